What follows belongs to an exercise in optimizing a design on an open flow for small area; a production flow would make more cautious choices.
Function was checked by simulation only, so behaviour that the tests miss may differ from the original.
The runs stand in the order in which they began. Some may have run side by side, so a run need not build on the results above it, and the first need not be the original design.
The series may have gaps, and a smaller design here may also do less where the tests do not look.
Power is estimated from default activity; no workload was simulated.

**design/flow/design.v**
```verilog
module ram_tester
#(
     parameter AXI_ID           = 0
)
(
     input          clk_i
    ,input          rst_i
    ,input          cfg_awvalid_i
    ,input  [31:0]  cfg_awaddr_i
    ,input          cfg_wvalid_i
    ,input  [31:0]  cfg_wdata_i
    ,input  [3:0]   cfg_wstrb_i
    ,input          cfg_bready_i
    ,input          cfg_arvalid_i
    ,input  [31:0]  cfg_araddr_i
    ,input          cfg_rready_i
    ,input          outport_awready_i
    ,input          outport_wready_i
    ,input          outport_bvalid_i
    ,input  [1:0]   outport_bresp_i
    ,input  [3:0]   outport_bid_i
    ,input          outport_arready_i
    ,input          outport_rvalid_i
    ,input  [31:0]  outport_rdata_i
    ,input  [1:0]   outport_rresp_i
    ,input  [3:0]   outport_rid_i
    ,input          outport_rlast_i
    ,output         cfg_awready_o
    ,output         cfg_wready_o
    ,output         cfg_bvalid_o
    ,output [1:0]   cfg_bresp_o
    ,output         cfg_arready_o
    ,output         cfg_rvalid_o
    ,output [31:0]  cfg_rdata_o
    ,output [1:0]   cfg_rresp_o
    ,output         outport_awvalid_o
    ,output [31:0]  outport_awaddr_o
    ,output [3:0]   outport_awid_o
    ,output [7:0]   outport_awlen_o
    ,output [1:0]   outport_awburst_o
    ,output         outport_wvalid_o
    ,output [31:0]  outport_wdata_o
    ,output [3:0]   outport_wstrb_o
    ,output         outport_wlast_o
    ,output         outport_bready_o
    ,output         outport_arvalid_o
    ,output [31:0]  outport_araddr_o
    ,output [3:0]   outport_arid_o
    ,output [7:0]   outport_arlen_o
    ,output [1:0]   outport_arburst_o
    ,output         outport_rready_o
);
reg awvalid_q;
reg wvalid_q;
wire wr_cmd_accepted_w  = (cfg_awvalid_i && cfg_awready_o) || awvalid_q;
wire wr_data_accepted_w = (cfg_wvalid_i  && cfg_wready_o)  || wvalid_q;
always @ (posedge clk_i or posedge rst_i)
if (rst_i)
    awvalid_q <= 1'b0;
else if (cfg_awvalid_i && cfg_awready_o && !wr_data_accepted_w)
    awvalid_q <= 1'b1;
else if (wr_data_accepted_w)
    awvalid_q <= 1'b0;
always @ (posedge clk_i or posedge rst_i)
if (rst_i)
    wvalid_q <= 1'b0;
else if (cfg_wvalid_i && cfg_wready_o && !wr_cmd_accepted_w)
    wvalid_q <= 1'b1;
else if (wr_cmd_accepted_w)
    wvalid_q <= 1'b0;
reg [7:0] wr_addr_q;
always @ (posedge clk_i or posedge rst_i)
if (rst_i)
    wr_addr_q <= 8'b0;
else if (cfg_awvalid_i && cfg_awready_o)
    wr_addr_q <= cfg_awaddr_i[7:0];
wire [7:0] wr_addr_w = awvalid_q ? wr_addr_q : cfg_awaddr_i[7:0];
reg [31:0] wr_data_q;
always @ (posedge clk_i or posedge rst_i)
if (rst_i)
    wr_data_q <= 32'b0;
else if (cfg_wvalid_i && cfg_wready_o)
    wr_data_q <= cfg_wdata_i;
wire [31:0] wr_data_w = wvalid_q ? wr_data_q : cfg_wdata_i;
wire read_en_w  = cfg_arvalid_i & cfg_arready_o;
wire write_en_w = wr_cmd_accepted_w && wr_data_accepted_w;
assign cfg_arready_o = ~cfg_rvalid_o;
assign cfg_awready_o = ~cfg_bvalid_o && ~cfg_arvalid_i && ~awvalid_q;
assign cfg_wready_o  = ~cfg_bvalid_o && ~cfg_arvalid_i && ~wvalid_q;
reg ram_test_cfg_wr_q;
always @ (posedge clk_i or posedge rst_i)
if (rst_i)
    ram_test_cfg_wr_q <= 1'b0;
else if (write_en_w && (wr_addr_w[7:0] == 8'h0))
    ram_test_cfg_wr_q <= 1'b1;
else
    ram_test_cfg_wr_q <= 1'b0;
reg [3:0]  ram_test_cfg_burst_len_q;
always @ (posedge clk_i or posedge rst_i)
if (rst_i)
    ram_test_cfg_burst_len_q <= 4'd0;
else if (write_en_w && (wr_addr_w[7:0] == 8'h0))
    ram_test_cfg_burst_len_q <= wr_data_w[31:28];
wire [3:0]  ram_test_cfg_burst_len_out_w = ram_test_cfg_burst_len_q;
reg        ram_test_cfg_read_q;
always @ (posedge clk_i or posedge rst_i)
if (rst_i)
    ram_test_cfg_read_q <= 1'd0;
else if (write_en_w && (wr_addr_w[7:0] == 8'h0))
    ram_test_cfg_read_q <= wr_data_w[8:8];
wire        ram_test_cfg_read_out_w = ram_test_cfg_read_q;
reg        ram_test_cfg_rnd_delay_q;
always @ (posedge clk_i or posedge rst_i)
if (rst_i)
    ram_test_cfg_rnd_delay_q <= 1'd0;
else if (write_en_w && (wr_addr_w[7:0] == 8'h0))
    ram_test_cfg_rnd_delay_q <= wr_data_w[7:7];
wire        ram_test_cfg_rnd_delay_out_w = ram_test_cfg_rnd_delay_q;
reg        ram_test_cfg_user_q;
always @ (posedge clk_i or posedge rst_i)
if (rst_i)
    ram_test_cfg_user_q <= 1'd0;
else if (write_en_w && (wr_addr_w[7:0] == 8'h0))
    ram_test_cfg_user_q <= wr_data_w[3:3];
else
    ram_test_cfg_user_q <= 1'd0;
wire        ram_test_cfg_user_out_w = ram_test_cfg_user_q;
reg        ram_test_cfg_incr_q;
always @ (posedge clk_i or posedge rst_i)
if (rst_i)
    ram_test_cfg_incr_q <= 1'd0;
else if (write_en_w && (wr_addr_w[7:0] == 8'h0))
    ram_test_cfg_incr_q <= wr_data_w[2:2];
else
    ram_test_cfg_incr_q <= 1'd0;
wire        ram_test_cfg_incr_out_w = ram_test_cfg_incr_q;
reg        ram_test_cfg_ones_q;
always @ (posedge clk_i or posedge rst_i)
if (rst_i)
    ram_test_cfg_ones_q <= 1'd0;
else if (write_en_w && (wr_addr_w[7:0] == 8'h0))
    ram_test_cfg_ones_q <= wr_data_w[1:1];
else
    ram_test_cfg_ones_q <= 1'd0;
wire        ram_test_cfg_ones_out_w = ram_test_cfg_ones_q;
reg        ram_test_cfg_zero_q;
always @ (posedge clk_i or posedge rst_i)
if (rst_i)
    ram_test_cfg_zero_q <= 1'd0;
else if (write_en_w && (wr_addr_w[7:0] == 8'h0))
    ram_test_cfg_zero_q <= wr_data_w[0:0];
else
    ram_test_cfg_zero_q <= 1'd0;
wire        ram_test_cfg_zero_out_w = ram_test_cfg_zero_q;
reg ram_test_base_wr_q;
always @ (posedge clk_i or posedge rst_i)
if (rst_i)
    ram_test_base_wr_q <= 1'b0;
else if (write_en_w && (wr_addr_w[7:0] == 8'h4))
    ram_test_base_wr_q <= 1'b1;
else
    ram_test_base_wr_q <= 1'b0;
reg [31:0]  ram_test_base_addr_q;
always @ (posedge clk_i or posedge rst_i)
if (rst_i)
    ram_test_base_addr_q <= 32'd0;
else if (write_en_w && (wr_addr_w[7:0] == 8'h4))
    ram_test_base_addr_q <= wr_data_w[31:0];
wire [31:0]  ram_test_base_addr_out_w = ram_test_base_addr_q;
reg ram_test_end_wr_q;
always @ (posedge clk_i or posedge rst_i)
if (rst_i)
    ram_test_end_wr_q <= 1'b0;
else if (write_en_w && (wr_addr_w[7:0] == 8'h8))
    ram_test_end_wr_q <= 1'b1;
else
    ram_test_end_wr_q <= 1'b0;
reg [31:0]  ram_test_end_addr_q;
always @ (posedge clk_i or posedge rst_i)
if (rst_i)
    ram_test_end_addr_q <= 32'd0;
else if (write_en_w && (wr_addr_w[7:0] == 8'h8))
    ram_test_end_addr_q <= wr_data_w[31:0];
wire [31:0]  ram_test_end_addr_out_w = ram_test_end_addr_q;
reg ram_test_sts_wr_q;
always @ (posedge clk_i or posedge rst_i)
if (rst_i)
    ram_test_sts_wr_q <= 1'b0;
else if (write_en_w && (wr_addr_w[7:0] == 8'hc))
    ram_test_sts_wr_q <= 1'b1;
else
    ram_test_sts_wr_q <= 1'b0;
reg ram_test_current_wr_q;
always @ (posedge clk_i or posedge rst_i)
if (rst_i)
    ram_test_current_wr_q <= 1'b0;
else if (write_en_w && (wr_addr_w[7:0] == 8'h10))
    ram_test_current_wr_q <= 1'b1;
else
    ram_test_current_wr_q <= 1'b0;
reg ram_test_write_wr_q;
always @ (posedge clk_i or posedge rst_i)
if (rst_i)
    ram_test_write_wr_q <= 1'b0;
else if (write_en_w && (wr_addr_w[7:0] == 8'h14))
    ram_test_write_wr_q <= 1'b1;
else
    ram_test_write_wr_q <= 1'b0;
reg [31:0]  ram_test_write_pattern_q;
always @ (posedge clk_i or posedge rst_i)
if (rst_i)
    ram_test_write_pattern_q <= 32'd0;
else if (write_en_w && (wr_addr_w[7:0] == 8'h14))
    ram_test_write_pattern_q <= wr_data_w[31:0];
wire [31:0]  ram_test_write_pattern_out_w = ram_test_write_pattern_q;
reg ram_test_time_wr_q;
always @ (posedge clk_i or posedge rst_i)
if (rst_i)
    ram_test_time_wr_q <= 1'b0;
else if (write_en_w && (wr_addr_w[7:0] == 8'h18))
    ram_test_time_wr_q <= 1'b1;
else
    ram_test_time_wr_q <= 1'b0;
reg ram_test_errors_wr_q;
always @ (posedge clk_i or posedge rst_i)
if (rst_i)
    ram_test_errors_wr_q <= 1'b0;
else if (write_en_w && (wr_addr_w[7:0] == 8'h1c))
    ram_test_errors_wr_q <= 1'b1;
else
    ram_test_errors_wr_q <= 1'b0;
reg ram_test_last_wr_q;
always @ (posedge clk_i or posedge rst_i)
if (rst_i)
    ram_test_last_wr_q <= 1'b0;
else if (write_en_w && (wr_addr_w[7:0] == 8'h20))
    ram_test_last_wr_q <= 1'b1;
else
    ram_test_last_wr_q <= 1'b0;
wire        ram_test_sts_busy_in_w;
wire [31:0]  ram_test_current_addr_in_w;
wire [31:0]  ram_test_time_cycles_in_w;
wire [31:0]  ram_test_errors_count_in_w;
wire [31:0]  ram_test_last_rd_data_in_w;
reg [31:0] data_r;
always @ *
begin
    data_r = 32'b0;
    case (cfg_araddr_i[7:0])
    8'h0:
    begin
        data_r[31:28] = ram_test_cfg_burst_len_q;
        data_r[8:8] = ram_test_cfg_read_q;
        data_r[7:7] = ram_test_cfg_rnd_delay_q;
    end
    8'h4:
    begin
        data_r[31:0] = ram_test_base_addr_q;
    end
    8'h8:
    begin
        data_r[31:0] = ram_test_end_addr_q;
    end
    8'hc:
    begin
        data_r[0:0] = ram_test_sts_busy_in_w;
    end
    8'h10:
    begin
        data_r[31:0] = ram_test_current_addr_in_w;
    end
    8'h14:
    begin
        data_r[31:0] = ram_test_write_pattern_q;
    end
    8'h18:
    begin
        data_r[31:0] = ram_test_time_cycles_in_w;
    end
    8'h1c:
    begin
        data_r[31:0] = ram_test_errors_count_in_w;
    end
    8'h20:
    begin
        data_r[31:0] = ram_test_last_rd_data_in_w;
    end
    default :
        data_r = 32'b0;
    endcase
end
reg rvalid_q;
always @ (posedge clk_i or posedge rst_i)
if (rst_i)
    rvalid_q <= 1'b0;
else if (read_en_w)
    rvalid_q <= 1'b1;
else if (cfg_rready_i)
    rvalid_q <= 1'b0;
assign cfg_rvalid_o = rvalid_q;
reg [31:0] rd_data_q;
always @ (posedge clk_i or posedge rst_i)
if (rst_i)
    rd_data_q <= 32'b0;
else if (!cfg_rvalid_o || cfg_rready_i)
    rd_data_q <= data_r;
assign cfg_rdata_o = rd_data_q;
assign cfg_rresp_o = 2'b0;
reg bvalid_q;
always @ (posedge clk_i or posedge rst_i)
if (rst_i)
    bvalid_q <= 1'b0;
else if (write_en_w)
    bvalid_q <= 1'b1;
else if (cfg_bready_i)
    bvalid_q <= 1'b0;
assign cfg_bvalid_o = bvalid_q;
assign cfg_bresp_o  = 2'b0;
wire [31:0] buffer_base_w     = {ram_test_base_addr_out_w[31:2], 2'b0};
wire [31:0] buffer_end_w      = {ram_test_end_addr_out_w[31:2],  2'b0};
wire [31:0] user_data_w       = ram_test_write_pattern_out_w;
wire        cfg_zero_w        = ram_test_cfg_zero_out_w;
wire        cfg_ones_w        = ram_test_cfg_ones_out_w;
wire        cfg_incr_w        = ram_test_cfg_incr_out_w;
wire        cfg_user_w        = ram_test_cfg_user_out_w;
wire        cfg_dly_w         = ram_test_cfg_rnd_delay_out_w;
wire        cfg_read_w        = ram_test_cfg_read_out_w;
wire        awvalid_w;
wire        arvalid_w;
wire [31:0] axaddr_w;
wire [7:0]  axlen_w;
wire        wvalid_w;
wire [31:0] wdata_w;
wire [3:0]  wstrb_w;
wire        wlast_w;
wire        accept_w;
reg [31:0]  current_addr_q;
reg [31:0]  outstanding_q;
reg         burst_q;
reg [7:0]   burst_cnt_q;
localparam STATE_W          = 3;
localparam STATE_IDLE       = 3'd0;
localparam STATE_ZERO       = 3'd1;
localparam STATE_ONES       = 3'd2;
localparam STATE_INCR       = 3'd3;
localparam STATE_USER       = 3'd4;
localparam STATE_WAIT       = 3'd5;
reg [STATE_W-1:0] state_q;
reg [STATE_W-1:0] next_state_r;
always @ *
begin
    next_state_r = state_q;
    case (state_q)
    STATE_IDLE :
    begin
        if (cfg_zero_w)
            next_state_r  = STATE_ZERO;
        else if (cfg_ones_w)
            next_state_r  = STATE_ONES;
        else if (cfg_incr_w)
            next_state_r  = STATE_INCR;
        else if (cfg_user_w)
            next_state_r  = STATE_USER;
    end
    STATE_ZERO, STATE_ONES, STATE_INCR, STATE_USER:
    begin
        if (current_addr_q == buffer_end_w && !burst_q)
            next_state_r = STATE_WAIT;
    end
    STATE_WAIT:
    begin
        if (outstanding_q == 32'd0)
            next_state_r = STATE_IDLE;
    end
    default :
       ;
    endcase
end
always @ (posedge clk_i or posedge rst_i)
if (rst_i)
    state_q <= STATE_IDLE;
else
    state_q <= next_state_r;
wire [3:0] rand_w;
ram_lfsr
#(
    .BITS(4),
    .N(16),
    .POLYNOMIAL(16'h8810)
)
u_rand
(
    .clk_i(clk_i),
    .rst_i(rst_i),
    .random_o(rand_w)
);
reg [31:0]  outstanding_r;
always @ *
begin
    outstanding_r = outstanding_q;
    if ((arvalid_w || awvalid_w) && accept_w)
        outstanding_r = outstanding_r + 32'd1;
    if (outport_bvalid_i && outport_bready_o)
        outstanding_r = outstanding_r - 32'd1;
    else if (outport_rvalid_i && outport_rlast_i && outport_rready_o)
        outstanding_r = outstanding_r - 32'd1;
end
always @ (posedge clk_i or posedge rst_i)
if (rst_i) 
    outstanding_q <= 32'b0;
else
    outstanding_q <= outstanding_r;
reg [3:0] delay_q;
always @ (posedge clk_i or posedge rst_i)
if (rst_i) 
    delay_q <= 4'b0;
else if ((awvalid_w || arvalid_w || wvalid_w) && accept_w)
    delay_q <= rand_w;
else if (delay_q != 4'b0)
    delay_q <= delay_q - 4'd1;
wire valid_w = (!cfg_dly_w || delay_q == 4'b0) &&
               (current_addr_q != buffer_end_w || burst_q) &&
               (state_q != STATE_IDLE && state_q != STATE_WAIT);
reg [7:0]   burst_length_r;
wire [31:0] remaining_w    = buffer_end_w - current_addr_q - 32'd4;
wire [31:0] remain_words_w = {2'b0, remaining_w[31:2]};
wire [31:0] max_words_w    = {28'b0, ram_test_cfg_burst_len_out_w};
always @ *
begin
    burst_length_r = 8'b0;
    if (remain_words_w > max_words_w)
        burst_length_r = max_words_w[7:0];
    else if (remain_words_w[7:0] == 8'd1 || 
             remain_words_w[7:0] == 8'd3 ||
             remain_words_w[7:0] == 8'd7)
        burst_length_r = remain_words_w[7:0];
end
wire [31:0] length_bytes_w = {22'b0, burst_length_r + 8'd1, 2'b0};
assign axlen_w = burst_length_r;
always @ (posedge clk_i or posedge rst_i)
if (rst_i) 
    burst_q <= 1'b0;
else if (awvalid_w && accept_w && axlen_w != 8'b0)
    burst_q <= 1'b1;
else if (wvalid_w && accept_w && burst_cnt_q == 8'b0)
    burst_q <= 1'b0;
always @ (posedge clk_i or posedge rst_i)
if (rst_i) 
    burst_cnt_q <= 8'b0;
else if (awvalid_w && accept_w)
    burst_cnt_q <= axlen_w - 8'd1;
else if (wvalid_w && accept_w)
    burst_cnt_q <= burst_cnt_q - 8'd1;
always @ (posedge clk_i or posedge rst_i)
if (rst_i) 
    current_addr_q <= 32'b0;
else if ((state_q == STATE_IDLE) && (next_state_r != STATE_IDLE))
    current_addr_q <= buffer_base_w;
else if (state_q != STATE_IDLE && (awvalid_w || arvalid_w) && accept_w)
    current_addr_q <= {current_addr_q[31:2], 2'b0} + length_bytes_w;
assign awvalid_w                  = valid_w & ~burst_q & ~cfg_read_w;
assign arvalid_w                  = valid_w & cfg_read_w;
assign axaddr_w                   = current_addr_q;
assign ram_test_current_addr_in_w = current_addr_q;
reg [31:0] write_data_q;
reg        cfg_inc_q;
always @ (posedge clk_i or posedge rst_i)
if (rst_i) 
    cfg_inc_q <= 1'b0;
else if (state_q == STATE_IDLE && next_state_r == STATE_INCR)
    cfg_inc_q <= 1'b1;
else if (state_q == STATE_IDLE)
    cfg_inc_q <= 1'b0;
always @ (posedge clk_i or posedge rst_i)
if (rst_i) 
    write_data_q <= 32'b0;
else if ((state_q == STATE_IDLE) && (next_state_r != STATE_IDLE))
begin
    if (next_state_r == STATE_ONES)
        write_data_q <= 32'hFFFFFFFF;
    else if (next_state_r == STATE_INCR)
        write_data_q <= 32'h33221100;
    else if (next_state_r == STATE_USER)
        write_data_q <= user_data_w;
    else
        write_data_q <= 32'b0;
end
else if (cfg_inc_q && wvalid_w && accept_w)
    write_data_q <= write_data_q + 32'h44444444;
else if (cfg_inc_q && outport_rvalid_i && outport_rready_o)
    write_data_q <= write_data_q + 32'h44444444;
assign wvalid_w = (burst_q | awvalid_w) & valid_w;
assign wdata_w  = write_data_q;
assign wstrb_w  = 4'hF;
assign wlast_w  = burst_q ? (burst_cnt_q == 8'd0) : (axlen_w == 8'd0);
reg [31:0] error_count_q;
always @ (posedge clk_i or posedge rst_i)
if (rst_i) 
    error_count_q <= 32'b0;
else if ((state_q == STATE_IDLE) && (next_state_r != STATE_IDLE))
    error_count_q <= 32'b0;
else if (outport_rvalid_i && outport_rready_o && outport_rdata_i != write_data_q)
    error_count_q <= error_count_q + 32'd1;
assign ram_test_errors_count_in_w = error_count_q;
reg [31:0] last_data_q;
always @ (posedge clk_i or posedge rst_i)
if (rst_i) 
    last_data_q <= 32'b0;
else if ((state_q == STATE_IDLE) && (next_state_r != STATE_IDLE))
    last_data_q <= 32'b0;
else if (outport_rvalid_i && outport_rready_o)
    last_data_q <= outport_rdata_i;
assign ram_test_last_rd_data_in_w = last_data_q;
reg [31:0] cycles_q;
always @ (posedge clk_i or posedge rst_i)
if (rst_i) 
    cycles_q <= 32'b0;
else if ((state_q == STATE_IDLE) && (next_state_r != STATE_IDLE))
    cycles_q <= 32'b0;
else if (state_q != STATE_IDLE)
    cycles_q <= cycles_q + 32'd1;
assign ram_test_time_cycles_in_w = cycles_q - 32'd2;  
wire        axi_valid_w;
wire        axi_awvalid_w;
wire        axi_arvalid_w;
wire        axi_wvalid_w;
wire        axi_pop_w;
generic_fifo
#(
     .WIDTH(1+1+32+8+1+32+4+1)
    ,.DEPTH(8)
    ,.ADDR_W(3)
)
u_request
(
     .clk_i(clk_i)
    ,.rst_i(rst_i)
    ,.push_i(awvalid_w | arvalid_w | wvalid_w)
    ,.data_in_i({awvalid_w, arvalid_w, axaddr_w, axlen_w, wvalid_w, wdata_w, wstrb_w, wlast_w})
    ,.accept_o(accept_w)
    ,.valid_o(axi_valid_w)
    ,.data_out_o({axi_awvalid_w, axi_arvalid_w, outport_awaddr_o, outport_awlen_o, 
                  axi_wvalid_w, outport_wdata_o, outport_wstrb_o, outport_wlast_o})
    ,.pop_i(axi_pop_w)
);
reg axi_awvalid_q;
reg axi_wvalid_q;
always @ (posedge clk_i or posedge rst_i)
if (rst_i) 
    axi_awvalid_q <= 1'b0;
else if (outport_awvalid_o && outport_awready_i && (outport_wvalid_o && !outport_wready_i))
    axi_awvalid_q <= 1'b1;
else if (axi_pop_w)
    axi_awvalid_q <= 1'b0;
always @ (posedge clk_i or posedge rst_i)
if (rst_i) 
    axi_wvalid_q <= 1'b0;
else if (outport_wvalid_o && outport_wready_i && (outport_awvalid_o && !outport_awready_i))
    axi_wvalid_q <= 1'b1;
else if (axi_pop_w)
    axi_wvalid_q <= 1'b0;
assign outport_awvalid_o = axi_valid_w & axi_awvalid_w & ~axi_awvalid_q;
assign outport_awid_o    = AXI_ID;
assign outport_awburst_o = 2'b01;
assign outport_wvalid_o  = axi_valid_w & axi_wvalid_w  & ~axi_wvalid_q;
assign outport_bready_o  = 1'b1;
assign outport_arvalid_o = axi_valid_w & axi_arvalid_w;
assign outport_arid_o    = AXI_ID;
assign outport_araddr_o  = outport_awaddr_o;
assign outport_arlen_o   = outport_awlen_o;
assign outport_arburst_o = outport_awburst_o;
assign outport_rready_o  = 1'b1;
assign axi_pop_w = (outport_arvalid_o   && outport_arready_i) ||
                   (((outport_awvalid_o && outport_awready_i) || axi_awvalid_q || !axi_awvalid_w) &&
                    ((outport_wvalid_o  && outport_wready_i)  || axi_wvalid_q || !axi_wvalid_w) && !axi_arvalid_w);
assign ram_test_sts_busy_in_w = (state_q != STATE_IDLE);
endmodule
module ram_lfsr
#(
  parameter POLYNOMIAL = 4'h9,
  parameter N          = 4,
  parameter BITS       = 4
)
(
  input  clk_i,
  input  rst_i,
  output [BITS-1:0] random_o
);
reg [N-1:0] data_q;
reg [N-1:0] data_next_r;
reg         feedback_r;
integer i;
always @* 
begin
  data_next_r = data_q;
  for (i=0; i<BITS; i=i+1)
  begin
    feedback_r  = ^( POLYNOMIAL & data_next_r);
    data_next_r = {data_next_r[N-2:0], ~feedback_r};
  end
end
always @ (posedge clk_i or posedge rst_i)
if (rst_i) 
    data_q <= 'b0;
else
    data_q <= data_next_r;
assign random_o = data_q[N-1:N-BITS];
endmodule
module generic_fifo
#(
    parameter WIDTH   = 8,
    parameter DEPTH   = 4,
    parameter ADDR_W  = 2
)
(
     input               clk_i
    ,input               rst_i
    ,input  [WIDTH-1:0]  data_in_i
    ,input               push_i
    ,input               pop_i
    ,output [WIDTH-1:0]  data_out_o
    ,output              accept_o
    ,output              valid_o
);
localparam COUNT_W = ADDR_W + 1;
reg [WIDTH-1:0]   ram_q[DEPTH-1:0];
reg [ADDR_W-1:0]  rd_ptr_q;
reg [ADDR_W-1:0]  wr_ptr_q;
reg [COUNT_W-1:0] count_q;
always @ (posedge clk_i or posedge rst_i)
if (rst_i)
begin
    count_q   <= {(COUNT_W) {1'b0}};
    rd_ptr_q  <= {(ADDR_W) {1'b0}};
    wr_ptr_q  <= {(ADDR_W) {1'b0}};
end
else
begin
    if (push_i & accept_o)
    begin
        ram_q[wr_ptr_q] <= data_in_i;
        wr_ptr_q        <= wr_ptr_q + 1;
    end
    if (pop_i & valid_o)
        rd_ptr_q      <= rd_ptr_q + 1;
    if ((push_i & accept_o) & ~(pop_i & valid_o))
        count_q <= count_q + 1;
    else if (~(push_i & accept_o) & (pop_i & valid_o))
        count_q <= count_q - 1;
end
/*verilator lint_off WIDTH*/
assign valid_o       = (count_q != 0);
assign accept_o      = (count_q != DEPTH);
/*verilator lint_on WIDTH*/
assign data_out_o    = ram_q[rd_ptr_q];
endmodule
```
**design/flow/run.sh**
```bash
#!/bin/bash
# synth_recipe.tcl (not shown) runs the flow's synth.tcl, then flattens the netlist and writes it again
# the make line also repeats each setting of config.mk as NAME=value (left out here)
make -C /OpenROAD-flow-scripts/flow DESIGN_CONFIG=/design/flow/config.mk WORK_HOME=/design/flow/orfs CLKGATE_MAP_FILE= SYNTH_SCRIPT=/design/flow/synth_recipe.tcl finish
```
**design/flow/config.mk**
```make
export PLATFORM = sky130hd
export DESIGN_NAME = ram_tester
export DESIGN_NICKNAME = ram_tester
export VERILOG_FILES = /design/flow/design.v
export SDC_FILE = /design/flow/constraint.sdc
export NUM_CORES = 4
export LEC_CHECK = 0
export CAP_MARGIN = 20
export CORE_MARGIN = 2
export CORE_UTILIZATION = 40
export SLEW_MARGIN = 20
```
**design/flow/constraint.sdc**
```tcl
create_clock -name core_clock -period 10.0 [get_ports {clk_i}]
set_input_delay 2.0000 -clock core_clock [delete_from_list [all_inputs] [get_ports {clk_i}]]
set_output_delay 2.0000 -clock core_clock [all_outputs]
set_load 0.01 [all_outputs]
```
==> impl_metrics.toml, run 1 <==
[pwr]
leakagePower_nw = 20.5
vdd_drop_max_mv = 0.156
power_density_nw_per_um2 = 326

[yosys]
yosysWarnings = 4
synth_most_common_cell = "edfxtp_1"
synth-xor-area-share_pct = 3.90
synthCells = 4062
yosysTopAreaCell = "edfxtp_1"
avgSynthCellArea_um2 = 11.7
synth_fa_ha_area_share_pct = 2.72
ys_seq_area_share_pct = 59.6
muxShareOfSynthArea_pct = 6.00
ys_top_cells_by_area = "edfxtp_1, dfrtp_1, mux2_2"
ys_ff_latch = 1009
synth-compound-area-share_pct = 12.1
yosys-top-cells-count = "edfxtp_1, dfrtp_1, nor2_1"
synth_top_family_by_area = "compound AO/OA/AOI/OAI gates"
synth.distinct_cells = 84
synth_top_flop_cell = "edfxtp_1"
synth_edf_count = 592
syn_area_um2 = 47300
yosysTopAreaCellShare_pct = 37.6
synthSimpleGateAreaFrac_pct = 11.4
synthArstFlopShare_pct = 41.3

[sta]
fmax_mhz = 115
setup_tns_ns = 0
worstMarginPinSlew_ns = 1.10
slew_headroom_pct = 26.4
setup_ws_ns = 1.31
grt_setup_unrepaired = "false"
finalHoldViolCount = 0
slew_violations = 0
skew_ns = 0.0292
fin_crit_sh_pct = 86.9
period_needed_ns = 8.69
setup-violations-final = 0

[layout]
regArea_um2 = 28200
multi_input_area_um2 = 17500
area_growth_pct = 15.0
layout.nets = 4469
fillers = 10700
drive_gt1_share_pct = 10.4

[place]
portBuffers = 241
hpwl_um = 93000
gp_congestion = 0.927
dp_slack_ns = 1.52

[routing]
num_vias = 33500
dr.pass1.iters = 8
wirelength_um = 140000
drcViolationCount = 0
post_drt_wl_per_cell_um = 24.1
via_per_inst = 5.75
drt_iter0_drc = 3975
drtAntennaViolNets = 0

[floorplan]
coreArea_um2 = 118000
io_pins = 332
fp.dieW_um = 348
die_area_um2 = 121000
initial_utilization_pct = 40.2
rows = 126
die_h_um = 348

[grt]
grt_usage_pct = 22.6
grt-ovfl-total = 0
grt_max_degree = 148
grt_pass1_vias = 31500
antenna_found_initial = 4
grt_pass1_wl_um = 207000

[worst_hold_path]
min_path_type = "reg2reg"

[clock_tree]
cts_buffers = 102
cts.sinks = 1009
postCtsSetupBuffers = 0
cts_tree = "done"
holdBufCountCts = 0
clk_pin_slew_ns = 0.06
clk_latency_ns = 0.70
cts_resized = 0
cts_htree_levels = 3
cts_buffer_depth = 3
root_buffer = "clkbuf_16"

[critical_path]
critPathSlowestCell = "mux2i_1"
path_class = "reg2reg"
required_ns = 10.61
crit_fanout = 12
critPathLaunchType = "register"
max_stage_delay_ns = 0.65
crit_top_cell = "o21ai_0"
crit_arrival_ns = 9.30
critPathCaptureType = "register"

[status]
status = "timing/DRC/antenna clean"

[run]
cap_violations = 0
==> routing by layer <==
| layer | vias to the layer above | part of all wire [%] | track usage, % |
|---|---|---|---|
| met1 | 16800 | 43 | 31.5 |
| li1 | 15200 | - | - |
| met5 | - | 0 | 0 |
| met2 | 1353 | 46 | 35.6 |
| met4 | 0 | 3.1 | 7.04 |
| met3 | 202 | 8.1 | 4.56 |
==> final cells by class <==
| type | instances | area share [%] |
|---|---|---|
| inverters | 154 | 1.07 |
| clock inverters | 62 | 1.21 |
| well taps | 1536 | 3.53 |
| repair buffers | 293 | 5.16 |
| multi-input cells | 2651 | 32.1 |
| diodes | 1 | 0.00460 |
| flip-flops and latches | 1009 | 51.9 |
| clock buffers | 127 | 5.03 |
==> sequential cells by signal, indices dropped and copies added, names as in the netlist, 8 cells and up <==
| name | flops |
|---|---|
| wr_addr_q | 8 |
| rd_data_q | 32 |
| u_rand.data_q | 16 |
| burst_cnt_q | 8 |
| current_addr_q | 30 |
| cycles_q | 32 |
| ram_test_end_addr_q | 32 |
| ram_test_base_addr_q | 32 |
| write_data_q | 32 |
| error_count_q | 32 |
| outstanding_q | 32 |
| last_data_q | 32 |
| u_request.ram_q | 592 |
| wr_data_q | 32 |
| ram_test_write_pattern_q | 32 |
==> power breakdown <==
group	leakage (nW)	switching [mW]	total (mW)	internal [mW]
combinational	8.02	4.36	7.40	3.04
sequential	10.8	1.02	6.46	5.44
clock	1.67	1.69	3.88	2.19
total	20.5	7.06	17.7	10.7
==> final timing paths <==
| check | start | to | cells after the start | slack [ns] |
|---|---|---|---|---|
| setup / recovery | current_addr_q[2] | current_addr_q[30] | 28 | 1.31 |
| hold / removal | u_rand.data_q[5] | u_rand.data_q[9] | 0 | 0.35 |
| setup reg to reg | current_addr_q[2] | current_addr_q[30] | 28 | 1.31 |
| hold reg to reg | u_rand.data_q[5] | u_rand.data_q[9] | 0 | 0.35 |
| max in group asynchronous | rst_i | wr_data_q[22] | 4 | 6.24 |
| min in group asynchronous | rst_i | u_request.rd_ptr_q[0] | 2 | 1.88 |
==> cells by family (layout without fill, tap and decap cells) <==
group | after synthesis | in the layout
AND/OR/NAND/NOR | 1179 | 1179
flip-flops | 1009 | 1009
AO/OA/AOI/OAI | 838 | 838
buffers and inverters | 461 | 636
multiplexers | 261 | 261
XOR/XNOR | 211 | 211
adder cells (fa/ha/maj) | 101 | 101
other | 2 | 62
==> critical path: cells and delay by family, from the launching register on <==
kind	cells	cell delay, ns
AOI/OAI and AO/OA	11	2.74
and+or+nand+nor	8	2.07
adders and majority gates	4	1.76
buffers and inverters	4	0.79
muxes	1	0.65
DFF	1	0.60
==> per-stage QoR <==
stage	area, um2	util [%]	cells	power [mW]	hold slack [ns]
final	54400	46.2	5833	17.7	0.350
after floorplan	47600	-	4121	10.9	0.331
after detailed placement	51000	43.3	5643	13.9	0.336
after global routing	54400	46.2	5832	18.7	0.353
after CTS	54400	46.2	5832	17.8	0.351
after global placement	51000	43.3	5643	13.8	0.333
==> layout by cell type (no fill, tap or decap), types with 41 or more instances in the layout <==
cell type / instances
edfxtp_1: 592
dfrtp_1: 415
nor2_1: 374
nand2_1: 363
a21oi_1: 253
clkdlybuf4s50_1: 240
mux2_2: 178
inv_1: 153
o21ai_0: 142
xor2_1: 119
a222oi_1: 119
clkbuf_16: 102
nand3_1: 98
ha_1: 94
xnor2_1: 92
mux2i_1: 82
nor3_1: 79
a41oi_1: 68
conb_1: 61
nand4_1: 55
buf_4: 51
a31oi_1: 46
a22oi_1: 41
==> run 2, diff against run 1 <==
==> design/flow/design.v (replaced) <==
module ram_tester
#(
     parameter AXI_ID           = 0
)
(
     input          clk_i
    ,input          rst_i
    ,input          cfg_awvalid_i
    ,input  [31:0]  cfg_awaddr_i
    ,input          cfg_wvalid_i
    ,input  [31:0]  cfg_wdata_i
    ,input  [3:0]   cfg_wstrb_i
    ,input          cfg_bready_i
    ,input          cfg_arvalid_i
    ,input  [31:0]  cfg_araddr_i
    ,input          cfg_rready_i
    ,input          outport_awready_i
    ,input          outport_wready_i
    ,input          outport_bvalid_i
    ,input  [1:0]   outport_bresp_i
    ,input  [3:0]   outport_bid_i
    ,input          outport_arready_i
    ,input          outport_rvalid_i
    ,input  [31:0]  outport_rdata_i
    ,input  [1:0]   outport_rresp_i
    ,input  [3:0]   outport_rid_i
    ,input          outport_rlast_i
    ,output         cfg_awready_o
    ,output         cfg_wready_o
    ,output         cfg_bvalid_o
    ,output [1:0]   cfg_bresp_o
    ,output         cfg_arready_o
    ,output         cfg_rvalid_o
    ,output [31:0]  cfg_rdata_o
    ,output [1:0]   cfg_rresp_o
    ,output         outport_awvalid_o
    ,output [31:0]  outport_awaddr_o
    ,output [3:0]   outport_awid_o
    ,output [7:0]   outport_awlen_o
    ,output [1:0]   outport_awburst_o
    ,output         outport_wvalid_o
    ,output [31:0]  outport_wdata_o
    ,output [3:0]   outport_wstrb_o
    ,output         outport_wlast_o
    ,output         outport_bready_o
    ,output         outport_arvalid_o
    ,output [31:0]  outport_araddr_o
    ,output [3:0]   outport_arid_o
    ,output [7:0]   outport_arlen_o
    ,output [1:0]   outport_arburst_o
    ,output         outport_rready_o
);
reg awvalid_q;
reg wvalid_q;
wire wr_cmd_accepted_w  = (cfg_awvalid_i && cfg_awready_o) || awvalid_q;
wire wr_data_accepted_w = (cfg_wvalid_i  && cfg_wready_o)  || wvalid_q;
always @ (posedge clk_i or posedge rst_i)
if (rst_i)
    awvalid_q <= 1'b0;
else if (cfg_awvalid_i && cfg_awready_o && !wr_data_accepted_w)
    awvalid_q <= 1'b1;
else if (wr_data_accepted_w)
    awvalid_q <= 1'b0;
always @ (posedge clk_i or posedge rst_i)
if (rst_i)
    wvalid_q <= 1'b0;
else if (cfg_wvalid_i && cfg_wready_o && !wr_cmd_accepted_w)
    wvalid_q <= 1'b1;
else if (wr_cmd_accepted_w)
    wvalid_q <= 1'b0;
wire [3:0] wr_dec_in_w;
assign wr_dec_in_w[0] = (cfg_awaddr_i[7:0] == 8'h0);
assign wr_dec_in_w[1] = (cfg_awaddr_i[7:0] == 8'h4);
assign wr_dec_in_w[2] = (cfg_awaddr_i[7:0] == 8'h8);
assign wr_dec_in_w[3] = (cfg_awaddr_i[7:0] == 8'h14);
reg [3:0] wr_dec_q;
always @ (posedge clk_i)
if (cfg_awvalid_i && cfg_awready_o)
    wr_dec_q <= wr_dec_in_w;
wire [3:0] wr_dec_w = awvalid_q ? wr_dec_q : wr_dec_in_w;
reg [31:0] wr_data_q;
always @ (posedge clk_i)
if (cfg_wvalid_i && cfg_wready_o)
    wr_data_q <= cfg_wdata_i;
wire [31:0] wr_data_w = wvalid_q ? wr_data_q : cfg_wdata_i;
wire read_en_w  = cfg_arvalid_i & cfg_arready_o;
wire write_en_w = wr_cmd_accepted_w && wr_data_accepted_w;
assign cfg_arready_o = ~cfg_rvalid_o;
assign cfg_awready_o = ~cfg_bvalid_o && ~cfg_arvalid_i && ~awvalid_q;
assign cfg_wready_o  = ~cfg_bvalid_o && ~cfg_arvalid_i && ~wvalid_q;
wire wr_cfg_w   = write_en_w & wr_dec_w[0];
wire wr_base_w  = write_en_w & wr_dec_w[1];
wire wr_end_w   = write_en_w & wr_dec_w[2];
wire wr_write_w = write_en_w & wr_dec_w[3];
reg [3:0]  cfg_burst_len_q;
reg        cfg_read_q;
reg        cfg_dly_q;
reg [31:0] base_q;
reg [31:0] end_q;
reg [31:0] user_q;
always @ (posedge clk_i or posedge rst_i)
if (rst_i)
begin
    cfg_burst_len_q <= 4'b0;
    cfg_read_q      <= 1'b0;
    cfg_dly_q       <= 1'b0;
end
else if (wr_cfg_w)
begin
    cfg_burst_len_q <= wr_data_w[31:28];
    cfg_read_q      <= wr_data_w[8:8];
    cfg_dly_q       <= wr_data_w[7:7];
end
always @ (posedge clk_i or posedge rst_i)
if (rst_i)
    base_q <= 32'b0;
else if (wr_base_w)
    base_q <= wr_data_w;
always @ (posedge clk_i or posedge rst_i)
if (rst_i)
    end_q <= 32'b0;
else if (wr_end_w)
    end_q <= wr_data_w;
always @ (posedge clk_i or posedge rst_i)
if (rst_i)
    user_q <= 32'b0;
else if (wr_write_w)
    user_q <= wr_data_w;
localparam STATE_IDLE  = 2'd0;
localparam STATE_START = 2'd1;
localparam STATE_RUN   = 2'd2;
localparam STATE_WAIT  = 2'd3;
reg [1:0]  state_q;
reg [1:0]  next_state_r;
reg [29:0] current_q;       
reg [30:0] outstanding_q;
reg        burst_q;
reg [3:0]  burst_cnt_q;
wire [29:0] rem_w    = end_q[31:2] - current_q;    
wire        at_end_w = (rem_w == 30'd0);
wire strobe_w = wr_cfg_w & (|wr_data_w[3:0]);
always @ *
begin
    next_state_r = state_q;
    case (state_q)
    STATE_START: next_state_r = STATE_RUN;
    STATE_RUN:
        if (at_end_w && !burst_q)
            next_state_r = STATE_WAIT;
    STATE_WAIT:
        if (outstanding_q == 31'd0)
            next_state_r = STATE_IDLE;
    default: ;
    endcase
    if (next_state_r == STATE_IDLE && strobe_w)
        next_state_r = STATE_START;
end
always @ (posedge clk_i or posedge rst_i)
if (rst_i)
    state_q <= STATE_IDLE;
else
    state_q <= next_state_r;
wire start_w = (state_q == STATE_START);
wire run_w   = (state_q == STATE_RUN);
wire busy_w  = state_q[1];
reg [31:0] write_data_q;
reg        cfg_inc_q;
wire pop_w;
wire out_w_w;       
always @ (posedge clk_i or posedge rst_i)
if (rst_i)
    cfg_inc_q <= 1'b0;
else if (next_state_r == STATE_START)
    cfg_inc_q <= ~wr_data_w[0] & ~wr_data_w[1] & wr_data_w[2];
always @ (posedge clk_i)
if (next_state_r == STATE_START)
begin
    if (wr_data_w[0])
        write_data_q <= 32'h00000000;
    else if (wr_data_w[1])
        write_data_q <= 32'hFFFFFFFF;
    else if (wr_data_w[2])
        write_data_q <= 32'h33221100;
    else
        write_data_q <= user_q;
end
else if (cfg_inc_q && ((pop_w && out_w_w) || outport_rvalid_i))
    write_data_q <= write_data_q + 32'h44444444;
reg [15:0] lfsr_q;
reg [15:0] lfsr_next_r;
reg        feedback_r;
integer i;
always @ *
begin
    lfsr_next_r = lfsr_q;
    for (i = 0; i < 4; i = i + 1)
    begin
        feedback_r  = ^(16'h8810 & lfsr_next_r);
        lfsr_next_r = {lfsr_next_r[14:0], ~feedback_r};
    end
end
always @ (posedge clk_i or posedge rst_i)
if (rst_i)
    lfsr_q <= 16'b0;
else
    lfsr_q <= lfsr_next_r;
reg [3:0] delay_q;
wire      push_w;
always @ (posedge clk_i or posedge rst_i)
if (rst_i)
    delay_q <= 4'b0;
else if (push_w)
    delay_q <= lfsr_q[15:12];
else if (delay_q != 4'b0)
    delay_q <= delay_q - 4'd1;
wire valid_w = (!cfg_dly_q || delay_q == 4'b0) &&
               (!at_end_w || burst_q) && run_w;
wire awvalid_w = valid_w & ~burst_q & ~cfg_read_q;
wire arvalid_w = valid_w & cfg_read_q;
wire wvalid_w  = (burst_q | awvalid_w) & valid_w;
reg  [3:0] count_q;
wire       accept_w = ~count_q[3];
assign push_w = (awvalid_w | arvalid_w | wvalid_w) & accept_w;
wire push_addr_w = (awvalid_w | arvalid_w) & accept_w;
wire [4:0] max_words_w = {1'b0, cfg_burst_len_q} + 5'd1;
wire       push_big_w = (|rem_w[29:5]) || (rem_w[4:0] > max_words_w);
reg  [3:0] push_len_r;
always @ *
begin
    if (push_big_w)
        push_len_r = cfg_burst_len_q;
    else if (rem_w[4:0] == 5'd2 || rem_w[4:0] == 5'd4 || rem_w[4:0] == 5'd8)
        push_len_r = rem_w[3:0] - 4'd1;
    else
        push_len_r = 4'd0;
end
always @ (posedge clk_i or posedge rst_i)
if (rst_i)
    burst_q <= 1'b0;
else if (awvalid_w && accept_w && push_len_r != 4'b0)
    burst_q <= 1'b1;
else if (wvalid_w && accept_w && burst_cnt_q == 4'b0)
    burst_q <= 1'b0;
always @ (posedge clk_i or posedge rst_i)
if (rst_i)
    burst_cnt_q <= 4'b0;
else if (awvalid_w && accept_w)
    burst_cnt_q <= push_len_r - 4'd1;
else if (wvalid_w && accept_w)
    burst_cnt_q <= burst_cnt_q - 4'd1;
always @ (posedge clk_i or posedge rst_i)
if (rst_i)
    current_q <= 30'b0;
else if (start_w)
    current_q <= base_q[31:2];
else if (push_addr_w)
    current_q <= current_q + {26'b0, push_len_r} + 30'd1;
reg  [7:0] pend_q;           
reg        out_burst_q;      
reg  [3:0] out_cnt_q;
reg        axi_awvalid_q;
reg        axi_wvalid_q;
wire       q_valid_w = (count_q != 4'd0);
wire       head_ar_w = cfg_read_q;
wire       head_aw_w = ~cfg_read_q & ~out_burst_q;
assign     out_w_w   = ~cfg_read_q;
wire [8:0] out_rem_lo_w = {1'b0, rem_w[7:0]} + {1'b0, pend_q};
wire       out_hi_w     = |rem_w[29:8];
wire       out_big_w    = out_hi_w || (out_rem_lo_w > {4'b0, max_words_w});
reg  [3:0] out_len_r;
always @ *
begin
    if (out_big_w)
        out_len_r = cfg_burst_len_q;
    else if (out_rem_lo_w == 9'd2 || out_rem_lo_w == 9'd4 || out_rem_lo_w == 9'd8)
        out_len_r = out_rem_lo_w[3:0] - 4'd1;
    else
        out_len_r = 4'd0;
end
assign outport_awvalid_o = q_valid_w & head_aw_w & ~axi_awvalid_q;
assign outport_wvalid_o  = q_valid_w & out_w_w   & ~axi_wvalid_q;
assign outport_arvalid_o = q_valid_w & head_ar_w;
assign pop_w = q_valid_w &
               ((outport_arvalid_o && outport_arready_i) ||
                (((outport_awvalid_o && outport_awready_i) || axi_awvalid_q || !head_aw_w) &&
                 ((outport_wvalid_o  && outport_wready_i)  || axi_wvalid_q  || !out_w_w) && !head_ar_w));
wire pop_addr_w = pop_w & (head_ar_w | head_aw_w);
always @ (posedge clk_i or posedge rst_i)
if (rst_i)
    count_q <= 4'b0;
else if (push_w & ~pop_w)
    count_q <= count_q + 4'd1;
else if (~push_w & pop_w)
    count_q <= count_q - 4'd1;
always @ (posedge clk_i or posedge rst_i)
if (rst_i)
    pend_q <= 8'b0;
else if (push_addr_w | pop_addr_w)
    pend_q <= pend_q + (push_addr_w ? {4'b0, push_len_r} + 8'd1 : 8'd0)
                     - (pop_addr_w  ? {4'b0, out_len_r}  + 8'd1 : 8'd0);
always @ (posedge clk_i or posedge rst_i)
if (rst_i)
    out_burst_q <= 1'b0;
else if (pop_w && head_aw_w && out_len_r != 4'b0)
    out_burst_q <= 1'b1;
else if (pop_w && out_burst_q && out_cnt_q == 4'b0)
    out_burst_q <= 1'b0;
always @ (posedge clk_i)
if (pop_w && head_aw_w)
    out_cnt_q <= out_len_r - 4'd1;
else if (pop_w)
    out_cnt_q <= out_cnt_q - 4'd1;
always @ (posedge clk_i or posedge rst_i)
if (rst_i)
    axi_awvalid_q <= 1'b0;
else if (outport_awvalid_o && outport_awready_i && (outport_wvalid_o && !outport_wready_i))
    axi_awvalid_q <= 1'b1;
else if (pop_w)
    axi_awvalid_q <= 1'b0;
always @ (posedge clk_i or posedge rst_i)
if (rst_i)
    axi_wvalid_q <= 1'b0;
else if (outport_wvalid_o && outport_wready_i && (outport_awvalid_o && !outport_awready_i))
    axi_wvalid_q <= 1'b1;
else if (pop_w)
    axi_wvalid_q <= 1'b0;
wire [29:0] out_addr_w = current_q - {22'b0, pend_q};
assign outport_awaddr_o  = {out_addr_w, 2'b00};
assign outport_awid_o    = AXI_ID;
assign outport_awlen_o   = {4'b0, out_len_r};
assign outport_awburst_o = 2'b01;
assign outport_wdata_o   = write_data_q;
assign outport_wstrb_o   = 4'hF;
assign outport_wlast_o   = out_burst_q ? (out_cnt_q == 4'd0) : (out_len_r == 4'd0);
assign outport_bready_o  = 1'b1;
assign outport_araddr_o  = {out_addr_w, 2'b00};
assign outport_arid_o    = AXI_ID;
assign outport_arlen_o   = {4'b0, out_len_r};
assign outport_arburst_o = 2'b01;
assign outport_rready_o  = 1'b1;
always @ (posedge clk_i or posedge rst_i)
if (rst_i)
    outstanding_q <= 31'b0;
else if (push_addr_w && !(outport_bvalid_i || (outport_rvalid_i && outport_rlast_i)))
    outstanding_q <= outstanding_q + 31'd1;
else if (!push_addr_w && (outport_bvalid_i || (outport_rvalid_i && outport_rlast_i)))
    outstanding_q <= outstanding_q - 31'd1;
reg [31:0] errors_q;
reg [31:0] last_q;
reg [31:0] time_q;      
always @ (posedge clk_i or posedge rst_i)
if (rst_i)
    errors_q <= 32'b0;
else if (start_w)
    errors_q <= 32'b0;
else if (outport_rvalid_i && outport_rdata_i != write_data_q)
    errors_q <= errors_q + 32'd1;
always @ (posedge clk_i or posedge rst_i)
if (rst_i)
    last_q <= 32'b0;
else if (start_w)
    last_q <= 32'b0;
else if (outport_rvalid_i)
    last_q <= outport_rdata_i;
always @ (posedge clk_i or posedge rst_i)
if (rst_i)
    time_q <= 32'hFFFFFFFE;
else if (start_w)
    time_q <= 32'hFFFFFFFE;
else if (busy_w)
    time_q <= time_q + 32'd1;
reg [31:0] data_r;
always @ *
begin
    data_r = 32'b0;
    case (cfg_araddr_i[7:0])
    8'h0:
    begin
        data_r[31:28] = cfg_burst_len_q;
        data_r[8:8]      = cfg_read_q;
        data_r[7:7] = cfg_dly_q;
    end
    8'h4:    data_r = base_q;
    8'h8:     data_r = end_q;
    8'hc:     data_r[0] = busy_w;
    8'h10: data_r = {current_q, 2'b00};
    8'h14:   data_r = user_q;
    8'h18:    data_r = time_q;
    8'h1c:  data_r = errors_q;
    8'h20:    data_r = last_q;
    default:           data_r = 32'b0;
    endcase
end
reg rvalid_q;
always @ (posedge clk_i or posedge rst_i)
if (rst_i)
    rvalid_q <= 1'b0;
else if (read_en_w)
    rvalid_q <= 1'b1;
else if (cfg_rready_i)
    rvalid_q <= 1'b0;
assign cfg_rvalid_o = rvalid_q;
reg [31:0] rd_data_q;
always @ (posedge clk_i)
if (!rvalid_q)
    rd_data_q <= data_r;
assign cfg_rdata_o = rd_data_q;
assign cfg_rresp_o = 2'b0;
reg bvalid_q;
always @ (posedge clk_i or posedge rst_i)
if (rst_i)
    bvalid_q <= 1'b0;
else if (write_en_w)
    bvalid_q <= 1'b1;
else if (cfg_bready_i)
    bvalid_q <= 1'b0;
assign cfg_bvalid_o = bvalid_q;
assign cfg_bresp_o  = 2'b0;
endmodule
==> run 2 against run 1 <==
Net effect:
- fmax up 2.9%
- highest routed layer unchanged
- wire length is 42% lower
- largest cell class is now multi-input combinational cells
- count of clock-buffer cells in the layout shrank 62
- still clean
==> impl_metrics.toml, run 2 <==
[floorplan]
die_area_um2 = 64800
die_h_um = 255
initial_utilization_pct = 40.6
io_pins = 332
rows = 91
fp.dieW_um = 255
coreArea_um2 = 61800

[critical_path]
crit_arrival_ns = 6.44
path_buf_inv = 3
required_ns = 8.00
critPathCaptureType = "output port"
critPathLaunchType = "register"
path_delay_family = "simple AND/OR/NAND/NOR gates"
crit_fanout = 7
max_stage_delay_ns = 0.64
critPathSlowestCell = "xnor2_1"
crit_chain = "inv_1 > ha_1 > nand2b_1 > nand2b_1 > a21oi_1 > xnor2_1 > ha_1 > xnor2_1 > ha_1 > o21ai_0 > nand2b_1 > a21oi_1 > a31oi_1 > nor2_1 > and4_1 > mux2i_1 > inv_2 > or4b_1 > o21ai_0 > clkdlybuf4s50_1"
path_class = "reg2out"

[grt]
antenna_found_initial = 0
grt-ovfl-total = 0
grt_usage_pct = 24.7
grt_max_degree = 159
grt_pass1_vias = 20500
grt_pass1_wl_um = 123000

[yosys]
yosysTopAreaCell = "dfrtp_1"
synthCells = 2691
ys_top_cells_by_area = "dfrtp_1, edfxtp_1, ha_1"
synth_most_common_cell = "dfrtp_1"
synthArstFlopShare_pct = 74.6
yosys-top-cells-count = "dfrtp_1, nand2_1, nor2_1"
ys_seq_area_share_pct = 43.1
ys_ff_latch = 410
synth_top_flop_cell = "dfrtp_1"
syn_area_um2 = 25100
yosysTopAreaCellShare_pct = 27.4
synth.distinct_cells = 89
yosysWarnings = 1
synth_edf_count = 104
avgSynthCellArea_um2 = 9.33

[routing]
met2_length_um = 36400
post_drt_wl_per_cell_um = 21.8
via_per_inst = 5.70
top_layer = "met4"
wl_met3_um = 5330
num_vias = 21200
drcViolationCount = 0
drt_iter0_drc = 1960
drtAntennaViolNets = 0
wirelength_um = 80800
met1_length_um = 37600
dr.pass1.iters = 6

[layout]
num_antenna_cells = 0
final_cell_mix = "dfrtp_1, nand2_1, nor2_1, clkdlybuf4s50_1, o21ai_0"
fillers = 5759
fin_area_um2 = 29500
drive_gt1_share_pct = 6.74
final_util_pct = 47.7
layout.nets = 3123
final_common_cell = "dfrtp_1"
area_growth_pct = 17.4

[sta]
holdWs_ns = 0.352
fin_crit_sh_pct = 84.4
worstMarginPinSlew_ns = 1.16
grt_setup_unrepaired = "false"
slew_violations = 0
finalHoldViolCount = 0
skew_ns = 0.0200
setup_tns_ns = 0
period_needed_ns = 8.44
setup-violations-final = 0
fmax_mhz = 118
slew_headroom_pct = 20.5

[clock_tree]
holdBufCountCts = 0
cts_buffer_depth = 3
clk_pin_slew_ns = 0.06
cts_htree_levels = 2
postCtsSetupBuffers = 0
cts_buffers = 46
cts.sinks = 410
root_buffer = "clkbuf_16"
cts_tree = "done"
clk_latency_ns = 0.60
cts_resized = 0

[place]
portBuffers = 233
gp_congestion = 0.897
hpwl_um = 60300
dpl_cell_area_um2 = 27900

[pwr]
leakagePower_nw = 12.1
vdd_drop_max_mv = 0.145
power_mw = 10.4
power_density_nw_per_um2 = 354

[status]
status = "timing/DRC/antenna clean"

[run]
cap_violations = 0

[worst_hold_path]
min_path_type = "reg2reg"
-- run 2: worst paths after layout --
kind	slack, ns	cells past startpoint	from	end
min in group asynchronous	1.73	2	rst_i	last_q[19]
worst min-delay path	0.35	0	lfsr_q[6]	lfsr_q[10]
worst max-delay path	1.56	20	current_q[1]	outport_wlast_o
worst min register to register	0.35	0	lfsr_q[6]	lfsr_q[10]
max in group asynchronous	6.16	4	rst_i	lfsr_q[13]
worst max register to register	1.63	29	current_q[20]	outstanding_q[29]
-- run 2: area by class of cell --
type,count,area (um2),area share (%)
multi-input combinational,2008,13000,44.2
sequential,410,10800,36.7
timing repair buffer,258,2530,8.57
clock buffer,65,1370,4.63
tap,837,1050,3.55
inverter,116,439,1.49
clock inverter,21,244,0.828
-- run 2: kinds of logic (layout without fill, tap and decap cells) --
| kind of cell | count (synthesis) | after routing | synth area share [%] |
|---|---|---|---|
| compound gates | 666 | 666 | 17.1 |
| xor+xnor | 201 | 201 | 7.01 |
| simple gates | 877 | 877 | 16.2 |
| flops | 410 | 410 | 43.1 |
| fa+ha+maj | 126 | 126 | 6.61 |
| buf+inv | 305 | 460 | 5.68 |
| mux | 104 | 104 | 4.27 |
| other cells | 2 | 34 | 0.0299 |
-- run 2: report_power, final --
group / total, mW / internal (mW) / switching (mW)
combinational: 5.63 / 2.49 / 3.14
clock: 1.80 / 1.04 / 0.755
sequential: 3.01 / 2.35 / 0.658
-- run 2: per-stage QoR --
stage | setup slack, ns | std cells
floorplan | 2.78 | 2723
global route | 0.938 | 3715
CTS | 1.53 | 3715
finish | 1.56 | 3715
detailed placement | 1.81 | 3629
global placement | 1.84 | 3629
-- run 2: layer usage --
metal / vias up / track usage (%)
li1: 9928 / -
met1: 10500 / 36.4
met2: 715 / 38.6
met3: 80 / 3.16
met4: 0 / 5.61
met5: - / 0
==> run 3, diff against run 2 <==
--- a/design/flow/design.v
+++ b/design/flow/design.v
@@ -136,8 +136,23 @@
 reg [30:0] outstanding_q;
 reg        burst_q;
 reg [3:0]  burst_cnt_q;
-wire [29:0] rem_w    = end_q[31:2] - current_q;    
-wire        at_end_w = (rem_w == 30'd0);
+wire [5:0]  lo_diff_w = {1'b0, end_q[6:2]} - {1'b0, current_q[4:0]};
+wire [4:0]  rem_lo_w  = lo_diff_w[4:0];
+wire        borrow_w  = lo_diff_w[5];
+wire [24:0] e_hi_w = end_q[31:7];
+wire [24:0] c_hi_w = current_q[29:5];
+wire [25:0] d_w    = {1'b0, e_hi_w ^ c_hi_w};
+wire        hi_eq_w = ~|d_w;
+reg         hi_eq1_r;
+integer     j;
+always @ *
+begin
+    hi_eq1_r = d_w[0];
+    for (j = 0; j < 25; j = j + 1)
+        hi_eq1_r = hi_eq1_r & ~(d_w[j+1] & ~d_w[j]) & ~(d_w[j] & (c_hi_w[j] ^ d_w[j+1]));
+end
+wire        rem_lt32_w = borrow_w ? hi_eq1_r : hi_eq_w;
+wire        at_end_w   = rem_lt32_w && (rem_lo_w == 5'd0);
 wire strobe_w = wr_cfg_w & (|wr_data_w[3:0]);
 always @ *
 begin
@@ -223,14 +238,14 @@
 assign push_w = (awvalid_w | arvalid_w | wvalid_w) & accept_w;
 wire push_addr_w = (awvalid_w | arvalid_w) & accept_w;
 wire [4:0] max_words_w = {1'b0, cfg_burst_len_q} + 5'd1;
-wire       push_big_w = (|rem_w[29:5]) || (rem_w[4:0] > max_words_w);
+wire       push_big_w = ~rem_lt32_w || (rem_lo_w > max_words_w);
 reg  [3:0] push_len_r;
 always @ *
 begin
     if (push_big_w)
         push_len_r = cfg_burst_len_q;
-    else if (rem_w[4:0] == 5'd2 || rem_w[4:0] == 5'd4 || rem_w[4:0] == 5'd8)
-        push_len_r = rem_w[3:0] - 4'd1;
+    else if (rem_lo_w == 5'd2 || rem_lo_w == 5'd4 || rem_lo_w == 5'd8)
+        push_len_r = rem_lo_w[3:0] - 4'd1;
     else
         push_len_r = 4'd0;
 end
@@ -248,13 +263,27 @@
     burst_cnt_q <= push_len_r - 4'd1;
 else if (wvalid_w && accept_w)
     burst_cnt_q <= burst_cnt_q - 4'd1;
+wire [4:0]  cur_lo_w = {1'b0, current_q[3:0]} + {1'b0, push_len_r} + 5'd1;
+reg  [25:0] cur_hi_r;
+reg         cur_a_r;
+integer     q;
+always @ *
+begin
+    cur_a_r = 1'b1;
+    for (q = 0; q < 26; q = q + 1)
+    begin
+        cur_hi_r[q] = current_q[q+4] ^ (cur_lo_w[4] & cur_a_r);
+        cur_a_r     = cur_a_r & current_q[q+4];
+    end
+end
+wire [29:0] cur_next_w = {cur_hi_r, cur_lo_w[3:0]};
 always @ (posedge clk_i or posedge rst_i)
 if (rst_i)
     current_q <= 30'b0;
 else if (start_w)
     current_q <= base_q[31:2];
 else if (push_addr_w)
-    current_q <= current_q + {26'b0, push_len_r} + 30'd1;
+    current_q <= cur_next_w;
 reg  [7:0] pend_q;           
 reg        out_burst_q;      
 reg  [3:0] out_cnt_q;
@@ -264,8 +293,8 @@
 wire       head_ar_w = cfg_read_q;
 wire       head_aw_w = ~cfg_read_q & ~out_burst_q;
 assign     out_w_w   = ~cfg_read_q;
-wire [8:0] out_rem_lo_w = {1'b0, rem_w[7:0]} + {1'b0, pend_q};
-wire       out_hi_w     = |rem_w[29:8];
+wire [8:0] out_rem_lo_w = {4'b0, rem_lo_w} + {1'b0, pend_q};
+wire       out_hi_w     = ~rem_lt32_w;
 wire       out_big_w    = out_hi_w || (out_rem_lo_w > {4'b0, max_words_w});
 reg  [3:0] out_len_r;
 always @ *
@@ -324,7 +353,20 @@
     axi_wvalid_q <= 1'b1;
 else if (pop_w)
     axi_wvalid_q <= 1'b0;
-wire [29:0] out_addr_w = current_q - {22'b0, pend_q};
+wire [8:0]  out_lo_w   = {1'b0, current_q[7:0]} - {1'b0, pend_q};
+reg  [21:0] out_hi_r;
+reg         out_z_r;
+integer     n;
+always @ *
+begin
+    out_z_r = 1'b1;
+    for (n = 0; n < 22; n = n + 1)
+    begin
+        out_hi_r[n] = current_q[n+8] ^ (out_lo_w[8] & out_z_r);
+        out_z_r     = out_z_r & ~current_q[n+8];
+    end
+end
+wire [29:0] out_addr_w = {out_hi_r, out_lo_w[7:0]};
 assign outport_awaddr_o  = {out_addr_w, 2'b00};
 assign outport_awid_o    = AXI_ID;
 assign outport_awlen_o   = {4'b0, out_len_r};
@@ -338,37 +380,71 @@
 assign outport_arlen_o   = {4'b0, out_len_r};
 assign outport_arburst_o = 2'b01;
 assign outport_rready_o  = 1'b1;
+wire resp_w  = outport_bvalid_i || (outport_rvalid_i && outport_rlast_i);
+wire out_up_w = push_addr_w & ~resp_w;
+wire out_dn_w = ~push_addr_w & resp_w;
+reg [30:0] outstanding_r;
+reg        all1_r;
+reg        all0_r;
+integer    m;
+always @ *
+begin
+    all1_r = 1'b1;
+    all0_r = 1'b1;
+    for (m = 0; m < 31; m = m + 1)
+    begin
+        outstanding_r[m] = outstanding_q[m] ^ ((out_up_w & all1_r) | (out_dn_w & all0_r));
+        all1_r = all1_r &  outstanding_q[m];
+        all0_r = all0_r & ~outstanding_q[m];
+    end
+end
 always @ (posedge clk_i or posedge rst_i)
 if (rst_i)
     outstanding_q <= 31'b0;
-else if (push_addr_w && !(outport_bvalid_i || (outport_rvalid_i && outport_rlast_i)))
-    outstanding_q <= outstanding_q + 31'd1;
-else if (!push_addr_w && (outport_bvalid_i || (outport_rvalid_i && outport_rlast_i)))
-    outstanding_q <= outstanding_q - 31'd1;
-reg [31:0] errors_q;
-reg [31:0] last_q;
-reg [31:0] time_q;      
-always @ (posedge clk_i or posedge rst_i)
-if (rst_i)
-    errors_q <= 32'b0;
-else if (start_w)
-    errors_q <= 32'b0;
-else if (outport_rvalid_i && outport_rdata_i != write_data_q)
-    errors_q <= errors_q + 32'd1;
+else
+    outstanding_q <= outstanding_r;
+function [31:0] inc32;
+    input [31:0] a;
+    input        cin;
+    integer      k;
+    reg          c;
+    begin
+        c = cin;
+        for (k = 0; k < 32; k = k + 1)
+        begin
+            inc32[k] = a[k] ^ c;
+            c        = a[k] & c;
+        end
+    end
+endfunction
+reg        init_q;
 always @ (posedge clk_i or posedge rst_i)
 if (rst_i)
-    last_q <= 32'b0;
-else if (start_w)
-    last_q <= 32'b0;
-else if (outport_rvalid_i)
+    init_q <= 1'b0;
+else
+    init_q <= ~start_w;
+reg [31:0] errors_q;
+reg [31:0] time_q;      
+reg [31:0] last_q;
+reg        last_vld_q;
+wire [31:0] errors_w = init_q ? errors_q : 32'h00000000;
+wire [31:0] time_w   = init_q ? time_q   : 32'hFFFFFFFE;
+always @ (posedge clk_i)
+begin
+    errors_q <= inc32(errors_w, outport_rvalid_i && outport_rdata_i != write_data_q);
+    time_q   <= inc32(time_w, busy_w);
+end
+always @ (posedge clk_i)
+if (outport_rvalid_i)
     last_q <= outport_rdata_i;
 always @ (posedge clk_i or posedge rst_i)
 if (rst_i)
-    time_q <= 32'hFFFFFFFE;
+    last_vld_q <= 1'b0;
 else if (start_w)
-    time_q <= 32'hFFFFFFFE;
-else if (busy_w)
-    time_q <= time_q + 32'd1;
+    last_vld_q <= 1'b0;
+else if (outport_rvalid_i)
+    last_vld_q <= 1'b1;
+wire [31:0] last_w = last_vld_q ? last_q : 32'h00000000;
 reg [31:0] data_r;
 always @ *
 begin
@@ -385,9 +461,9 @@
     8'hc:     data_r[0] = busy_w;
     8'h10: data_r = {current_q, 2'b00};
     8'h14:   data_r = user_q;
-    8'h18:    data_r = time_q;
-    8'h1c:  data_r = errors_q;
-    8'h20:    data_r = last_q;
+    8'h18:    data_r = time_w;
+    8'h1c:  data_r = errors_w;
+    8'h20:    data_r = last_w;
     default:           data_r = 32'b0;
     endcase
 end
==> design/flow/flow/run.sh (new file) <==
#!/bin/bash
# The standard layout (standard.sh: the standard flow's synthesis and ORFS flow), with two
# changes to how the layout is made:
#  - port buffers are sky130_fd_sc_hd__buf_1 (every port still gets one);
#  - CTS builds the tree from clkbuf_8 (clusters of at most 14 sinks within
#    50 um) and inserts no dummy loads.
# ORFS writes each step's full log under orfs/logs/; the make output goes to
# standard.log in this folder.
set -euo pipefail
export BUFFER_PORTS_ARGS="-buffer_cell sky130_fd_sc_hd__buf_1"
export CTS_ARGS="-sink_clustering_enable -repair_clock_nets -dont_use_dummy_load -buf_list sky130_fd_sc_hd__clkbuf_8 -sink_clustering_size 14 -sink_clustering_max_diameter 50"
bash standard.sh > standard.log 2>&1
==> design/flow/standard.sh (new file) <==
#!/bin/bash
# synth_recipe.tcl (not shown) runs the flow's synth.tcl, then flattens the netlist and writes it again
# the make line also repeats each setting of config.mk as NAME=value (left out here)
make -C /OpenROAD-flow-scripts/flow DESIGN_CONFIG=/design/flow/config.mk WORK_HOME=/design/flow/orfs CLKGATE_MAP_FILE= SYNTH_SCRIPT=/design/flow/synth_recipe.tcl "${@:-finish}"
--- a/design/flow/config.mk
+++ b/design/flow/config.mk
@@ -7,5 +7,5 @@
 export LEC_CHECK = 0
 export CAP_MARGIN = 20
 export CORE_MARGIN = 2
-export CORE_UTILIZATION = 40
+export CORE_UTILIZATION = 50
 export SLEW_MARGIN = 20
removed: design/flow/run.sh
==> run 3 against run 2 <==
Net effect:
- still clean on timing, DRC and antenna
- die area decreased by 28%
- global-route usage increased by 3.9 points
- hold slack improved by 0.00089 ns
- first-iteration DRC count decreased by 7.8%
- wire length decreased by 17%
- sequential power decreased by about 10%
- final area decreased by 18%
- combinational power decreased by 39%
- worst setup slack got worse by 0.084 ns
- fmax decreased by 0.99%
- register-to-register slack improved by 0.72 ns
- critical path type is now in2reg
==> impl_metrics.toml, run 3 <==
[status]
status = "timing/DRC/antenna clean"

[critical_path]
crit_arrival_ns = 9.10
critPathSlowestCell = "xnor2_1"
critPathCaptureType = "register"
crit_fanout = 2
path_class = "in2reg"
max_stage_delay_ns = 0.36
critPathLaunchType = "input pin"
required_ns = 10.57
crit_top_cell = "ha_1"

[sta]
slew_headroom_pct = 27.2
slew_violations = 0
grt_setup_unrepaired = "false"
setup-violations-final = 0
finalHoldViolCount = 0
skew_ns = 0.0992
worstMarginPinSlew_ns = 1.09
period_needed_ns = 8.53
fmax_mhz = 117
fin_crit_sh_pct = 85.3
setup_ws_ns = 1.47
setup_tns_ns = 0

[run]
cap_violations = 0

[layout]
final_common_cell = "buf_1"
num_antenna_cells = 0
drive_gt1_share_pct = 4.77
area_growth_pct = 7.40
fillers = 4062
layout.nets = 2664
final_cell_mix = "buf_1, nand2_1, dfrtp_1, o21ai_0, edfxtp_1"

[yosys]
ys_top_cells_by_area = "dfrtp_1, edfxtp_1, ha_1"
ys_ff_latch = 412
synth_top_family_by_area = "simple AND/OR/NAND/NOR gates"
synth_fa_ha_area_share_pct = 7.96
yosysTopAreaCell = "dfrtp_1"
synthSimpleGateAreaFrac_pct = 14.8
synthArstFlopShare_pct = 51.5
synth.distinct_cells = 88
avgSynthCellArea_um2 = 10.1
muxShareOfSynthArea_pct = 2.85
synth-compound-area-share_pct = 13.8
synth-xor-area-share_pct = 7.43
yosysWarnings = 1
synth_top_flop_cell = "dfrtp_1"
syn_area_um2 = 22500
synthCells = 2220
yosys-top-cells-count = "nand2_1, dfrtp_1, o21ai_0"
synth_most_common_cell = "nand2_1"
synth_edf_count = 136
ys_seq_area_share_pct = 47.4
yosysTopAreaCellShare_pct = 23.6

[clock_tree]
cts_tree = "done"
root_buffer = "clkbuf_8"
clk_pin_slew_ns = 0.08
cts.sinks = 412
cts_resized = 0
holdBufCountCts = 0
postCtsSetupBuffers = 0
cts_htree_levels = 2
cts_buffers = 47
cts_buffer_depth = 3
clk_latency_ns = 0.68

[routing]
via_per_inst = 5.87
drt_iter0_drc = 1807
num_vias = 17400
dr.pass1.iters = 7
wirelength_um = 67000
drtAntennaViolNets = 0
drcViolationCount = 0
post_drt_wl_per_cell_um = 22.6

[floorplan]
coreArea_um2 = 44300
die_h_um = 216
rows = 77
die_area_um2 = 46700
fp.dieW_um = 216
initial_utilization_pct = 50.7
io_pins = 332

[worst_hold_path]
min_path_type = "reg2reg"

[pwr]
vdd_drop_max_mv = 0.220
leakagePower_nw = 10.1
power_density_nw_per_um2 = 295

[grt]
grt-ovfl-total = 0
grt_pass1_vias = 16500
antenna_found_initial = 0
grt_pass1_wl_um = 101000
grt_usage_pct = 28.6
grt_max_degree = 80

[place]
hpwl_um = 50000
dp_slack_ns = 0.813
portBuffers = 233
gp_congestion = 0.907
-- run 3: cell count changes in the layout (fill, tap and decap cells not counted), moves of 34 or more --
cell             change
clkbuf_8            +37
a21oi_1             -75
mux2i_1             -34
buf_1              +232
dfrtp_1             -63
clkdlybuf4s50_1    -232
xor2_1              -37
nand2_1             -47
clkbuf_16           -48
nor2_1             -155
dfxtp_1             +64
-- run 3: kinds of logic after synthesis --
| kind of cell | Yosys count |
|---|---|
| xor+xnor | 190 |
| other cells | 2 |
| flops | 412 |
| simple gates | 667 |
| mux | 61 |
| fa+ha+maj | 137 |
| buf+inv | 265 |
| compound gates | 486 |
-- run 3: final timing paths --
check                               startpoint           end  slack (ns)  cells past startpoint
max                        outport_rdata_i[28]  errors_q[31]        1.47                     37
min                                  lfsr_q[0]     lfsr_q[4]        0.35                      0
max reg2reg                    write_data_q[9]  errors_q[31]        2.35                     36
min reg2reg                          lfsr_q[0]     lfsr_q[4]        0.35                      0
max in group asynchronous                rst_i    count_q[2]        6.62                      5
min in group asynchronous                rst_i     end_q[17]        1.46                      2
-- run 3: metal layers --
metal	track usage, %	up-vias	wire length [um]	share of wire, %
met5	0	-	0	0
met4	9.93	0	2220	3.3
met3	4.13	118	4580	6.8
met2	44.8	635	30500	46
met1	40.7	8545	29700	44
li1	-	8080	-	-
-- run 3: metrics by stage --
step                cell area [um2]  util (%)  instances  hold slack, ns  power [mW]
floorplan                     22600         -       2252           0.331        5.26
finish                        24200      54.5       2960           0.353        7.12
global placement              23500      52.9       2912           0.334        6.03
global route                  24200      54.5       2960           0.369        7.71
detailed placement            23500      52.9       2912           0.340        6.14
CTS                           24100      54.4       2959           0.357        7.15
-- run 3: power breakdown --
group	internal (mW)	switching, mW
combinational	1.37	2.05
sequential	2.18	0.524
clock	0.416	0.582
total	3.97	3.15
-- run 3: layout make-up --
type / instances / area [um2] / area share [%]
clock buffers: 47 / 647 / 2.68
inverters: 82 / 315 / 1.31
multi-input cells: 1575 / 10700 / 44.5
flip-flops and latches: 412 / 10700 / 44.2
well taps: 592 / 741 / 3.07
repair buffers: 252 / 1040 / 4.30
-- run 3: worst max-delay path: cells and delay by family --
kind,cells,cell delay [ns]
AOI/OAI and AO/OA,1,0.25
buffers and inverters,1,0.10
and+or+nand+nor,2,0.34
xor gates and xnor gates,2,0.48
adders and majority gates,31,5.91
==> run 4, diff against run 3 <==
==> design/flow/flow/run.sh (replaced) <==
#!/bin/bash
# The standard layout (standard.sh: the standard flow's synthesis and ORFS flow), with
# these changes to how the layout is made:
#  - synthesis is synth_recipe.tcl with ABC's script swapped for
#    flow/abc.script (flow/synth.tcl);
#  - port buffers are sky130_fd_sc_hd__buf_1 (every port still gets one);
#  - CTS builds the tree from clkbuf_8 (clusters of at most 16 sinks within
#    60 um) and inserts no dummy loads;
#  - after global routing, repair_timing -recover_power 100 downsizes gates
#    off the critical paths (ORFS's RECOVER_POWER).
# ORFS writes each step's full log under orfs/logs/; the make output goes to
# standard.log in this folder.
set -euo pipefail
export FLOW_WORK="$PWD"
export FLOW_ABC_SCRIPT="$PWD/flow/abc.script"
export BUFFER_PORTS_ARGS="-buffer_cell sky130_fd_sc_hd__buf_1"
export RECOVER_POWER=100
export CTS_ARGS="-sink_clustering_enable -repair_clock_nets -dont_use_dummy_load -buf_list sky130_fd_sc_hd__clkbuf_8 -sink_clustering_size 16 -sink_clustering_max_diameter 60"
sed "s#SYNTH_SCRIPT=[^ ]*synth_recipe\.tcl#SYNTH_SCRIPT=$PWD/flow/synth.tcl#" standard.sh > standard_abc.sh
grep -q "SYNTH_SCRIPT=$PWD/flow/synth.tcl" standard_abc.sh
bash standard_abc.sh > standard.log 2>&1
grep -q "flow: ABC script" orfs/logs/*/ram_tester/base/1_2_yosys.log
==> design/flow/flow/abc.script (new file) <==
&get -n
&st
&dch
&nf
&st
&syn2
&dch
&nf
&st
&dch
&nf
&put
buffer -c
topo
stime -c
upsize -c
dnsize -c
==> design/flow/flow/synth.tcl (new file) <==
# synth_recipe.tcl unchanged, except that ABC maps the logic with
# flow/abc.script (registers are mapped by dfflibmap before ABC runs, so
# they are the standard synthesis's).
trace add variable ::abc_args write flow_abc_script
proc flow_abc_script {args} {
  trace remove variable ::abc_args write flow_abc_script
  set i [lsearch -exact $::abc_args -script]
  lset ::abc_args [expr {$i + 1}] $::env(FLOW_ABC_SCRIPT)
  puts "flow: ABC script $::env(FLOW_ABC_SCRIPT)"
}
source $::env(FLOW_WORK)/synth_recipe.tcl
==> run 4 against run 3 <==
Net effect:
- the layout now fails its checks (max-capacitance violations, max-slew violations)
- power up 12%
- critical path depth up 2
- final cell count down 1.8%
- first-iteration DRC count down 14%
- fmax down 3.4%
- clock skew down 0.028 ns
- sequential power up 11%
- sequential cell count unchanged
- area after synthesis down 2.1%
- global-route usage up 0.12 points
- largest power group unchanged
- core utilization down 0.17 points
==> impl_metrics.toml, run 4 <==
[status]
status = "failed layout checks"
violations = "max-capacitance violations, max-slew violations"

[pwr]
vdd_drop_max_mv = 0.210
leakagePower_nw = 9.56
seq_power_share_pct = 37.5
netSwitchingFraction_pct = 46.0
p_comb_share_pct = 51.0
power_density_nw_per_um2 = 341
netSwitchingPower_mw = 3.69
power_frac_clock_pct = 11.5
p_int_mw = 4.32

[floorplan]
initial_utilization_pct = 50.9
fp.dieW_um = 214
io_pins = 332
coreArea_um2 = 43300
rows = 76
die_h_um = 214
die_area_um2 = 45700

[grt]
grt-ovfl-total = 0
grt_pass1_vias = 16200
grt_usage_pct = 28.7
grt_max_degree = 136
antenna_found_initial = 1
grt_pass1_wl_um = 97800

[yosys]
ys_seq_area_share_pct = 48.5
synth_most_common_cell = "dfrtp_1"
synth.distinct_cells = 79
yosysWarnings = 1
synth_edf_count = 136
syn_area_um2 = 22000
yosysTopAreaCellShare_pct = 24.1
synthArstFlopShare_pct = 51.5
ys_ff_latch = 412
yosys-top-cells-count = "dfrtp_1, nor2_1, a21oi_1"
synthCells = 2161
ys_top_cells_by_area = "dfrtp_1, edfxtp_1, ha_1"
yosysTopAreaCell = "dfrtp_1"
synth_top_flop_cell = "dfrtp_1"
avgSynthCellArea_um2 = 10.2

[routing]
drcViolationCount = 0
via_per_inst = 5.86
wirelength_um = 64900
num_vias = 17000
drt_iter0_drc = 1560
post_drt_wl_per_cell_um = 22.3
drtAntennaViolNets = 0
dr.pass1.iters = 9

[clock_tree]
cts_tree = "done"
cts_buffer_depth = 3
postCtsSetupBuffers = 0
cts_htree_levels = 2
cts_buffers = 39
cts.sinks = 412
clk_pin_slew_ns = 0.11
root_buffer = "clkbuf_8"
holdBufCountCts = 0
cts_resized = 0
clk_latency_ns = 0.63

[run]
cap_violations = 14

[layout]
layout.nets = 2616
fillers = 3999
final_common_cell = "buf_1"
drive_gt1_share_pct = 3.36
final_cell_mix = "buf_1, dfrtp_1, nor2_1, a21oi_1, edfxtp_1"
fin_area_um2 = 23500
area_growth_pct = 6.77
final_util_pct = 54.3

[worst_hold_path]
hold_end = "lfsr_q[9]"
hp-start = "lfsr_q[5]"
min_path_type = "reg2reg"
holdPathStages = 0

[critical_path]
critPathSlowestCell = "nor4_1"
r2r-end = "time_q[31]"
r2r_cells = 32
required_ns = 10.52
crit_fanout = 2
rrSetupSlack_ns = 1.64
path_class = "in2reg"
crit_start = "outport_rdata_i[4]"
critPathCaptureType = "register"
critPathLaunchType = "input pin"
r2r-start = "init_q"
max_stage_delay_ns = 0.45
crit_arrival_ns = 9.35
crit_top_cell = "ha_1"

[sta]
slew_headroom_pct = -193
skew_ns = 0.0711
period_needed_ns = 8.82
slew_violations = 709
finalHoldViolCount = 0
setup-violations-final = 0
fin_crit_sh_pct = 88.2
grt_setup_unrepaired = "false"
worstMarginPinSlew_ns = 4.40
fmax_mhz = 113
setup_tns_ns = 0

[place]
gp_congestion = 0.906
portBuffers = 233
hpwl_um = 47700
dpl_cell_area_um2 = 23100
==> run 4: cell type report <==
cell class / count / area, um2 / area share (%)
antenna: 1 / 2.50 / 0.0106
clock buffer: 39 / 537 / 2.28
inverter: 111 / 418 / 1.78
multi-input combinational: 1502 / 10200 / 43.2
sequential: 412 / 10700 / 45.4
tap: 585 / 732 / 3.11
timing repair buffer: 256 / 991 / 4.22
==> run 4: critical path, delay by kind of cell <==
kind	cells	cell delay [ns]
XOR/XNOR	2	0.39
adder cells (fa/ha/maj)	31	5.71
buffers and inverters	1	0.09
AND/OR/NAND/NOR	5	1.12
==> run 4: stage by stage <==
stage               worst slack [ns]  hold WS [ns]  total power, mW  std cells
floorplan                       1.62         0.331             6.03       2193
global route                   0.694         0.374             8.74       2906
CTS                             1.15         0.368             8.06       2904
global placement               0.641         0.336             6.98       2865
detailed placement             0.509         0.342             7.12       2865
finish                          1.18         0.363             8.01       2906
==> run 4: power by group through the flow <==
stage	combinational, mW	clock, mW	sequential (mW)
3_5_place_dp	4.11	0	3.01
2_1_floorplan	3.29	0	2.73
5_1_grt	4.67	1.00	3.08
3_3_place_gp	3.98	0	2.99
6_report	4.08	0.918	3.01
4_1_cts	4.14	0.943	2.98
==> run 4: kinds of logic after synthesis <==
group | share of synthesized area [%]
AND/OR/NAND/NOR | 14.7
multiplexers | 2.85
XOR/XNOR | 5.64
flip-flops | 48.5
other | 0.0341
adder cells (fa/ha/maj) | 8.13
buffers and inverters | 5.99
AO/OA/AOI/OAI | 14.1
==> run 4: worst max-delay path by stage <==
stage,to,slack (ns),cells after the start
6_report,errors_q[31],1.18,39
4_1_cts,errors_q[31],1.15,39
5_1_grt,outport_wlast_o,0.69,21
3_5_place_dp,errors_q[31],0.51,39
3_3_place_gp,errors_q[31],0.64,39
2_1_floorplan,errors_q[31],1.62,37
==> run 4: layer usage <==
metal / track usage [%] / routed length, um
met3: 5.55 / 5570
met1: 42.5 / 29400
met5: 0 / 0
met2: 42.7 / 28400
met4: 8.33 / 1570
==> run 5, diff against run 4 <==
--- a/design/flow/flow/run.sh
+++ b/design/flow/flow/run.sh
@@ -5,16 +5,13 @@
 #    flow/abc.script (flow/synth.tcl);
 #  - port buffers are sky130_fd_sc_hd__buf_1 (every port still gets one);
 #  - CTS builds the tree from clkbuf_8 (clusters of at most 16 sinks within
-#    60 um) and inserts no dummy loads;
-#  - after global routing, repair_timing -recover_power 100 downsizes gates
-#    off the critical paths (ORFS's RECOVER_POWER).
+#    60 um) and inserts no dummy loads.
 # ORFS writes each step's full log under orfs/logs/; the make output goes to
 # standard.log in this folder.
 set -euo pipefail
 export FLOW_WORK="$PWD"
 export FLOW_ABC_SCRIPT="$PWD/flow/abc.script"
 export BUFFER_PORTS_ARGS="-buffer_cell sky130_fd_sc_hd__buf_1"
-export RECOVER_POWER=100
 export CTS_ARGS="-sink_clustering_enable -repair_clock_nets -dont_use_dummy_load -buf_list sky130_fd_sc_hd__clkbuf_8 -sink_clustering_size 16 -sink_clustering_max_diameter 60"
 sed "s#SYNTH_SCRIPT=[^ ]*synth_recipe\.tcl#SYNTH_SCRIPT=$PWD/flow/synth.tcl#" standard.sh > standard_abc.sh
 grep -q "SYNTH_SCRIPT=$PWD/flow/synth.tcl" standard_abc.sh
==> run 5 against run 4 <==
Net effect:
- now clean on timing, DRC and antenna
- register-to-register slack gained 0.45 ns
- critical endpoint unchanged
- sequential share of layout area is 0.25 points lower
- die area stayed put
- hold slack improved by 0.0016 ns
- highest routed layer unchanged
- largest power group unchanged
- power is 0.24% higher
- first-iteration DRC count is 8.8% higher
- core utilization grew 0.30 points
- clock power down 0.4%
==> impl_metrics.toml, run 5 <==
[grt]
antenna_found_initial = 1
grt_pass1_vias = 16200
grt_pass1_wl_um = 97800
grt-ovfl-total = 0
grt_max_degree = 136
grt_usage_pct = 28.7

[yosys]
syn_area_um2 = 22000
yosysTopAreaCell = "dfrtp_1"
synth_top_flop_cell = "dfrtp_1"
yosysWarnings = 1
ys_top_cells_by_area = "dfrtp_1, edfxtp_1, ha_1"
synth_most_common_cell = "dfrtp_1"
synthCells = 2161
ys_seq_area_share_pct = 48.5
synthArstFlopShare_pct = 51.5
synth.distinct_cells = 79
ys_ff_latch = 412
synth_edf_count = 136
yosysTopAreaCellShare_pct = 24.1
avgSynthCellArea_um2 = 10.2
yosys-top-cells-count = "dfrtp_1, nor2_1, a21oi_1"

[clock_tree]
holdBufCountCts = 0
clk_latency_ns = 0.63
cts.sinks = 412
cts_buffer_depth = 3
cts_buffers = 39
cts_htree_levels = 2
root_buffer = "clkbuf_8"
cts_resized = 0
clk_pin_slew_ns = 0.11
postCtsSetupBuffers = 0
cts_tree = "done"

[pwr]
p_comb_share_pct = 51.2
p_int_mw = 4.33
vdd_drop_max_mv = 0.210
power_frac_clock_pct = 11.4
seq_power_share_pct = 37.4
netSwitchingFraction_pct = 46.1
leakagePower_nw = 9.65
netSwitchingPower_mw = 3.70
power_density_nw_per_um2 = 340

[run]
cap_violations = 0

[layout]
fillers = 3969
final_cell_mix = "buf_1, dfrtp_1, nor2_1, a21oi_1, edfxtp_1"
layout.nets = 2616
drive_gt1_share_pct = 4.57
final_common_cell = "buf_1"
multi_input_area_um2 = 10200
stdcell_count = 2906
final_util_pct = 54.6
regArea_um2 = 10700
area_growth_pct = 7.36

[place]
gp_congestion = 0.906
dp_slack_ns = 0.509
placed_cells = 2865
hpwl_um = 47700
portBuffers = 233

[sta]
setup_tns_ns = 0
skew_ns = 0.0683
setup_ws_ns = 1.20
period_needed_ns = 8.80
grt_setup_unrepaired = "false"
fmax_mhz = 114
worstMarginPinSlew_ns = 1.10
fin_crit_sh_pct = 88.0
setup-violations-final = 0
slew_violations = 0
finalHoldViolCount = 0
holdWs_ns = 0.365
slew_headroom_pct = 26.4

[critical_path]
crit_fanout = 2
critPathCaptureType = "register"
critPathLaunchType = "input pin"
path_class = "in2reg"
max_stage_delay_ns = 0.45
crit_top_cell = "ha_1"
crit_arrival_ns = 9.33
critPathSlowestCell = "nor4_1"
required_ns = 10.52

[floorplan]
die_area_um2 = 45700
io_pins = 332
initial_utilization_pct = 50.9
coreArea_um2 = 43300
fp.dieW_um = 214
rows = 76
die_h_um = 214

[routing]
via_per_inst = 5.84
drt_iter0_drc = 1697
wirelength_um = 64900
num_vias = 17000
post_drt_wl_per_cell_um = 22.3
drtAntennaViolNets = 0
drcViolationCount = 0
dr.pass1.iters = 6

[status]
status = "timing/DRC/antenna clean"

[worst_hold_path]
min_path_type = "reg2reg"
==> run 5: cells by family after synthesis <==
| kind of cell | after synthesis | share of synthesized area (%) |
|---|---|---|
| simple gates | 650 | 14.7 |
| compound gates | 479 | 14.1 |
| flops | 412 | 48.5 |
| buf+inv | 279 | 5.99 |
| xor+xnor | 141 | 5.64 |
| fa+ha+maj | 137 | 8.13 |
| mux | 61 | 2.85 |
| other cells | 2 | 0.0341 |
==> run 5: stage by stage <==
step | total power [mW] | area (um2)
floorplan | 6.03 | 22100
global placement | 6.98 | 23100
detailed placement | 7.12 | 23100
CTS | 8.06 | 23600
global route | 8.76 | 23600
finish | 8.03 | 23600
==> run 5: per-layer routing <==
layer  vias to the layer above  part of all wire, %  track usage, %
li1                       7933                    -               -
met4                         0                  2.5            8.33
met3                        89                  7.7            5.55
met1                      8296                   46            42.5
met2                       652                   44            42.7
met5                         -                    0               0
==> run 5: worst max-delay path: cells and delay by family <==
kind,cells,cell delay [ns]
AND/OR/NAND/NOR,5,1.11
adder cells (fa/ha/maj),31,5.72
XOR/XNOR,2,0.39
buffers and inverters,1,0.09
==> run 5: path summary, 6_finish.rpt <==
check / startpoint / slack (ns) / cells past startpoint / endpoint
setup / recovery: outport_rdata_i[4] / 1.20 / 39 / errors_q[31]
hold / removal: lfsr_q[6] / 0.36 / 0 / lfsr_q[10]
setup reg to reg: write_data_q[4] / 2.09 / 38 / errors_q[31]
hold reg to reg: lfsr_q[6] / 0.36 / 0 / lfsr_q[10]
max in group asynchronous: rst_i / 7.25 / 3 / base_q[21]
min in group asynchronous: rst_i / 1.47 / 2 / bvalid_q
==> run 5: power by group through the flow <==
stage / Combinational (mW) / Clock, mW / Sequential (mW)
global placement: 3.98 / 0 / 2.99
floorplan: 3.29 / 0 / 2.73
detailed placement: 4.11 / 0 / 3.01
CTS: 4.14 / 0.943 / 2.98
finish: 4.11 / 0.914 / 3.00
global route: 4.69 / 1.00 / 3.07
==> run 5: cell type report <==
cell class	count	share of cell area, %
Sequential cell	412	45.1
Multi-Input combinational cell	1502	43.1
Timing Repair Buffer	256	4.54
Tap cell	585	3.10
Clock buffer	39	2.27
Inverter	111	1.79
Antenna cell	1	0.0106
==> run 6, diff against run 5 <==
--- a/design/flow/flow/run.sh
+++ b/design/flow/flow/run.sh
@@ -5,13 +5,16 @@
 #    flow/abc.script (flow/synth.tcl);
 #  - port buffers are sky130_fd_sc_hd__buf_1 (every port still gets one);
 #  - CTS builds the tree from clkbuf_8 (clusters of at most 16 sinks within
-#    60 um) and inserts no dummy loads.
+#    60 um) and inserts no dummy loads;
+#  - floorplan keeps synthesis's single tie-hi/tie-lo cell for the constant
+#    outputs instead of one per load (SKIP_REPAIR_TIE_FANOUT).
 # ORFS writes each step's full log under orfs/logs/; the make output goes to
 # standard.log in this folder.
 set -euo pipefail
 export FLOW_WORK="$PWD"
 export FLOW_ABC_SCRIPT="$PWD/flow/abc.script"
 export BUFFER_PORTS_ARGS="-buffer_cell sky130_fd_sc_hd__buf_1"
+export SKIP_REPAIR_TIE_FANOUT=1
 export CTS_ARGS="-sink_clustering_enable -repair_clock_nets -dont_use_dummy_load -buf_list sky130_fd_sc_hd__clkbuf_8 -sink_clustering_size 16 -sink_clustering_max_diameter 60"
 sed "s#SYNTH_SCRIPT=[^ ]*synth_recipe\.tcl#SYNTH_SCRIPT=$PWD/flow/synth.tcl#" standard.sh > standard_abc.sh
 grep -q "SYNTH_SCRIPT=$PWD/flow/synth.tcl" standard_abc.sh
--- a/design/flow/config.mk
+++ b/design/flow/config.mk
@@ -7,5 +7,5 @@
 export LEC_CHECK = 0
 export CAP_MARGIN = 20
 export CORE_MARGIN = 2
-export CORE_UTILIZATION = 50
+export CORE_UTILIZATION = 70
 export SLEW_MARGIN = 20
==> run 6 against run 5 <==
Net effect:
- die area decreased by 28%
- global-route usage increased by 8.7 points
- synthesized cell count unchanged
- highest routed layer is now met5
- largest power group unchanged
- final cell count decreased by 7.9%
==> impl_metrics.toml, run 6 <==
[sta]
skew_ns = 0.0726
slew_headroom_pct = 30.8
fmax_mhz = 111
grt_setup_unrepaired = "false"
slew_violations = 0
finalHoldViolCount = 0
setup_ws_ns = 0.965
fin_crit_sh_pct = 90.3
period_needed_ns = 9.03
setup-violations-final = 0
setup_tns_ns = 0
worstMarginPinSlew_ns = 1.04

[floorplan]
initial_utilization_pct = 71.6
die_h_um = 181
rows = 64
io_pins = 332
fp.dieW_um = 181
die_area_um2 = 32900
coreArea_um2 = 30700

[critical_path]
required_ns = 10.45
path_class = "in2reg"
r2r-end = "errors_q[31]"
crit_fanout = 2
critPathLaunchType = "input pin"
critPathCaptureType = "register"
critPathSlowestCell = "nor4_1"
path_delay_family = "adder cells"
r2r-start = "write_data_q[4]"
r2r_cells = 38
max_stage_delay_ns = 0.42
path_buf_inv = 1
crit_arrival_ns = 9.48
rrSetupSlack_ns = 1.87
crit_top_cell = "ha_1"

[grt]
antenna_found_initial = 1
grt-ovfl-total = 0
grt_max_degree = 76
grt_pass1_vias = 16700
grt_pass1_wl_um = 94500
grt_usage_pct = 37.3

[yosys]
ys_seq_area_share_pct = 48.5
yosys-top-cells-count = "dfrtp_1, nor2_1, a21oi_1"
synthCells = 2161
yosysTopAreaCellShare_pct = 24.1
yosysTopAreaCell = "dfrtp_1"
synth_edf_count = 136
synth.distinct_cells = 79
avgSynthCellArea_um2 = 10.2
syn_area_um2 = 22000
synth_top_flop_cell = "dfrtp_1"
synth_most_common_cell = "dfrtp_1"
ys_top_cells_by_area = "dfrtp_1, edfxtp_1, ha_1"
ys_ff_latch = 412
synthArstFlopShare_pct = 51.5
yosysWarnings = 1

[routing]
drtAntennaViolNets = 0
post_drt_wl_per_cell_um = 22.9
num_vias = 17500
drcViolationCount = 0
via_per_inst = 6.53
wirelength_um = 61300
drt_iter0_drc = 2143
dr.pass1.iters = 6

[layout]
area_growth_pct = 5.32
final_common_cell = "buf_1"
num_antenna_cells = 0
drive_gt1_share_pct = 4.38
final_cell_mix = "buf_1, dfrtp_1, nor2_1, a21oi_1, edfxtp_1"
layout.nets = 2577
stdcell_count = 2677
fillers = 2227

[place]
placed_cells = 2642
hpwl_um = 44600
gp_congestion = 0.965
portBuffers = 233
dp_slack_ns = 0.498

[worst_hold_path]
hold_end = "lfsr_q[9]"
hp-start = "lfsr_q[5]"
min_path_type = "reg2reg"
holdPathStages = 0

[pwr]
p_int_mw = 4.30
leakagePower_nw = 9.49
netSwitchingPower_mw = 3.67
seq_power_share_pct = 37.6
power_mw = 7.96
power_frac_clock_pct = 10.7
vdd_drop_max_mv = 0.187
power_density_nw_per_um2 = 343
p_comb_share_pct = 51.7
netSwitchingFraction_pct = 46.0

[clock_tree]
cts.sinks = 412
cts_tree = "done"
cts_resized = 0
cts_htree_levels = 2
holdBufCountCts = 0
clk_latency_ns = 0.58
root_buffer = "clkbuf_8"
postCtsSetupBuffers = 0
clk_pin_slew_ns = 0.10
cts_buffers = 35
cts_buffer_depth = 3

[run]
cap_violations = 0

[status]
status = "timing/DRC/antenna clean"
==> run 6: worst max-delay path by stage <==
stage / from / endpoint / cells past startpoint
2_1_floorplan: outport_rdata_i[8] / errors_q[31] / 37
3_3_place_gp: outport_rdata_i[4] / errors_q[31] / 39
3_5_place_dp: outport_rdata_i[4] / errors_q[31] / 39
4_1_cts: outport_rdata_i[4] / errors_q[31] / 39
5_1_grt: outport_rdata_i[4] / errors_q[31] / 39
6_report: outport_rdata_i[4] / errors_q[31] / 39
==> run 6: area by class of cell <==
| type | count | area (um2) | share of cell area, % |
|---|---|---|---|
| sequential | 412 | 10700 | 46.0 |
| clock buffer | 35 | 482 | 2.08 |
| tap | 396 | 495 | 2.14 |
| multi-input combinational | 1470 | 10100 | 43.5 |
| inverter | 111 | 424 | 1.83 |
| timing repair buffer | 253 | 1030 | 4.42 |
==> run 6: through the flow <==
step	hold slack (ns)	area (um2)	util, %
final	0.358	23200	75.4
after global routing	0.387	23200	75.4
after CTS	0.361	23200	75.4
after detailed placement	0.340	22700	73.8
after global placement	0.334	22700	73.8
after floorplan	0.331	22000	-
==> run 6: logic make-up after synthesis <==
| logic type | share of synthesized area [%] |
|---|---|
| other | 0.0341 |
| XOR/XNOR | 5.64 |
| AO/OA/AOI/OAI | 14.1 |
| adder cells (fa/ha/maj) | 8.13 |
| flip-flops | 48.5 |
| AND/OR/NAND/NOR | 14.7 |
| buffers and inverters | 5.99 |
| multiplexers | 2.85 |
==> run 6: per-layer routing <==
layer / part of all wire [%] / routed length (um) / vias up / GRT usage, %
li1: - / - / 7883 / -
met1: 41 / 25400 / 8526 / 53.8
met2: 45 / 27800 / 955 / 58.0
met3: 10 / 6260 / 119 / 7.32
met4: 2.9 / 1770 / 2 / 11.1
met5: 0.016 / 10 / - / 0
==> run 6: worst register-to-register path: cells and delay by family (launching register included) <==
kind          cells  cell delay, ns
fa+ha+maj        31            5.79
xor+xnor          2            0.48
simple gates      5            1.19
flops             1            0.54
==> run 6: power by group through the flow <==
stage | clock network (mW) | logic [mW] | registers, mW
2_1_floorplan | 0 | 3.29 | 2.73
3_3_place_gp | 0 | 3.87 | 2.96
3_5_place_dp | 0 | 4.07 | 2.99
4_1_cts | 0.857 | 4.10 | 2.96
5_1_grt | 0.910 | 4.60 | 3.05
6_report | 0.849 | 4.12 | 3.00
==> run 7, diff against run 6 <==
--- a/design/flow/design.v
+++ b/design/flow/design.v
@@ -133,7 +133,7 @@
 reg [1:0]  state_q;
 reg [1:0]  next_state_r;
 reg [29:0] current_q;       
-reg [30:0] outstanding_q;
+reg [29:0] outstanding_q;      
 reg        burst_q;
 reg [3:0]  burst_cnt_q;
 wire [5:0]  lo_diff_w = {1'b0, end_q[6:2]} - {1'b0, current_q[4:0]};
@@ -163,7 +163,7 @@
         if (at_end_w && !burst_q)
             next_state_r = STATE_WAIT;
     STATE_WAIT:
-        if (outstanding_q == 31'd0)
+        if (outstanding_q == 30'd0)
             next_state_r = STATE_IDLE;
     default: ;
     endcase
@@ -383,7 +383,7 @@
 wire resp_w  = outport_bvalid_i || (outport_rvalid_i && outport_rlast_i);
 wire out_up_w = push_addr_w & ~resp_w;
 wire out_dn_w = ~push_addr_w & resp_w;
-reg [30:0] outstanding_r;
+reg [29:0] outstanding_r;
 reg        all1_r;
 reg        all0_r;
 integer    m;
@@ -391,7 +391,7 @@
 begin
     all1_r = 1'b1;
     all0_r = 1'b1;
-    for (m = 0; m < 31; m = m + 1)
+    for (m = 0; m < 30; m = m + 1)
     begin
         outstanding_r[m] = outstanding_q[m] ^ ((out_up_w & all1_r) | (out_dn_w & all0_r));
         all1_r = all1_r &  outstanding_q[m];
@@ -400,7 +400,7 @@
 end
 always @ (posedge clk_i or posedge rst_i)
 if (rst_i)
-    outstanding_q <= 31'b0;
+    outstanding_q <= 30'b0;
 else
     outstanding_q <= outstanding_r;
 function [31:0] inc32;
@@ -423,15 +423,15 @@
     init_q <= 1'b0;
 else
     init_q <= ~start_w;
-reg [31:0] errors_q;
+reg [29:0] errors_q;    
 reg [31:0] time_q;      
 reg [31:0] last_q;
 reg        last_vld_q;
-wire [31:0] errors_w = init_q ? errors_q : 32'h00000000;
+wire [29:0] errors_w = init_q ? errors_q : 30'h00000000;
 wire [31:0] time_w   = init_q ? time_q   : 32'hFFFFFFFE;
 always @ (posedge clk_i)
 begin
-    errors_q <= inc32(errors_w, outport_rvalid_i && outport_rdata_i != write_data_q);
+    errors_q <= inc32({2'b00, errors_w}, outport_rvalid_i && outport_rdata_i != write_data_q);
     time_q   <= inc32(time_w, busy_w);
 end
 always @ (posedge clk_i)
@@ -462,7 +462,7 @@
     8'h10: data_r = {current_q, 2'b00};
     8'h14:   data_r = user_q;
     8'h18:    data_r = time_w;
-    8'h1c:  data_r = errors_w;
+    8'h1c:  data_r = {2'b00, errors_w};
     8'h20:    data_r = last_w;
     default:           data_r = 32'b0;
     endcase
==> run 7 against run 6 <==
Net effect:
- still clean on timing, DRC and antenna
- area after synthesis about the same
- die area about the same
- clock power decreased by 2%
- non-clock buffer count decreased by 3
- wire length decreased by 1.2%
- sequential cell count decreased by 3
- critical endpoint is now errors_q[29]
==> impl_metrics.toml, run 7 <==
[critical_path]
critPathSlowestCell = "a2111oi_0"
r2r_cells = 29
path_class = "in2reg"
path_buf_inv = 2
max_stage_delay_ns = 0.44
critPathCapture = "errors_q[29]"
critical_path_depth = 36
path_delay_family = "adder cells"
r2r-end = "pend_q[7]"
crit_fanout = 2
critPathLaunchType = "input pin"
r2r-start = "current_q[1]"
rrSetupSlack_ns = 2.39
critPathCaptureType = "register"
crit_start = "outport_rdata_i[25]"
crit_arrival_ns = 8.95
crit_top_cell = "ha_1"
required_ns = 10.44

[yosys]
synth_edf_count = 136
syn_area_um2 = 22000
ys_ff_latch = 409
yosys-top-cells-count = "nor2_1, dfrtp_1, a21oi_1"
ys_top_cells_by_area = "dfrtp_1, edfxtp_1, ha_1"
synthCells = 2150
avgSynthCellArea_um2 = 10.2
synth_top_flop_cell = "dfrtp_1"
synth.distinct_cells = 90
synthArstFlopShare_pct = 51.6
yosysTopAreaCell = "dfrtp_1"
yosysWarnings = 1
synth_most_common_cell = "nor2_1"
ys_seq_area_share_pct = 48.1
yosysTopAreaCellShare_pct = 24.0

[grt]
grt-ovfl-total = 0
grt_max_degree = 140
antenna_found_initial = 2
grt_pass1_wl_um = 93800
gr-max-usage-layer = "met2"
grt_pass1_vias = 16800
grt_usage_pct = 36.8
use_met1_pct = 53.4
grtUsageMet2_pct = 56.1
met3_usage_pct = 6.38

[clock_tree]
cts_buffer_depth = 3
postCtsSetupBuffers = 0
cts_resized = 0
cts_buffers = 34
clk_latency_ns = 0.59
root_buffer = "clkbuf_8"
holdBufCountCts = 0
cts_tree = "done"
cts.sinks = 409
cts_htree_levels = 2
clk_pin_slew_ns = 0.10

[layout]
fin_area_um2 = 23200
area_growth_pct = 5.08
final_cell_mix = "buf_1, nor2_1, dfrtp_1, a21oi_1, edfxtp_1"
num_antenna_cells = 0
layout.nets = 2562
final_common_cell = "buf_1"
drive_gt1_share_pct = 4.94

[sta]
grt_setup_unrepaired = "false"
slew_violations = 0
fin_crit_sh_pct = 85.2
setup-violations-final = 0
period_needed_ns = 8.52
setup_tns_ns = 0
finalHoldViolCount = 0
slew_headroom_pct = 25.3
fmax_mhz = 117
skew_ns = 0.0862
worstMarginPinSlew_ns = 1.11

[floorplan]
die_h_um = 181
coreArea_um2 = 30800
fp.dieW_um = 181
initial_utilization_pct = 71.5
io_pins = 332
die_area_um2 = 32900
rows = 64

[routing]
post_drt_wl_per_cell_um = 22.7
dr.pass1.iters = 6
drt_iter0_drc = 2203
drcViolationCount = 0
drtAntennaViolNets = 0
wirelength_um = 60500
num_vias = 17700
via_per_inst = 6.63

[pwr]
leakagePower_nw = 9.49
vdd_drop_max_mv = 0.250
power_density_nw_per_um2 = 348

[place]
portBuffers = 233
hpwl_um = 44500
gp_congestion = 0.972
dpl_cell_area_um2 = 22700

[status]
status = "timing/DRC/antenna clean"

[worst_hold_path]
min_path_type = "reg2reg"

[run]
cap_violations = 0
run 7: changes by cell type after synthesis, moves of 11 or more:
cell	delta
nand2_1	-21
nor2_1	+25
nor4_1	-11
xor2_1	-15
clkbuf_1	-17
o21ai_0	-20
run 7: report_power, final:
part           internal, mW  leakage (nW)  total (mW)  switching [mW]
Sequential             2.34          4.31        3.12           0.778
Clock                 0.307         0.244       0.831           0.524
Combinational          1.68          4.93        4.10            2.42
Total                  4.33          9.49        8.05            3.72
run 7: final cells by class:
| type | count | area (um2) |
|---|---|---|
| Timing Repair Buffer | 250 | 1000 |
| Multi-Input combinational cell | 1465 | 10200 |
| Fill cell | 2216 | 7670 |
| Tap cell | 396 | 495 |
| Inverter | 110 | 420 |
| Clock buffer | 34 | 468 |
| Sequential cell | 409 | 10600 |
run 7: how the worst min path moves through the flow:
| stage | start | end | cells past startpoint |
|---|---|---|---|
| after floorplan | lfsr_q[6] | lfsr_q[10] | 0 |
| after global placement | lfsr_q[0] | lfsr_q[4] | 0 |
| after detailed placement | lfsr_q[7] | lfsr_q[11] | 0 |
| after CTS | lfsr_q[7] | lfsr_q[11] | 0 |
| after global routing | lfsr_q[6] | lfsr_q[10] | 0 |
| final | lfsr_q[7] | lfsr_q[11] | 0 |
run 7: per-layer routing:
| layer | share of wire [%] | wire length (um) | vias to the layer above |
|---|---|---|---|
| met2 | 44 | 26800 | 1154 |
| met1 | 40 | 24500 | 8508 |
| li1 | - | - | 7872 |
| met4 | 3.5 | 2130 | 0 |
| met3 | 12 | 7080 | 130 |
| met5 | 0 | 0 | - |
run 7: through the flow:
step	utilization, %	setup slack, ns	hold slack [ns]	total power [mW]	std cells
3_3_place_gp	73.6	1.19	0.331	6.93	2630
4_1_cts	75.1	1.62	0.357	7.98	2664
6_report	75.1	1.48	0.356	8.05	2664
5_1_grt	75.1	1.32	0.359	8.64	2664
2_1_floorplan	-	1.73	0.331	6.06	2150
3_5_place_dp	73.6	1.05	0.336	7.14	2630
run 7: kinds of logic (layout without fill, tap and decap cells):
logic type | after synthesis | after routing | share of synthesized area [%]
adder cells (fa/ha/maj) | 135 | 135 | 8.01
multiplexers | 61 | 61 | 2.92
AND/OR/NAND/NOR | 664 | 664 | 15.5
AO/OA/AOI/OAI | 469 | 469 | 13.9
flip-flops | 409 | 409 | 48.1
other | 2 | 2 | 0.0341
XOR/XNOR | 134 | 134 | 5.39
buffers and inverters | 276 | 394 | 6.07
run 7: worst reg2reg max path: cells and delay by family (launching register included):
kind	cells	cell delay (ns)
AO/OA/AOI/OAI	10	1.69
buffers and inverters	3	0.39
AND/OR/NAND/NOR	6	0.90
multiplexers	1	0.50
XOR/XNOR	3	1.21
adder cells (fa/ha/maj)	6	2.25
flip-flops	1	0.55
==> run 8, diff against run 7 <==
==> design/flow/flow/abc.script (replaced) <==
&get -n
&st
&dch
&nf -R 1000
&st
&syn2
&dch
&nf -R 1000
&st
&dch
&nf -R 1000
&st
&dch
&nf -R 1000
&put
buffer -c
topo
stime -c
upsize -c
dnsize -c
==> run 8 against run 7 <==
Net effect:
- still clean on timing, DRC and antenna
- final cell count is 0.86% lower
- clock skew is 0.030 ns lower
- area after synthesis is 1.9% lower
- non-clock buffer count is 1 higher
- first-iteration DRC count is 0.45% lower
- core utilization is 0.43 points lower
- register-to-register slack worse by 0.27 ns
- largest power group unchanged
- highest routed layer is now met5
==> impl_metrics.toml, run 8 <==
[yosys]
synth_edf_count = 136
syn_area_um2 = 21600
avgSynthCellArea_um2 = 10.2
yosysWarnings = 1
yosys-top-cells-count = "nor2_1, a21oi_1, dfrtp_1"
yosysTopAreaCellShare_pct = 24.4
synth.distinct_cells = 69
ys_top_cells_by_area = "dfrtp_1, edfxtp_1, ha_1"
ys_ff_latch = 409
ys_seq_area_share_pct = 49.0
synthCells = 2125
synth_most_common_cell = "nor2_1"
synthArstFlopShare_pct = 51.6
synth_top_flop_cell = "dfrtp_1"
yosysTopAreaCell = "dfrtp_1"

[layout]
fillers = 2256
drive_gt1_share_pct = 4.14
stdcell_count = 2641
layout.nets = 2539
area_growth_pct = 5.35
final_cell_mix = "buf_1, nor2_1, a21oi_1, dfrtp_1, edfxtp_1"
final_common_cell = "buf_1"
num_antenna_cells = 0

[pwr]
leakagePower_nw = 9.40
netSwitchingPower_mw = 3.36
vdd_drop_max_mv = 0.214
seq_power_share_pct = 39.3
p_int_mw = 4.04
p_comb_share_pct = 49.5
power_mw = 7.40
power_density_nw_per_um2 = 325
power_frac_clock_pct = 11.2
netSwitchingFraction_pct = 45.4

[critical_path]
crit_arrival_ns = 9.32
required_ns = 10.47
r2r_cells = 31
path_class = "in2reg"
critPathSlowestCell = "o41a_1"
critPathLaunchType = "input pin"
crit_top_cell = "ha_1"
r2r-start = "current_q[1]"
crit_fanout = 2
r2r-end = "pend_q[7]"
max_stage_delay_ns = 0.46
rrSetupSlack_ns = 2.12
critPathCaptureType = "register"

[sta]
holdWs_ns = 0.361
worstMarginPinSlew_ns = 1.02
setup_tns_ns = 0
setup-violations-final = 0
period_needed_ns = 8.85
finalHoldViolCount = 0
slew_headroom_pct = 30.3
skew_ns = 0.0563
fin_crit_sh_pct = 88.5
fmax_mhz = 113
grt_setup_unrepaired = "false"
slew_violations = 0

[routing]
drtAntennaViolNets = 0
dr.pass1.iters = 9
via_per_inst = 6.50
wirelength_um = 59400
met1_length_um = 24300
post_drt_wl_per_cell_um = 22.5
top_layer = "met5"
num_vias = 17200
drt_iter0_drc = 2193
drcViolationCount = 0
wl_met3_um = 7510
met2_length_um = 26200

[clock_tree]
postCtsSetupBuffers = 0
cts_buffers = 34
cts.sinks = 409
clk_pin_slew_ns = 0.10
clk_latency_ns = 0.57
cts_htree_levels = 2
root_buffer = "clkbuf_8"
cts_tree = "done"
cts_resized = 0
holdBufCountCts = 0
cts_buffer_depth = 3

[floorplan]
fp.dieW_um = 180
rows = 64
initial_utilization_pct = 70.9
io_pins = 332
die_h_um = 180
die_area_um2 = 32300
coreArea_um2 = 30500

[worst_hold_path]
hp-start = "lfsr_q[5]"
min_path_type = "reg2reg"
hold_end = "lfsr_q[9]"
holdPathStages = 0

[grt]
grt_pass1_wl_um = 92200
grt_pass1_vias = 16500
antenna_found_initial = 1
grt_usage_pct = 36.3
grt_max_degree = 75
grt-ovfl-total = 0

[status]
status = "timing/DRC/antenna clean"

[place]
hpwl_um = 44300
gp_congestion = 0.956
portBuffers = 233
placed_cells = 2607

[run]
cap_violations = 0
-- run 8: power by group through the flow --
| stage | clock [mW] | combinational (mW) | sequential (mW) |
|---|---|---|---|
| global placement | 0 | 3.45 | 2.87 |
| detailed placement | 0 | 3.62 | 2.90 |
| global route | 0.897 | 4.11 | 2.96 |
| finish | 0.829 | 3.67 | 2.91 |
| floorplan | 0 | 2.99 | 2.58 |
| CTS | 0.837 | 3.65 | 2.87 |
-- run 8: cells by family after synthesis --
group,count (synthesis),share of synthesized area (%)
and+or+nand+nor,631,14.4
AOI/OAI and AO/OA,492,14.5
DFF,409,49.0
buffers and inverters,271,5.98
adders and majority gates,135,8.16
xor gates and xnor gates,130,5.26
muxes,55,2.60
other,2,0.0347
-- run 8: stage by stage --
stage / util, % / worst slack [ns] / instance area (um2)
floorplan: - / 1.40 / 21600
global placement: 73.1 / 0.634 / 22300
detailed placement: 73.1 / 0.562 / 22300
CTS: 74.7 / 1.15 / 22800
global route: 74.7 / 0.876 / 22800
finish: 74.7 / 1.15 / 22800
-- run 8: layer usage --
layer	global-route usage [%]	vias up
met5	0	-
met4	9.53	2
met3	9.34	113
met2	54.8	988
met1	52.8	8287
li1	-	7765
-- run 8: how the worst max path moves through the flow --
stage | from | end | slack [ns] | cells past startpoint
4_1_cts | outport_rdata_i[10] | errors_q[29] | 1.15 | 38
2_1_floorplan | outport_rdata_i[10] | errors_q[29] | 1.40 | 37
6_report | outport_rdata_i[10] | errors_q[29] | 1.15 | 38
3_3_place_gp | outport_rdata_i[0] | errors_q[29] | 0.63 | 37
3_5_place_dp | outport_rdata_i[10] | errors_q[29] | 0.56 | 38
5_1_grt | outport_rdata_i[10] | errors_q[29] | 0.88 | 38
-- run 8: worst max-delay path, delay by kind of cell --
family	cells	cell delay, ns
adders and majority gates	29	5.38
AOI/OAI and AO/OA	4	1.19
and+or+nand+nor	2	0.31
xor gates and xnor gates	2	0.26
buffers and inverters	1	0.17
-- run 8: area by class of cell --
| cell class | count | area, um2 | share of cell area [%] |
|---|---|---|---|
| Inverter | 106 | 405 | 1.78 |
| Multi-Input combinational cell | 1445 | 9800 | 43.0 |
| Clock buffer | 34 | 468 | 2.05 |
| Tap cell | 396 | 495 | 2.17 |
| Timing Repair Buffer | 251 | 1010 | 4.44 |
| Sequential cell | 409 | 10600 | 46.6 |
==> run 9, diff against run 8 <==
--- a/design/flow/design.v
+++ b/design/flow/design.v
@@ -445,28 +445,6 @@
 else if (outport_rvalid_i)
     last_vld_q <= 1'b1;
 wire [31:0] last_w = last_vld_q ? last_q : 32'h00000000;
-reg [31:0] data_r;
-always @ *
-begin
-    data_r = 32'b0;
-    case (cfg_araddr_i[7:0])
-    8'h0:
-    begin
-        data_r[31:28] = cfg_burst_len_q;
-        data_r[8:8]      = cfg_read_q;
-        data_r[7:7] = cfg_dly_q;
-    end
-    8'h4:    data_r = base_q;
-    8'h8:     data_r = end_q;
-    8'hc:     data_r[0] = busy_w;
-    8'h10: data_r = {current_q, 2'b00};
-    8'h14:   data_r = user_q;
-    8'h18:    data_r = time_w;
-    8'h1c:  data_r = {2'b00, errors_w};
-    8'h20:    data_r = last_w;
-    default:           data_r = 32'b0;
-    endcase
-end
 reg rvalid_q;
 always @ (posedge clk_i or posedge rst_i)
 if (rst_i)
@@ -477,9 +455,29 @@
     rvalid_q <= 1'b0;
 assign cfg_rvalid_o = rvalid_q;
 reg [31:0] rd_data_q;
+wire       rd_ld_w = ~rvalid_q;
+wire [7:0] ra_w    = cfg_araddr_i[7:0];
+wire       s_cfg_w  = rd_ld_w & (ra_w == 8'h0);
+wire       s_base_w = rd_ld_w & (ra_w == 8'h4);
+wire       s_end_w  = rd_ld_w & (ra_w == 8'h8);
+wire       s_sts_w  = rd_ld_w & (ra_w == 8'hc);
+wire       s_cur_w  = rd_ld_w & (ra_w == 8'h10);
+wire       s_user_w = rd_ld_w & (ra_w == 8'h14);
+wire       s_time_w = rd_ld_w & (ra_w == 8'h18);
+wire       s_err_w  = rd_ld_w & (ra_w == 8'h1c);
+wire       s_last_w = rd_ld_w & (ra_w == 8'h20);
+wire [31:0] cfg_rd_w = {cfg_burst_len_q, 19'b0, cfg_read_q, cfg_dly_q, 7'b0};
 always @ (posedge clk_i)
-if (!rvalid_q)
-    rd_data_q <= data_r;
+    rd_data_q <= ({32{s_cfg_w}}  & cfg_rd_w)
+               | ({32{s_base_w}} & base_q)
+               | ({32{s_end_w}}  & end_q)
+               | ({32{s_sts_w}}  & {31'b0, busy_w})
+               | ({32{s_cur_w}}  & {current_q, 2'b00})
+               | ({32{s_user_w}} & user_q)
+               | ({32{s_time_w}} & time_w)
+               | ({32{s_err_w}}  & {2'b00, errors_w})
+               | ({32{s_last_w}} & last_w)
+               | ({32{rvalid_q}} & rd_data_q);
 assign cfg_rdata_o = rd_data_q;
 assign cfg_rresp_o = 2'b0;
 reg bvalid_q;
==> run 9 against run 8 <==
Net effect:
- critical path type is now reg2out
- core utilization fell by 0.12 points
- combinational power fell by 7.1%
- still clean on timing, DRC and antenna
- non-clock buffer count rose by 4
- sequential share of layout area fell by 1.1 points
- worst setup slack improved by 0.27 ns
- synthesized cell count rose by 0.85%
- clock skew fell by 0.016 ns
- wire length rose by 0.60%
- critical endpoint is now outport_wlast_o
- sequential cell count did not move
- sequential power fell by 4%
- clock power fell by 3.9%
- count of clock-buffer cells in the layout fell by 3
==> impl_metrics.toml, run 9 <==
[yosys]
yosysTopAreaCell = "dfrtp_1"
syn_area_um2 = 21500
yosys-top-cells-count = "nor2_1, dfrtp_1, a21oi_1"
synth_edf_count = 104
ys_top_cells_by_area = "dfrtp_1, edfxtp_1, dfxtp_1"
synth.distinct_cells = 73
synth_most_common_cell = "nor2_1"
synthArstFlopShare_pct = 51.6
avgSynthCellArea_um2 = 10.0
synthCells = 2143
ys_ff_latch = 409
yosysWarnings = 1
ys_seq_area_share_pct = 47.9
synth_top_flop_cell = "dfrtp_1"
yosysTopAreaCellShare_pct = 24.6

[sta]
fmax_mhz = 117
worstMarginPinSlew_ns = 1.11
holdWs_ns = 0.360
finalHoldViolCount = 0
setup_tns_ns = 0
grt_setup_unrepaired = "false"
skew_ns = 0.0398
fin_crit_sh_pct = 85.8
setup-violations-final = 0
slew_violations = 0
period_needed_ns = 8.58
slew_headroom_pct = 26.0

[layout]
area_growth_pct = 5.46
layout.nets = 2558
drive_gt1_share_pct = 4.28
final_cell_mix = "buf_1, nor2_1, dfrtp_1, a21oi_1, ha_1"
fillers = 2211
final_common_cell = "buf_1"

[clock_tree]
cts_buffers = 31
cts_tree = "done"
cts_htree_levels = 1
clk_pin_slew_ns = 0.10
cts_buffer_depth = 3
root_buffer = "clkbuf_8"
cts_resized = 0
postCtsSetupBuffers = 0
clk_latency_ns = 0.65
cts.sinks = 409
holdBufCountCts = 0

[pwr]
power_density_nw_per_um2 = 309
leakagePower_nw = 9.55
vdd_drop_max_mv = 0.193

[worst_hold_path]
min_path_type = "reg2reg"

[routing]
wirelength_um = 59800
drcViolationCount = 0
drtAntennaViolNets = 0
post_drt_wl_per_cell_um = 22.5
dr.pass1.iters = 7
drt_iter0_drc = 1978
via_per_inst = 6.42
num_vias = 17100

[grt]
grt_pass1_vias = 16100
grt_max_degree = 75
grt-ovfl-total = 0
grt_pass1_wl_um = 90400
antenna_found_initial = 2
grt_usage_pct = 37.3

[critical_path]
crit_fanout = 6
rrSetupSlack_ns = 2.06
path_class = "reg2out"
crit_arrival_ns = 6.58
required_ns = 8.00
critPathLaunchType = "register"
critPathCaptureType = "output port"

[status]
status = "timing/DRC/antenna clean"

[floorplan]
fp.dieW_um = 179
rows = 64
coreArea_um2 = 30300
die_area_um2 = 32100
io_pins = 332
initial_utilization_pct = 70.7
die_h_um = 179

[run]
cap_violations = 0

[place]
portBuffers = 233
hpwl_um = 43800
gp_congestion = 0.942
-- run 9: cell types whose count changed in the layout (fill, tap and decap cells not counted), moves of 7 or more --
cell      before  now
xor2_1        47   57
nand4_1       10   17
xnor2_1       83   94
a221oi_1       7   17
dfxtp_1       62   94
o21ai_0       54   65
nor2b_1       28   19
and3_1        22   15
nand2_1       79  102
edfxtp_1     136  104
a22oi_1       60   30
a22o_1         5   20
-- run 9: worst max-delay path, stage by stage (launching register included) --
cell and delay, ns:
dfrtp_1 0.50, inv_1 0.20, fa_1 0.45, xor2_1 0.49, ha_1 0.38, xnor2_1 0.40, ha_1 0.33, nand2_1 0.08
nor2_1 0.04, a211oi_1 0.21, nor2_1 0.08, a211oi_1 0.17, a21oi_1 0.07, a21oi_1 0.11, o21ai_0 0.09, a2111o_1 0.42
or3_1 0.45, o21ai_0 0.74, inv_1 0.10, ha_1 0.21, inv_1 0.05, or3_1 0.14, o21ai_0 0.08, buf_1 0.14
-- run 9: metal layers --
metal  vias to the layer above  part of all wire, %  track usage [%]
li1                       7795                    -                -
met1                      8269                   42             54.6
met2                       910                   44             55.5
met3                       103                   12             9.25
met4                         2                  2.7             10.5
met5                         -                0.020                0
-- run 9: report_power, final --
group / internal (mW) / switching [mW] / total, mW
Clock: 0.276 / 0.521 / 0.797
Combinational: 1.39 / 2.02 / 3.41
Sequential: 2.20 / 0.595 / 2.79
-- run 9: final timing paths --
check	from	end	cells after the start
worst min-delay path	lfsr_q[5]	lfsr_q[9]	0
worst min register to register	lfsr_q[5]	lfsr_q[9]	0
max in group asynchronous	rst_i	outstanding_q[6]	3
min in group asynchronous	rst_i	awvalid_q	2
worst max register to register	current_q[1]	pend_q[7]	31
worst max-delay path	current_q[1]	outport_wlast_o	23
-- run 9: final cells by class --
type / instances / area, um2 / area share (%)
sequential: 409 / 10300 / 45.5
multi-input combinational: 1464 / 9970 / 44.1
timing repair buffer: 255 / 1040 / 4.60
tap: 396 / 495 / 2.19
clock buffer: 31 / 427 / 1.89
inverter: 105 / 404 / 1.79
antenna: 1 / 2.50 / 0.0111
-- run 9: cell families (layout without fill, tap and decap cells) --
logic type,after synthesis,in the layout,share of synthesized area (%)
AO/OA/AOI/OAI,492,492,14.7
XOR/XNOR,151,151,6.16
adder cells (fa/ha/maj),135,135,8.22
buffers and inverters,270,391,6.00
flip-flops,409,409,47.9
multiplexers,46,46,2.18
other,2,3,0.0350
AND/OR/NAND/NOR,638,638,14.8
-- run 9: stage by stage --
stage | cells | instance area [um2] | setup slack (ns) | utilization [%] | power (mW)
finish | 2661 | 22600 | 1.42 | 74.6 | 7.00
global route | 2661 | 22600 | 0.929 | 74.6 | 7.56
CTS | 2660 | 22600 | 1.47 | 74.5 | 6.96
detailed placement | 2629 | 22200 | 1.15 | 73.1 | 6.17
global placement | 2629 | 22200 | 1.16 | 73.1 | 6.00
floorplan | 2143 | 21500 | 1.95 | - | 5.30

-- re-timing with driven ports --
In the flow no input, the clock included, has a driving cell. The finished layouts below were timed again as built, in two steps.
Step 1 (the two cells are an assumption about what drives the block):
set clk [get_ports {clk_i}]
set_driving_cell -lib_cell sky130_fd_sc_hd__clkbuf_16 $clk
set_driving_cell -lib_cell sky130_fd_sc_hd__buf_2 [delete_from_list [all_inputs] $clk]
Step 2 times the ports against the registers' clock, not the clock port: input delays grow and output delays shrink by t, the midpoint of the rising clock arrivals with the driver on.
Slacks: no drivers / after step 1 / after step 2; pairs: no drivers / after step 1.
run	shift t [ns]	slack for setup (ns)	worst register clock-pin slew, ns	worst data-port slew with drivers (ns)
run 1	0.758	1.308 / 1.308 / 1.308	0.07 / 0.07	0.07
run 2	0.647	1.556 / 1.499 / 1.633	0.07 / 0.07	0.07
run 3	0.683	1.472 / 1.507 / 0.823	0.09 / 0.09	0.04
run 4	0.653	1.176 / 1.204 / 0.551	0.11 / 0.11	0.08
run 5	0.647	1.195 / 1.225 / 0.578	0.11 / 0.11	0.08
run 6	0.596	0.965 / 0.993 / 0.398	0.11 / 0.11	0.06
run 7	0.593	1.481 / 1.508 / 0.915	0.11 / 0.11	0.06
run 8	0.597	1.150 / 1.180 / 0.584	0.10 / 0.10	0.06
run 9	0.677	1.425 / 1.375 / 1.089	0.11 / 0.11	0.08
For run 3, which loses most, drivers alone change the setup slack by +0.035 ns; drivers and shift together by -0.649 ns.
